This is an optimization exercise on Yosys and OpenROAD, whose aim is small area, not a production implementation.
RTL that was checked went through simulation tests only; none was proved equivalent to the original.
The runs stand in the order in which they began. Some may have run side by side, so a run need not build on the results above it, and the first need not be the original design.
Not every run is shown, and edits may drop behaviour that the tests do not exercise.
For run 1, only the layout was checked, not whether the RTL still works.
Power and IR drop assume default switching activity.

<file path="flow/design.v">
module sine_lut (input wire [7:0] addr, output reg [11:0] data);
  always @(*) begin
    case (addr)
      8'd0  : data = 12'd2048;
      8'd1  : data = 12'd2098;
      8'd2  : data = 12'd2148;
      8'd3  : data = 12'd2199;
      8'd4  : data = 12'd2249;
      8'd5  : data = 12'd2299;
      8'd6  : data = 12'd2348;
      8'd7  : data = 12'd2398;
      8'd8  : data = 12'd2447;
      8'd9  : data = 12'd2497;
      8'd10 : data = 12'd2545;
      8'd11 : data = 12'd2594;
      8'd12 : data = 12'd2642;
      8'd13 : data = 12'd2690;
      8'd14 : data = 12'd2738;
      8'd15 : data = 12'd2785;
      8'd16 : data = 12'd2831;
      8'd17 : data = 12'd2878;
      8'd18 : data = 12'd2923;
      8'd19 : data = 12'd2968;
      8'd20 : data = 12'd3013;
      8'd21 : data = 12'd3057;
      8'd22 : data = 12'd3100;
      8'd23 : data = 12'd3143;
      8'd24 : data = 12'd3185;
      8'd25 : data = 12'd3227;
      8'd26 : data = 12'd3267;
      8'd27 : data = 12'd3307;
      8'd28 : data = 12'd3347;
      8'd29 : data = 12'd3385;
      8'd30 : data = 12'd3423;
      8'd31 : data = 12'd3459;
      8'd32 : data = 12'd3495;
      8'd33 : data = 12'd3531;
      8'd34 : data = 12'd3565;
      8'd35 : data = 12'd3598;
      8'd36 : data = 12'd3630;
      8'd37 : data = 12'd3662;
      8'd38 : data = 12'd3692;
      8'd39 : data = 12'd3722;
      8'd40 : data = 12'd3750;
      8'd41 : data = 12'd3777;
      8'd42 : data = 12'd3804;
      8'd43 : data = 12'd3829;
      8'd44 : data = 12'd3853;
      8'd45 : data = 12'd3876;
      8'd46 : data = 12'd3898;
      8'd47 : data = 12'd3919;
      8'd48 : data = 12'd3939;
      8'd49 : data = 12'd3958;
      8'd50 : data = 12'd3975;
      8'd51 : data = 12'd3992;
      8'd52 : data = 12'd4007;
      8'd53 : data = 12'd4021;
      8'd54 : data = 12'd4034;
      8'd55 : data = 12'd4045;
      8'd56 : data = 12'd4056;
      8'd57 : data = 12'd4065;
      8'd58 : data = 12'd4073;
      8'd59 : data = 12'd4080;
      8'd60 : data = 12'd4085;
      8'd61 : data = 12'd4089;
      8'd62 : data = 12'd4093;
      8'd63 : data = 12'd4094;
      8'd64 : data = 12'd4095;
      8'd65 : data = 12'd4094;
      8'd66 : data = 12'd4093;
      8'd67 : data = 12'd4089;
      8'd68 : data = 12'd4085;
      8'd69 : data = 12'd4080;
      8'd70 : data = 12'd4073;
      8'd71 : data = 12'd4065;
      8'd72 : data = 12'd4056;
      8'd73 : data = 12'd4045;
      8'd74 : data = 12'd4034;
      8'd75 : data = 12'd4021;
      8'd76 : data = 12'd4007;
      8'd77 : data = 12'd3992;
      8'd78 : data = 12'd3975;
      8'd79 : data = 12'd3958;
      8'd80 : data = 12'd3939;
      8'd81 : data = 12'd3919;
      8'd82 : data = 12'd3898;
      8'd83 : data = 12'd3876;
      8'd84 : data = 12'd3853;
      8'd85 : data = 12'd3829;
      8'd86 : data = 12'd3804;
      8'd87 : data = 12'd3777;
      8'd88 : data = 12'd3750;
      8'd89 : data = 12'd3722;
      8'd90 : data = 12'd3692;
      8'd91 : data = 12'd3662;
      8'd92 : data = 12'd3630;
      8'd93 : data = 12'd3598;
      8'd94 : data = 12'd3565;
      8'd95 : data = 12'd3531;
      8'd96 : data = 12'd3495;
      8'd97 : data = 12'd3459;
      8'd98 : data = 12'd3423;
      8'd99 : data = 12'd3385;
      8'd100: data = 12'd3347;
      8'd101: data = 12'd3307;
      8'd102: data = 12'd3267;
      8'd103: data = 12'd3227;
      8'd104: data = 12'd3185;
      8'd105: data = 12'd3143;
      8'd106: data = 12'd3100;
      8'd107: data = 12'd3057;
      8'd108: data = 12'd3013;
      8'd109: data = 12'd2968;
      8'd110: data = 12'd2923;
      8'd111: data = 12'd2878;
      8'd112: data = 12'd2831;
      8'd113: data = 12'd2785;
      8'd114: data = 12'd2738;
      8'd115: data = 12'd2690;
      8'd116: data = 12'd2642;
      8'd117: data = 12'd2594;
      8'd118: data = 12'd2545;
      8'd119: data = 12'd2497;
      8'd120: data = 12'd2447;
      8'd121: data = 12'd2398;
      8'd122: data = 12'd2348;
      8'd123: data = 12'd2299;
      8'd124: data = 12'd2249;
      8'd125: data = 12'd2199;
      8'd126: data = 12'd2148;
      8'd127: data = 12'd2098;
      8'd128: data = 12'd2048;
      8'd129: data = 12'd1998;
      8'd130: data = 12'd1948;
      8'd131: data = 12'd1897;
      8'd132: data = 12'd1847;
      8'd133: data = 12'd1797;
      8'd134: data = 12'd1748;
      8'd135: data = 12'd1698;
      8'd136: data = 12'd1649;
      8'd137: data = 12'd1599;
      8'd138: data = 12'd1551;
      8'd139: data = 12'd1502;
      8'd140: data = 12'd1454;
      8'd141: data = 12'd1406;
      8'd142: data = 12'd1358;
      8'd143: data = 12'd1311;
      8'd144: data = 12'd1265;
      8'd145: data = 12'd1218;
      8'd146: data = 12'd1173;
      8'd147: data = 12'd1128;
      8'd148: data = 12'd1083;
      8'd149: data = 12'd1039;
      8'd150: data = 12'd996;
      8'd151: data = 12'd953;
      8'd152: data = 12'd911;
      8'd153: data = 12'd869;
      8'd154: data = 12'd829;
      8'd155: data = 12'd789;
      8'd156: data = 12'd749;
      8'd157: data = 12'd711;
      8'd158: data = 12'd673;
      8'd159: data = 12'd637;
      8'd160: data = 12'd601;
      8'd161: data = 12'd565;
      8'd162: data = 12'd531;
      8'd163: data = 12'd498;
      8'd164: data = 12'd466;
      8'd165: data = 12'd434;
      8'd166: data = 12'd404;
      8'd167: data = 12'd374;
      8'd168: data = 12'd346;
      8'd169: data = 12'd319;
      8'd170: data = 12'd292;
      8'd171: data = 12'd267;
      8'd172: data = 12'd243;
      8'd173: data = 12'd220;
      8'd174: data = 12'd198;
      8'd175: data = 12'd177;
      8'd176: data = 12'd157;
      8'd177: data = 12'd138;
      8'd178: data = 12'd121;
      8'd179: data = 12'd104;
      8'd180: data = 12'd89;
      8'd181: data = 12'd75;
      8'd182: data = 12'd62;
      8'd183: data = 12'd51;
      8'd184: data = 12'd40;
      8'd185: data = 12'd31;
      8'd186: data = 12'd23;
      8'd187: data = 12'd16;
      8'd188: data = 12'd11;
      8'd189: data = 12'd7;
      8'd190: data = 12'd3;
      8'd191: data = 12'd2;
      8'd192: data = 12'd1;
      8'd193: data = 12'd2;
      8'd194: data = 12'd3;
      8'd195: data = 12'd7;
      8'd196: data = 12'd11;
      8'd197: data = 12'd16;
      8'd198: data = 12'd23;
      8'd199: data = 12'd31;
      8'd200: data = 12'd40;
      8'd201: data = 12'd51;
      8'd202: data = 12'd62;
      8'd203: data = 12'd75;
      8'd204: data = 12'd89;
      8'd205: data = 12'd104;
      8'd206: data = 12'd121;
      8'd207: data = 12'd138;
      8'd208: data = 12'd157;
      8'd209: data = 12'd177;
      8'd210: data = 12'd198;
      8'd211: data = 12'd220;
      8'd212: data = 12'd243;
      8'd213: data = 12'd267;
      8'd214: data = 12'd292;
      8'd215: data = 12'd319;
      8'd216: data = 12'd346;
      8'd217: data = 12'd374;
      8'd218: data = 12'd404;
      8'd219: data = 12'd434;
      8'd220: data = 12'd466;
      8'd221: data = 12'd498;
      8'd222: data = 12'd531;
      8'd223: data = 12'd565;
      8'd224: data = 12'd601;
      8'd225: data = 12'd637;
      8'd226: data = 12'd673;
      8'd227: data = 12'd711;
      8'd228: data = 12'd749;
      8'd229: data = 12'd789;
      8'd230: data = 12'd829;
      8'd231: data = 12'd869;
      8'd232: data = 12'd911;
      8'd233: data = 12'd953;
      8'd234: data = 12'd996;
      8'd235: data = 12'd1039;
      8'd236: data = 12'd1083;
      8'd237: data = 12'd1128;
      8'd238: data = 12'd1173;
      8'd239: data = 12'd1218;
      8'd240: data = 12'd1265;
      8'd241: data = 12'd1311;
      8'd242: data = 12'd1358;
      8'd243: data = 12'd1406;
      8'd244: data = 12'd1454;
      8'd245: data = 12'd1502;
      8'd246: data = 12'd1551;
      8'd247: data = 12'd1599;
      8'd248: data = 12'd1649;
      8'd249: data = 12'd1698;
      8'd250: data = 12'd1748;
      8'd251: data = 12'd1797;
      8'd252: data = 12'd1847;
      8'd253: data = 12'd1897;
      8'd254: data = 12'd1948;
      8'd255: data = 12'd1998;
      default: data = 12'd2048;
    endcase
  end
endmodule
module dds_synth #(
  parameter integer NVOICES  = 8,
  parameter integer PHASE_W  = 32,
  parameter integer SAMPLE_W = 16
) (
  input  wire                       clk,
  input  wire                       rst,         
  input  wire                       tick,        
  input  wire [NVOICES*PHASE_W-1:0] freq_flat,
  input  wire [NVOICES-1:0]         gate_flat,
  input  wire [NVOICES*3-1:0]       wave_flat,
  input  wire [NVOICES*8-1:0]       level_flat,
  output reg  signed [SAMPLE_W-1:0] sample_o,
  output reg                        sample_valid
);
  reg  [PHASE_W-1:0] phase [0:NVOICES-1];
  integer i;
  localparam ST_IDLE = 1'b0, ST_RUN = 1'b1;
  reg        state;
  reg  [3:0] vcnt;
  reg  signed [SAMPLE_W+4:0] mix;         
  wire [PHASE_W-1:0] cur_freq  = freq_flat [vcnt*PHASE_W +: PHASE_W];
  wire               cur_gate  = gate_flat [vcnt];
  wire [2:0]         cur_wave  = wave_flat [vcnt*3 +: 3];
  wire [7:0]         cur_level = level_flat[vcnt*8 +: 8];
  wire [PHASE_W-1:0] phase_next = phase[vcnt] + cur_freq;
  wire [7:0]         phase_top  = phase_next[PHASE_W-1 -: 8];
  wire [11:0] sine_u;
  sine_lut u_sine (.addr(phase_top), .data(sine_u));
  wire [15:0] saw_u    = phase_next[PHASE_W-1 -: 16];
  wire [15:0] tri_ramp = phase_next[PHASE_W-1] ? ~phase_next[PHASE_W-2 -: 16]
                                               :  phase_next[PHASE_W-2 -: 16];
  reg signed [SAMPLE_W-1:0] wave_s;
  always @(*) begin
    case (cur_wave[1:0])
      2'd0: wave_s = $signed({(sine_u ^ 12'h800), 4'b0});             
      2'd1: wave_s = $signed(saw_u ^ 16'h8000);                       
      2'd2: wave_s = phase_next[PHASE_W-1] ? 16'sh7FFF : -16'sh8000;  
      2'd3: wave_s = $signed(tri_ramp ^ 16'h8000);                    
      default: wave_s = {SAMPLE_W{1'b0}};
    endcase
  end
  wire signed [SAMPLE_W+8:0] prod   = wave_s * $signed({1'b0, cur_level});
  wire signed [SAMPLE_W-1:0] scaled = cur_gate ? prod[SAMPLE_W+7:8] : {SAMPLE_W{1'b0}};
  wire signed [SAMPLE_W+5:0] mix_sum = mix + scaled;
  wire signed [SAMPLE_W-1:0] mix_out = mix_sum[SAMPLE_W+2:3];
  always @(posedge clk or posedge rst) begin
    if (rst) begin
      state        <= ST_IDLE;
      vcnt         <= 4'd0;
      mix          <= 0;
      sample_o     <= 0;
      sample_valid <= 1'b0;
      for (i = 0; i < NVOICES; i = i + 1) phase[i] <= {PHASE_W{1'b0}};
    end
    else begin
      sample_valid <= 1'b0;
      case (state)
        ST_IDLE: begin
          if (tick) begin
            vcnt  <= 4'd0;
            mix   <= 0;
            state <= ST_RUN;
          end
        end
        ST_RUN: begin
          phase[vcnt] <= phase_next;                  
          if (vcnt == NVOICES-1) begin
            sample_o     <= mix_out;                   
            sample_valid <= 1'b1;
            state        <= ST_IDLE;
          end
          else begin
            mix  <= mix + scaled;
            vcnt <= vcnt + 4'd1;
          end
        end
      endcase
    end
  end
endmodule
module core
  (
    input   wire rst_n_i,
    input   wire clk_i,
    input   wire wb_cyc_i,
    input   wire wb_stb_i,
    input   wire [2:1] wb_adr_i,
    input   wire [1:0] wb_sel_i,
    input   wire wb_we_i,
    input   wire [15:0] wb_dat_i,
    output  wire wb_ack_o,
    output  wire wb_err_o,
    output  wire wb_rty_o,
    output  wire wb_stall_o,
    output  reg [15:0] wb_dat_o,
    input   wire [15:0] magic_i,
    input   wire [15:0] fpga_id_i,
    output  wire [15:0] scratch_o,
    input   wire [15:0] version_i
  );
  wire rd_req_int;
  wire wr_req_int;
  reg rd_ack_int;
  reg wr_ack_int;
  wire wb_en;
  wire ack_int;
  reg wb_rip;
  reg wb_wip;
  reg [15:0] scratch_reg;
  reg scratch_wreq;
  wire scratch_wack;
  reg rd_ack_d0;
  reg [15:0] rd_dat_d0;
  reg wr_req_d0;
  reg [2:1] wr_adr_d0;
  reg [15:0] wr_dat_d0;
  assign wb_en = wb_cyc_i & wb_stb_i;
  always @(posedge(clk_i))
  begin
    if (!rst_n_i)
      wb_rip <= 1'b0;
    else
      wb_rip <= (wb_rip | (wb_en & ~wb_we_i)) & ~rd_ack_int;
  end
  assign rd_req_int = (wb_en & ~wb_we_i) & ~wb_rip;
  always @(posedge(clk_i))
  begin
    if (!rst_n_i)
      wb_wip <= 1'b0;
    else
      wb_wip <= (wb_wip | (wb_en & wb_we_i)) & ~wr_ack_int;
  end
  assign wr_req_int = (wb_en & wb_we_i) & ~wb_wip;
  assign ack_int = rd_ack_int | wr_ack_int;
  assign wb_ack_o = ack_int;
  assign wb_stall_o = ~ack_int & wb_en;
  assign wb_rty_o = 1'b0;
  assign wb_err_o = 1'b0;
  always @(posedge(clk_i))
  begin
    if (!rst_n_i)
      begin
        rd_ack_int <= 1'b0;
        wb_dat_o <= 16'b0000000000000000;
        wr_req_d0 <= 1'b0;
        wr_adr_d0 <= 2'b00;
        wr_dat_d0 <= 16'b0000000000000000;
      end
    else
      begin
        rd_ack_int <= rd_ack_d0;
        wb_dat_o <= rd_dat_d0;
        wr_req_d0 <= wr_req_int;
        wr_adr_d0 <= wb_adr_i;
        wr_dat_d0 <= wb_dat_i;
      end
  end
  assign scratch_o = scratch_reg;
  assign scratch_wack = scratch_wreq;
  always @(posedge(clk_i))
  begin
    if (!rst_n_i)
      scratch_reg <= 16'b0000000000000000;
    else
      if (scratch_wreq == 1'b1)
        scratch_reg <= wr_dat_d0;
  end
  always @(*)
  begin
    scratch_wreq = 1'b0;
    case (wr_adr_d0[2:1])
    2'b00:
      wr_ack_int = wr_req_d0;
    2'b01:
      wr_ack_int = wr_req_d0;
    2'b10:
      begin
        scratch_wreq = wr_req_d0;
        wr_ack_int = scratch_wack;
      end
    2'b11:
      wr_ack_int = wr_req_d0;
    default:
      wr_ack_int = wr_req_d0;
    endcase
  end
  always @(*)
  begin
    rd_dat_d0 = 16'h0000;
    case (wb_adr_i[2:1])
    2'b00:
      begin
        rd_ack_d0 = rd_req_int;
        rd_dat_d0 = magic_i;
      end
    2'b01:
      begin
        rd_ack_d0 = rd_req_int;
        rd_dat_d0 = fpga_id_i;
      end
    2'b10:
      begin
        rd_ack_d0 = rd_req_int;
        rd_dat_d0 = scratch_reg;
      end
    2'b11:
      begin
        rd_ack_d0 = rd_req_int;
        rd_dat_d0 = version_i;
      end
    default:
      rd_ack_d0 = rd_req_int;
    endcase
  end
endmodule
module audio
  (
    input   wire rst_n_i,
    input   wire clk_i,
    input   wire wb_cyc_i,
    input   wire wb_stb_i,
    input   wire [6:1] wb_adr_i,
    input   wire [1:0] wb_sel_i,
    input   wire wb_we_i,
    input   wire [15:0] wb_dat_i,
    output  wire wb_ack_o,
    output  wire wb_err_o,
    output  wire wb_rty_o,
    output  wire wb_stall_o,
    output  reg [15:0] wb_dat_o,
    output  wire ctrl_enable_o,
    output  wire [1:0] ctrl_srate_o,
    input   wire [7:0] status_active_voices_i,
    input   wire [15:0] sample_i,
    input   wire [15:0] dac_i,
    output  wire [31:0] voice_0_freq_o,
    output  wire voice_0_ctrl_gate_o,
    output  wire [2:0] voice_0_ctrl_wave_o,
    output  wire [7:0] voice_0_ctrl_level_o,
    output  wire [31:0] voice_1_freq_o,
    output  wire voice_1_ctrl_gate_o,
    output  wire [2:0] voice_1_ctrl_wave_o,
    output  wire [7:0] voice_1_ctrl_level_o,
    output  wire [31:0] voice_2_freq_o,
    output  wire voice_2_ctrl_gate_o,
    output  wire [2:0] voice_2_ctrl_wave_o,
    output  wire [7:0] voice_2_ctrl_level_o,
    output  wire [31:0] voice_3_freq_o,
    output  wire voice_3_ctrl_gate_o,
    output  wire [2:0] voice_3_ctrl_wave_o,
    output  wire [7:0] voice_3_ctrl_level_o,
    output  wire [31:0] voice_4_freq_o,
    output  wire voice_4_ctrl_gate_o,
    output  wire [2:0] voice_4_ctrl_wave_o,
    output  wire [7:0] voice_4_ctrl_level_o,
    output  wire [31:0] voice_5_freq_o,
    output  wire voice_5_ctrl_gate_o,
    output  wire [2:0] voice_5_ctrl_wave_o,
    output  wire [7:0] voice_5_ctrl_level_o,
    output  wire [31:0] voice_6_freq_o,
    output  wire voice_6_ctrl_gate_o,
    output  wire [2:0] voice_6_ctrl_wave_o,
    output  wire [7:0] voice_6_ctrl_level_o,
    output  wire [31:0] voice_7_freq_o,
    output  wire voice_7_ctrl_gate_o,
    output  wire [2:0] voice_7_ctrl_wave_o,
    output  wire [7:0] voice_7_ctrl_level_o
  );
  wire rd_req_int;
  wire wr_req_int;
  reg rd_ack_int;
  reg wr_ack_int;
  wire wb_en;
  wire ack_int;
  reg wb_rip;
  reg wb_wip;
  reg ctrl_enable_reg;
  reg [1:0] ctrl_srate_reg;
  reg ctrl_wreq;
  wire ctrl_wack;
  reg [31:0] voice_0_freq_reg;
  reg [1:0] voice_0_freq_wreq;
  wire [1:0] voice_0_freq_wack;
  reg voice_0_ctrl_gate_reg;
  reg [2:0] voice_0_ctrl_wave_reg;
  reg [7:0] voice_0_ctrl_level_reg;
  reg voice_0_ctrl_wreq;
  wire voice_0_ctrl_wack;
  reg [31:0] voice_1_freq_reg;
  reg [1:0] voice_1_freq_wreq;
  wire [1:0] voice_1_freq_wack;
  reg voice_1_ctrl_gate_reg;
  reg [2:0] voice_1_ctrl_wave_reg;
  reg [7:0] voice_1_ctrl_level_reg;
  reg voice_1_ctrl_wreq;
  wire voice_1_ctrl_wack;
  reg [31:0] voice_2_freq_reg;
  reg [1:0] voice_2_freq_wreq;
  wire [1:0] voice_2_freq_wack;
  reg voice_2_ctrl_gate_reg;
  reg [2:0] voice_2_ctrl_wave_reg;
  reg [7:0] voice_2_ctrl_level_reg;
  reg voice_2_ctrl_wreq;
  wire voice_2_ctrl_wack;
  reg [31:0] voice_3_freq_reg;
  reg [1:0] voice_3_freq_wreq;
  wire [1:0] voice_3_freq_wack;
  reg voice_3_ctrl_gate_reg;
  reg [2:0] voice_3_ctrl_wave_reg;
  reg [7:0] voice_3_ctrl_level_reg;
  reg voice_3_ctrl_wreq;
  wire voice_3_ctrl_wack;
  reg [31:0] voice_4_freq_reg;
  reg [1:0] voice_4_freq_wreq;
  wire [1:0] voice_4_freq_wack;
  reg voice_4_ctrl_gate_reg;
  reg [2:0] voice_4_ctrl_wave_reg;
  reg [7:0] voice_4_ctrl_level_reg;
  reg voice_4_ctrl_wreq;
  wire voice_4_ctrl_wack;
  reg [31:0] voice_5_freq_reg;
  reg [1:0] voice_5_freq_wreq;
  wire [1:0] voice_5_freq_wack;
  reg voice_5_ctrl_gate_reg;
  reg [2:0] voice_5_ctrl_wave_reg;
  reg [7:0] voice_5_ctrl_level_reg;
  reg voice_5_ctrl_wreq;
  wire voice_5_ctrl_wack;
  reg [31:0] voice_6_freq_reg;
  reg [1:0] voice_6_freq_wreq;
  wire [1:0] voice_6_freq_wack;
  reg voice_6_ctrl_gate_reg;
  reg [2:0] voice_6_ctrl_wave_reg;
  reg [7:0] voice_6_ctrl_level_reg;
  reg voice_6_ctrl_wreq;
  wire voice_6_ctrl_wack;
  reg [31:0] voice_7_freq_reg;
  reg [1:0] voice_7_freq_wreq;
  wire [1:0] voice_7_freq_wack;
  reg voice_7_ctrl_gate_reg;
  reg [2:0] voice_7_ctrl_wave_reg;
  reg [7:0] voice_7_ctrl_level_reg;
  reg voice_7_ctrl_wreq;
  wire voice_7_ctrl_wack;
  reg rd_ack_d0;
  reg [15:0] rd_dat_d0;
  reg wr_req_d0;
  reg [6:1] wr_adr_d0;
  reg [15:0] wr_dat_d0;
  assign wb_en = wb_cyc_i & wb_stb_i;
  always @(posedge(clk_i))
  begin
    if (!rst_n_i)
      wb_rip <= 1'b0;
    else
      wb_rip <= (wb_rip | (wb_en & ~wb_we_i)) & ~rd_ack_int;
  end
  assign rd_req_int = (wb_en & ~wb_we_i) & ~wb_rip;
  always @(posedge(clk_i))
  begin
    if (!rst_n_i)
      wb_wip <= 1'b0;
    else
      wb_wip <= (wb_wip | (wb_en & wb_we_i)) & ~wr_ack_int;
  end
  assign wr_req_int = (wb_en & wb_we_i) & ~wb_wip;
  assign ack_int = rd_ack_int | wr_ack_int;
  assign wb_ack_o = ack_int;
  assign wb_stall_o = ~ack_int & wb_en;
  assign wb_rty_o = 1'b0;
  assign wb_err_o = 1'b0;
  always @(posedge(clk_i))
  begin
    if (!rst_n_i)
      begin
        rd_ack_int <= 1'b0;
        wb_dat_o <= 16'b0000000000000000;
        wr_req_d0 <= 1'b0;
        wr_adr_d0 <= 6'b000000;
        wr_dat_d0 <= 16'b0000000000000000;
      end
    else
      begin
        rd_ack_int <= rd_ack_d0;
        wb_dat_o <= rd_dat_d0;
        wr_req_d0 <= wr_req_int;
        wr_adr_d0 <= wb_adr_i;
        wr_dat_d0 <= wb_dat_i;
      end
  end
  assign ctrl_enable_o = ctrl_enable_reg;
  assign ctrl_srate_o = ctrl_srate_reg;
  assign ctrl_wack = ctrl_wreq;
  always @(posedge(clk_i))
  begin
    if (!rst_n_i)
      begin
        ctrl_enable_reg <= 1'b0;
        ctrl_srate_reg <= 2'b00;
      end
    else
      if (ctrl_wreq == 1'b1)
        begin
          ctrl_enable_reg <= wr_dat_d0[0];
          ctrl_srate_reg <= wr_dat_d0[2:1];
        end
  end
  assign voice_0_freq_o = voice_0_freq_reg;
  assign voice_0_freq_wack = voice_0_freq_wreq;
  always @(posedge(clk_i))
  begin
    if (!rst_n_i)
      voice_0_freq_reg <= 32'b00000000000000000000000000000000;
    else
      begin
        if (voice_0_freq_wreq[0] == 1'b1)
          voice_0_freq_reg[15:0] <= wr_dat_d0;
        if (voice_0_freq_wreq[1] == 1'b1)
          voice_0_freq_reg[31:16] <= wr_dat_d0;
      end
  end
  assign voice_0_ctrl_gate_o = voice_0_ctrl_gate_reg;
  assign voice_0_ctrl_wave_o = voice_0_ctrl_wave_reg;
  assign voice_0_ctrl_level_o = voice_0_ctrl_level_reg;
  assign voice_0_ctrl_wack = voice_0_ctrl_wreq;
  always @(posedge(clk_i))
  begin
    if (!rst_n_i)
      begin
        voice_0_ctrl_gate_reg <= 1'b0;
        voice_0_ctrl_wave_reg <= 3'b000;
        voice_0_ctrl_level_reg <= 8'b00000000;
      end
    else
      if (voice_0_ctrl_wreq == 1'b1)
        begin
          voice_0_ctrl_gate_reg <= wr_dat_d0[0];
          voice_0_ctrl_wave_reg <= wr_dat_d0[3:1];
          voice_0_ctrl_level_reg <= wr_dat_d0[15:8];
        end
  end
  assign voice_1_freq_o = voice_1_freq_reg;
  assign voice_1_freq_wack = voice_1_freq_wreq;
  always @(posedge(clk_i))
  begin
    if (!rst_n_i)
      voice_1_freq_reg <= 32'b00000000000000000000000000000000;
    else
      begin
        if (voice_1_freq_wreq[0] == 1'b1)
          voice_1_freq_reg[15:0] <= wr_dat_d0;
        if (voice_1_freq_wreq[1] == 1'b1)
          voice_1_freq_reg[31:16] <= wr_dat_d0;
      end
  end
  assign voice_1_ctrl_gate_o = voice_1_ctrl_gate_reg;
  assign voice_1_ctrl_wave_o = voice_1_ctrl_wave_reg;
  assign voice_1_ctrl_level_o = voice_1_ctrl_level_reg;
  assign voice_1_ctrl_wack = voice_1_ctrl_wreq;
  always @(posedge(clk_i))
  begin
    if (!rst_n_i)
      begin
        voice_1_ctrl_gate_reg <= 1'b0;
        voice_1_ctrl_wave_reg <= 3'b000;
        voice_1_ctrl_level_reg <= 8'b00000000;
      end
    else
      if (voice_1_ctrl_wreq == 1'b1)
        begin
          voice_1_ctrl_gate_reg <= wr_dat_d0[0];
          voice_1_ctrl_wave_reg <= wr_dat_d0[3:1];
          voice_1_ctrl_level_reg <= wr_dat_d0[15:8];
        end
  end
  assign voice_2_freq_o = voice_2_freq_reg;
  assign voice_2_freq_wack = voice_2_freq_wreq;
  always @(posedge(clk_i))
  begin
    if (!rst_n_i)
      voice_2_freq_reg <= 32'b00000000000000000000000000000000;
    else
      begin
        if (voice_2_freq_wreq[0] == 1'b1)
          voice_2_freq_reg[15:0] <= wr_dat_d0;
        if (voice_2_freq_wreq[1] == 1'b1)
          voice_2_freq_reg[31:16] <= wr_dat_d0;
      end
  end
  assign voice_2_ctrl_gate_o = voice_2_ctrl_gate_reg;
  assign voice_2_ctrl_wave_o = voice_2_ctrl_wave_reg;
  assign voice_2_ctrl_level_o = voice_2_ctrl_level_reg;
  assign voice_2_ctrl_wack = voice_2_ctrl_wreq;
  always @(posedge(clk_i))
  begin
    if (!rst_n_i)
      begin
        voice_2_ctrl_gate_reg <= 1'b0;
        voice_2_ctrl_wave_reg <= 3'b000;
        voice_2_ctrl_level_reg <= 8'b00000000;
      end
    else
      if (voice_2_ctrl_wreq == 1'b1)
        begin
          voice_2_ctrl_gate_reg <= wr_dat_d0[0];
          voice_2_ctrl_wave_reg <= wr_dat_d0[3:1];
          voice_2_ctrl_level_reg <= wr_dat_d0[15:8];
        end
  end
  assign voice_3_freq_o = voice_3_freq_reg;
  assign voice_3_freq_wack = voice_3_freq_wreq;
  always @(posedge(clk_i))
  begin
    if (!rst_n_i)
      voice_3_freq_reg <= 32'b00000000000000000000000000000000;
    else
      begin
        if (voice_3_freq_wreq[0] == 1'b1)
          voice_3_freq_reg[15:0] <= wr_dat_d0;
        if (voice_3_freq_wreq[1] == 1'b1)
          voice_3_freq_reg[31:16] <= wr_dat_d0;
      end
  end
  assign voice_3_ctrl_gate_o = voice_3_ctrl_gate_reg;
  assign voice_3_ctrl_wave_o = voice_3_ctrl_wave_reg;
  assign voice_3_ctrl_level_o = voice_3_ctrl_level_reg;
  assign voice_3_ctrl_wack = voice_3_ctrl_wreq;
  always @(posedge(clk_i))
  begin
    if (!rst_n_i)
      begin
        voice_3_ctrl_gate_reg <= 1'b0;
        voice_3_ctrl_wave_reg <= 3'b000;
        voice_3_ctrl_level_reg <= 8'b00000000;
      end
    else
      if (voice_3_ctrl_wreq == 1'b1)
        begin
          voice_3_ctrl_gate_reg <= wr_dat_d0[0];
          voice_3_ctrl_wave_reg <= wr_dat_d0[3:1];
          voice_3_ctrl_level_reg <= wr_dat_d0[15:8];
        end
  end
  assign voice_4_freq_o = voice_4_freq_reg;
  assign voice_4_freq_wack = voice_4_freq_wreq;
  always @(posedge(clk_i))
  begin
    if (!rst_n_i)
      voice_4_freq_reg <= 32'b00000000000000000000000000000000;
    else
      begin
        if (voice_4_freq_wreq[0] == 1'b1)
          voice_4_freq_reg[15:0] <= wr_dat_d0;
        if (voice_4_freq_wreq[1] == 1'b1)
          voice_4_freq_reg[31:16] <= wr_dat_d0;
      end
  end
  assign voice_4_ctrl_gate_o = voice_4_ctrl_gate_reg;
  assign voice_4_ctrl_wave_o = voice_4_ctrl_wave_reg;
  assign voice_4_ctrl_level_o = voice_4_ctrl_level_reg;
  assign voice_4_ctrl_wack = voice_4_ctrl_wreq;
  always @(posedge(clk_i))
  begin
    if (!rst_n_i)
      begin
        voice_4_ctrl_gate_reg <= 1'b0;
        voice_4_ctrl_wave_reg <= 3'b000;
        voice_4_ctrl_level_reg <= 8'b00000000;
      end
    else
      if (voice_4_ctrl_wreq == 1'b1)
        begin
          voice_4_ctrl_gate_reg <= wr_dat_d0[0];
          voice_4_ctrl_wave_reg <= wr_dat_d0[3:1];
          voice_4_ctrl_level_reg <= wr_dat_d0[15:8];
        end
  end
  assign voice_5_freq_o = voice_5_freq_reg;
  assign voice_5_freq_wack = voice_5_freq_wreq;
  always @(posedge(clk_i))
  begin
    if (!rst_n_i)
      voice_5_freq_reg <= 32'b00000000000000000000000000000000;
    else
      begin
        if (voice_5_freq_wreq[0] == 1'b1)
          voice_5_freq_reg[15:0] <= wr_dat_d0;
        if (voice_5_freq_wreq[1] == 1'b1)
          voice_5_freq_reg[31:16] <= wr_dat_d0;
      end
  end
  assign voice_5_ctrl_gate_o = voice_5_ctrl_gate_reg;
  assign voice_5_ctrl_wave_o = voice_5_ctrl_wave_reg;
  assign voice_5_ctrl_level_o = voice_5_ctrl_level_reg;
  assign voice_5_ctrl_wack = voice_5_ctrl_wreq;
  always @(posedge(clk_i))
  begin
    if (!rst_n_i)
      begin
        voice_5_ctrl_gate_reg <= 1'b0;
        voice_5_ctrl_wave_reg <= 3'b000;
        voice_5_ctrl_level_reg <= 8'b00000000;
      end
    else
      if (voice_5_ctrl_wreq == 1'b1)
        begin
          voice_5_ctrl_gate_reg <= wr_dat_d0[0];
          voice_5_ctrl_wave_reg <= wr_dat_d0[3:1];
          voice_5_ctrl_level_reg <= wr_dat_d0[15:8];
        end
  end
  assign voice_6_freq_o = voice_6_freq_reg;
  assign voice_6_freq_wack = voice_6_freq_wreq;
  always @(posedge(clk_i))
  begin
    if (!rst_n_i)
      voice_6_freq_reg <= 32'b00000000000000000000000000000000;
    else
      begin
        if (voice_6_freq_wreq[0] == 1'b1)
          voice_6_freq_reg[15:0] <= wr_dat_d0;
        if (voice_6_freq_wreq[1] == 1'b1)
          voice_6_freq_reg[31:16] <= wr_dat_d0;
      end
  end
  assign voice_6_ctrl_gate_o = voice_6_ctrl_gate_reg;
  assign voice_6_ctrl_wave_o = voice_6_ctrl_wave_reg;
  assign voice_6_ctrl_level_o = voice_6_ctrl_level_reg;
  assign voice_6_ctrl_wack = voice_6_ctrl_wreq;
  always @(posedge(clk_i))
  begin
    if (!rst_n_i)
      begin
        voice_6_ctrl_gate_reg <= 1'b0;
        voice_6_ctrl_wave_reg <= 3'b000;
        voice_6_ctrl_level_reg <= 8'b00000000;
      end
    else
      if (voice_6_ctrl_wreq == 1'b1)
        begin
          voice_6_ctrl_gate_reg <= wr_dat_d0[0];
          voice_6_ctrl_wave_reg <= wr_dat_d0[3:1];
          voice_6_ctrl_level_reg <= wr_dat_d0[15:8];
        end
  end
  assign voice_7_freq_o = voice_7_freq_reg;
  assign voice_7_freq_wack = voice_7_freq_wreq;
  always @(posedge(clk_i))
  begin
    if (!rst_n_i)
      voice_7_freq_reg <= 32'b00000000000000000000000000000000;
    else
      begin
        if (voice_7_freq_wreq[0] == 1'b1)
          voice_7_freq_reg[15:0] <= wr_dat_d0;
        if (voice_7_freq_wreq[1] == 1'b1)
          voice_7_freq_reg[31:16] <= wr_dat_d0;
      end
  end
  assign voice_7_ctrl_gate_o = voice_7_ctrl_gate_reg;
  assign voice_7_ctrl_wave_o = voice_7_ctrl_wave_reg;
  assign voice_7_ctrl_level_o = voice_7_ctrl_level_reg;
  assign voice_7_ctrl_wack = voice_7_ctrl_wreq;
  always @(posedge(clk_i))
  begin
    if (!rst_n_i)
      begin
        voice_7_ctrl_gate_reg <= 1'b0;
        voice_7_ctrl_wave_reg <= 3'b000;
        voice_7_ctrl_level_reg <= 8'b00000000;
      end
    else
      if (voice_7_ctrl_wreq == 1'b1)
        begin
          voice_7_ctrl_gate_reg <= wr_dat_d0[0];
          voice_7_ctrl_wave_reg <= wr_dat_d0[3:1];
          voice_7_ctrl_level_reg <= wr_dat_d0[15:8];
        end
  end
  always @(*)
  begin
    ctrl_wreq = 1'b0;
    voice_0_freq_wreq = 2'b0;
    voice_0_ctrl_wreq = 1'b0;
    voice_1_freq_wreq = 2'b0;
    voice_1_ctrl_wreq = 1'b0;
    voice_2_freq_wreq = 2'b0;
    voice_2_ctrl_wreq = 1'b0;
    voice_3_freq_wreq = 2'b0;
    voice_3_ctrl_wreq = 1'b0;
    voice_4_freq_wreq = 2'b0;
    voice_4_ctrl_wreq = 1'b0;
    voice_5_freq_wreq = 2'b0;
    voice_5_ctrl_wreq = 1'b0;
    voice_6_freq_wreq = 2'b0;
    voice_6_ctrl_wreq = 1'b0;
    voice_7_freq_wreq = 2'b0;
    voice_7_ctrl_wreq = 1'b0;
    case (wr_adr_d0[6:2])
    5'b00000:
      case (wr_adr_d0[1:1])
      1'b0:
        begin
          ctrl_wreq = wr_req_d0;
          wr_ack_int = ctrl_wack;
        end
      1'b1:
        wr_ack_int = wr_req_d0;
      default:
        wr_ack_int = wr_req_d0;
      endcase
    5'b00001:
      case (wr_adr_d0[1:1])
      1'b0:
        wr_ack_int = wr_req_d0;
      1'b1:
        wr_ack_int = wr_req_d0;
      default:
        wr_ack_int = wr_req_d0;
      endcase
    5'b10000:
      case (wr_adr_d0[1:1])
      1'b0:
        begin
          voice_0_freq_wreq[1] = wr_req_d0;
          wr_ack_int = voice_0_freq_wack[1];
        end
      1'b1:
        begin
          voice_0_freq_wreq[0] = wr_req_d0;
          wr_ack_int = voice_0_freq_wack[0];
        end
      default:
        wr_ack_int = wr_req_d0;
      endcase
    5'b10001:
      case (wr_adr_d0[1:1])
      1'b0:
        begin
          voice_0_ctrl_wreq = wr_req_d0;
          wr_ack_int = voice_0_ctrl_wack;
        end
      default:
        wr_ack_int = wr_req_d0;
      endcase
    5'b10010:
      case (wr_adr_d0[1:1])
      1'b0:
        begin
          voice_1_freq_wreq[1] = wr_req_d0;
          wr_ack_int = voice_1_freq_wack[1];
        end
      1'b1:
        begin
          voice_1_freq_wreq[0] = wr_req_d0;
          wr_ack_int = voice_1_freq_wack[0];
        end
      default:
        wr_ack_int = wr_req_d0;
      endcase
    5'b10011:
      case (wr_adr_d0[1:1])
      1'b0:
        begin
          voice_1_ctrl_wreq = wr_req_d0;
          wr_ack_int = voice_1_ctrl_wack;
        end
      default:
        wr_ack_int = wr_req_d0;
      endcase
    5'b10100:
      case (wr_adr_d0[1:1])
      1'b0:
        begin
          voice_2_freq_wreq[1] = wr_req_d0;
          wr_ack_int = voice_2_freq_wack[1];
        end
      1'b1:
        begin
          voice_2_freq_wreq[0] = wr_req_d0;
          wr_ack_int = voice_2_freq_wack[0];
        end
      default:
        wr_ack_int = wr_req_d0;
      endcase
    5'b10101:
      case (wr_adr_d0[1:1])
      1'b0:
        begin
          voice_2_ctrl_wreq = wr_req_d0;
          wr_ack_int = voice_2_ctrl_wack;
        end
      default:
        wr_ack_int = wr_req_d0;
      endcase
    5'b10110:
      case (wr_adr_d0[1:1])
      1'b0:
        begin
          voice_3_freq_wreq[1] = wr_req_d0;
          wr_ack_int = voice_3_freq_wack[1];
        end
      1'b1:
        begin
          voice_3_freq_wreq[0] = wr_req_d0;
          wr_ack_int = voice_3_freq_wack[0];
        end
      default:
        wr_ack_int = wr_req_d0;
      endcase
    5'b10111:
      case (wr_adr_d0[1:1])
      1'b0:
        begin
          voice_3_ctrl_wreq = wr_req_d0;
          wr_ack_int = voice_3_ctrl_wack;
        end
      default:
        wr_ack_int = wr_req_d0;
      endcase
    5'b11000:
      case (wr_adr_d0[1:1])
      1'b0:
        begin
          voice_4_freq_wreq[1] = wr_req_d0;
          wr_ack_int = voice_4_freq_wack[1];
        end
      1'b1:
        begin
          voice_4_freq_wreq[0] = wr_req_d0;
          wr_ack_int = voice_4_freq_wack[0];
        end
      default:
        wr_ack_int = wr_req_d0;
      endcase
    5'b11001:
      case (wr_adr_d0[1:1])
      1'b0:
        begin
          voice_4_ctrl_wreq = wr_req_d0;
          wr_ack_int = voice_4_ctrl_wack;
        end
      default:
        wr_ack_int = wr_req_d0;
      endcase
    5'b11010:
      case (wr_adr_d0[1:1])
      1'b0:
        begin
          voice_5_freq_wreq[1] = wr_req_d0;
          wr_ack_int = voice_5_freq_wack[1];
        end
      1'b1:
        begin
          voice_5_freq_wreq[0] = wr_req_d0;
          wr_ack_int = voice_5_freq_wack[0];
        end
      default:
        wr_ack_int = wr_req_d0;
      endcase
    5'b11011:
      case (wr_adr_d0[1:1])
      1'b0:
        begin
          voice_5_ctrl_wreq = wr_req_d0;
          wr_ack_int = voice_5_ctrl_wack;
        end
      default:
        wr_ack_int = wr_req_d0;
      endcase
    5'b11100:
      case (wr_adr_d0[1:1])
      1'b0:
        begin
          voice_6_freq_wreq[1] = wr_req_d0;
          wr_ack_int = voice_6_freq_wack[1];
        end
      1'b1:
        begin
          voice_6_freq_wreq[0] = wr_req_d0;
          wr_ack_int = voice_6_freq_wack[0];
        end
      default:
        wr_ack_int = wr_req_d0;
      endcase
    5'b11101:
      case (wr_adr_d0[1:1])
      1'b0:
        begin
          voice_6_ctrl_wreq = wr_req_d0;
          wr_ack_int = voice_6_ctrl_wack;
        end
      default:
        wr_ack_int = wr_req_d0;
      endcase
    5'b11110:
      case (wr_adr_d0[1:1])
      1'b0:
        begin
          voice_7_freq_wreq[1] = wr_req_d0;
          wr_ack_int = voice_7_freq_wack[1];
        end
      1'b1:
        begin
          voice_7_freq_wreq[0] = wr_req_d0;
          wr_ack_int = voice_7_freq_wack[0];
        end
      default:
        wr_ack_int = wr_req_d0;
      endcase
    5'b11111:
      case (wr_adr_d0[1:1])
      1'b0:
        begin
          voice_7_ctrl_wreq = wr_req_d0;
          wr_ack_int = voice_7_ctrl_wack;
        end
      default:
        wr_ack_int = wr_req_d0;
      endcase
    default:
      wr_ack_int = wr_req_d0;
    endcase
  end
  always @(*)
  begin
    rd_dat_d0 = 16'h0000;
    case (wb_adr_i[6:2])
    5'b00000:
      case (wb_adr_i[1:1])
      1'b0:
        begin
          rd_ack_d0 = rd_req_int;
          rd_dat_d0[0] = ctrl_enable_reg;
          rd_dat_d0[2:1] = ctrl_srate_reg;
          rd_dat_d0[15:3] = 13'b0;
        end
      1'b1:
        begin
          rd_ack_d0 = rd_req_int;
          rd_dat_d0[7:0] = status_active_voices_i;
          rd_dat_d0[15:8] = 8'b0;
        end
      default:
        rd_ack_d0 = rd_req_int;
      endcase
    5'b00001:
      case (wb_adr_i[1:1])
      1'b0:
        begin
          rd_ack_d0 = rd_req_int;
          rd_dat_d0 = sample_i;
        end
      1'b1:
        begin
          rd_ack_d0 = rd_req_int;
          rd_dat_d0 = dac_i;
        end
      default:
        rd_ack_d0 = rd_req_int;
      endcase
    5'b10000:
      case (wb_adr_i[1:1])
      1'b0:
        begin
          rd_ack_d0 = rd_req_int;
          rd_dat_d0 = voice_0_freq_reg[31:16];
        end
      1'b1:
        begin
          rd_ack_d0 = rd_req_int;
          rd_dat_d0 = voice_0_freq_reg[15:0];
        end
      default:
        rd_ack_d0 = rd_req_int;
      endcase
    5'b10001:
      case (wb_adr_i[1:1])
      1'b0:
        begin
          rd_ack_d0 = rd_req_int;
          rd_dat_d0[0] = voice_0_ctrl_gate_reg;
          rd_dat_d0[3:1] = voice_0_ctrl_wave_reg;
          rd_dat_d0[7:4] = 4'b0;
          rd_dat_d0[15:8] = voice_0_ctrl_level_reg;
        end
      default:
        rd_ack_d0 = rd_req_int;
      endcase
    5'b10010:
      case (wb_adr_i[1:1])
      1'b0:
        begin
          rd_ack_d0 = rd_req_int;
          rd_dat_d0 = voice_1_freq_reg[31:16];
        end
      1'b1:
        begin
          rd_ack_d0 = rd_req_int;
          rd_dat_d0 = voice_1_freq_reg[15:0];
        end
      default:
        rd_ack_d0 = rd_req_int;
      endcase
    5'b10011:
      case (wb_adr_i[1:1])
      1'b0:
        begin
          rd_ack_d0 = rd_req_int;
          rd_dat_d0[0] = voice_1_ctrl_gate_reg;
          rd_dat_d0[3:1] = voice_1_ctrl_wave_reg;
          rd_dat_d0[7:4] = 4'b0;
          rd_dat_d0[15:8] = voice_1_ctrl_level_reg;
        end
      default:
        rd_ack_d0 = rd_req_int;
      endcase
    5'b10100:
      case (wb_adr_i[1:1])
      1'b0:
        begin
          rd_ack_d0 = rd_req_int;
          rd_dat_d0 = voice_2_freq_reg[31:16];
        end
      1'b1:
        begin
          rd_ack_d0 = rd_req_int;
          rd_dat_d0 = voice_2_freq_reg[15:0];
        end
      default:
        rd_ack_d0 = rd_req_int;
      endcase
    5'b10101:
      case (wb_adr_i[1:1])
      1'b0:
        begin
          rd_ack_d0 = rd_req_int;
          rd_dat_d0[0] = voice_2_ctrl_gate_reg;
          rd_dat_d0[3:1] = voice_2_ctrl_wave_reg;
          rd_dat_d0[7:4] = 4'b0;
          rd_dat_d0[15:8] = voice_2_ctrl_level_reg;
        end
      default:
        rd_ack_d0 = rd_req_int;
      endcase
    5'b10110:
      case (wb_adr_i[1:1])
      1'b0:
        begin
          rd_ack_d0 = rd_req_int;
          rd_dat_d0 = voice_3_freq_reg[31:16];
        end
      1'b1:
        begin
          rd_ack_d0 = rd_req_int;
          rd_dat_d0 = voice_3_freq_reg[15:0];
        end
      default:
        rd_ack_d0 = rd_req_int;
      endcase
    5'b10111:
      case (wb_adr_i[1:1])
      1'b0:
        begin
          rd_ack_d0 = rd_req_int;
          rd_dat_d0[0] = voice_3_ctrl_gate_reg;
          rd_dat_d0[3:1] = voice_3_ctrl_wave_reg;
          rd_dat_d0[7:4] = 4'b0;
          rd_dat_d0[15:8] = voice_3_ctrl_level_reg;
        end
      default:
        rd_ack_d0 = rd_req_int;
      endcase
    5'b11000:
      case (wb_adr_i[1:1])
      1'b0:
        begin
          rd_ack_d0 = rd_req_int;
          rd_dat_d0 = voice_4_freq_reg[31:16];
        end
      1'b1:
        begin
          rd_ack_d0 = rd_req_int;
          rd_dat_d0 = voice_4_freq_reg[15:0];
        end
      default:
        rd_ack_d0 = rd_req_int;
      endcase
    5'b11001:
      case (wb_adr_i[1:1])
      1'b0:
        begin
          rd_ack_d0 = rd_req_int;
          rd_dat_d0[0] = voice_4_ctrl_gate_reg;
          rd_dat_d0[3:1] = voice_4_ctrl_wave_reg;
          rd_dat_d0[7:4] = 4'b0;
          rd_dat_d0[15:8] = voice_4_ctrl_level_reg;
        end
      default:
        rd_ack_d0 = rd_req_int;
      endcase
    5'b11010:
      case (wb_adr_i[1:1])
      1'b0:
        begin
          rd_ack_d0 = rd_req_int;
          rd_dat_d0 = voice_5_freq_reg[31:16];
        end
      1'b1:
        begin
          rd_ack_d0 = rd_req_int;
          rd_dat_d0 = voice_5_freq_reg[15:0];
        end
      default:
        rd_ack_d0 = rd_req_int;
      endcase
    5'b11011:
      case (wb_adr_i[1:1])
      1'b0:
        begin
          rd_ack_d0 = rd_req_int;
          rd_dat_d0[0] = voice_5_ctrl_gate_reg;
          rd_dat_d0[3:1] = voice_5_ctrl_wave_reg;
          rd_dat_d0[7:4] = 4'b0;
          rd_dat_d0[15:8] = voice_5_ctrl_level_reg;
        end
      default:
        rd_ack_d0 = rd_req_int;
      endcase
    5'b11100:
      case (wb_adr_i[1:1])
      1'b0:
        begin
          rd_ack_d0 = rd_req_int;
          rd_dat_d0 = voice_6_freq_reg[31:16];
        end
      1'b1:
        begin
          rd_ack_d0 = rd_req_int;
          rd_dat_d0 = voice_6_freq_reg[15:0];
        end
      default:
        rd_ack_d0 = rd_req_int;
      endcase
    5'b11101:
      case (wb_adr_i[1:1])
      1'b0:
        begin
          rd_ack_d0 = rd_req_int;
          rd_dat_d0[0] = voice_6_ctrl_gate_reg;
          rd_dat_d0[3:1] = voice_6_ctrl_wave_reg;
          rd_dat_d0[7:4] = 4'b0;
          rd_dat_d0[15:8] = voice_6_ctrl_level_reg;
        end
      default:
        rd_ack_d0 = rd_req_int;
      endcase
    5'b11110:
      case (wb_adr_i[1:1])
      1'b0:
        begin
          rd_ack_d0 = rd_req_int;
          rd_dat_d0 = voice_7_freq_reg[31:16];
        end
      1'b1:
        begin
          rd_ack_d0 = rd_req_int;
          rd_dat_d0 = voice_7_freq_reg[15:0];
        end
      default:
        rd_ack_d0 = rd_req_int;
      endcase
    5'b11111:
      case (wb_adr_i[1:1])
      1'b0:
        begin
          rd_ack_d0 = rd_req_int;
          rd_dat_d0[0] = voice_7_ctrl_gate_reg;
          rd_dat_d0[3:1] = voice_7_ctrl_wave_reg;
          rd_dat_d0[7:4] = 4'b0;
          rd_dat_d0[15:8] = voice_7_ctrl_level_reg;
        end
      default:
        rd_ack_d0 = rd_req_int;
      endcase
    default:
      rd_ack_d0 = rd_req_int;
    endcase
  end
endmodule
module fmc_wb_bridge (
  input  wire        clk,           
  input  wire        rst,           
  input  wire [15:0] AD_i,          
  output wire [15:0] AD_o,          
  output wire        AD_oe,         
  input  wire        NADV,          
  input  wire        NOE,           
  input  wire        NWE,           
  input  wire        NE1,           
  output wire        NWAIT,         
  output reg         wb_cyc_o,
  output reg         wb_stb_o,
  output reg  [7:0]  wb_adr_o,      
  output wire [1:0]  wb_sel_o,
  output reg         wb_we_o,
  output reg  [15:0] wb_dat_o,
  input  wire [15:0] wb_dat_i,
  input  wire        wb_ack_i
);
  reg [1:0] ne1_s, noe_s, nwe_s, nadv_s;
  always @(posedge clk) begin
    ne1_s  <= {ne1_s[0],  NE1};
    noe_s  <= {noe_s[0],  NOE};
    nwe_s  <= {nwe_s[0],  NWE};
    nadv_s <= {nadv_s[0], NADV};
  end
  wire ne1  = ne1_s[1];
  wire noe  = noe_s[1];
  wire nwe  = nwe_s[1];
  wire nadv = nadv_s[1];
  reg [15:0] ad_s0, ad_in;
  always @(posedge clk) begin
    ad_s0 <= AD_i;
    ad_in <= ad_s0;
  end
  reg [15:0] addr;
  always @(posedge clk or posedge rst) begin
    if (rst)        addr <= 16'd0;
    else if (!nadv) addr <= ad_in;
  end
  reg [15:0] wdata;
  always @(posedge clk) begin
    if (!ne1 && !nwe) wdata <= ad_in;
  end
  localparam ST_IDLE = 2'd0, ST_RD = 2'd1, ST_WR = 2'd2;
  reg [1:0]  state;
  reg        nwe_d;
  reg        rd_done;
  reg [15:0] rd_data;
  assign wb_sel_o = 2'b11;
  always @(posedge clk or posedge rst) begin
    if (rst) begin
      state    <= ST_IDLE;
      wb_cyc_o <= 1'b0;
      wb_stb_o <= 1'b0;
      wb_we_o  <= 1'b0;
      wb_adr_o <= 8'd0;
      wb_dat_o <= 16'd0;
      rd_done  <= 1'b0;
      rd_data  <= 16'd0;
      nwe_d    <= 1'b1;
    end
    else begin
      nwe_d <= nwe;
      case (state)
        ST_IDLE: begin
          wb_cyc_o <= 1'b0;
          wb_stb_o <= 1'b0;
          if (!ne1 && !noe && !rd_done) begin
            wb_cyc_o <= 1'b1;             
            wb_stb_o <= 1'b1;
            wb_we_o  <= 1'b0;
            wb_adr_o <= addr[7:0];
            state    <= ST_RD;
          end
          else if (!ne1 && nwe && !nwe_d) begin
            wb_cyc_o <= 1'b1;             
            wb_stb_o <= 1'b1;
            wb_we_o  <= 1'b1;
            wb_adr_o <= addr[7:0];
            wb_dat_o <= wdata;
            state    <= ST_WR;
          end
        end
        ST_RD: begin
          if (wb_ack_i) begin
            rd_data  <= wb_dat_i;
            rd_done  <= 1'b1;
            wb_cyc_o <= 1'b0;
            wb_stb_o <= 1'b0;
            state    <= ST_IDLE;
          end
        end
        ST_WR: begin
          if (wb_ack_i) begin
            wb_cyc_o <= 1'b0;
            wb_stb_o <= 1'b0;
            state    <= ST_IDLE;
          end
        end
        default: state <= ST_IDLE;
      endcase
      if (noe) rd_done <= 1'b0;
    end
  end
  wire drive_ad = (!ne1) && (!noe);
  assign AD_oe = drive_ad;
  assign AD_o  = drive_ad ? rd_data : 16'd0;
  assign NWAIT = 1'b1;
endmodule
module acm_top #(
  parameter integer TICK_DIV = 562           
) (
  input  wire        clk,
  input  wire        rst,                     
  input  wire [15:0] FMC_AD_i,                
  output wire [15:0] FMC_AD_o,                
  output wire        FMC_AD_oe,               
  input  wire        FMC_NADV,
  input  wire        FMC_NOE,
  input  wire        FMC_NWE,
  input  wire        FMC_NE1,
  output wire        FMC_NWAIT,
  input  wire [15:0] magic_i,
  input  wire [15:0] fpga_id_i,
  input  wire [15:0] version_i,
  output wire [15:0] scratch_o                
);
  wire        wb_cyc, wb_stb, wb_we, wb_ack;
  wire [7:0]  wb_adr;
  wire [1:0]  wb_sel;
  wire [15:0] wb_wdata, wb_rdata;
  fmc_wb_bridge bridge_inst (
    .clk(clk),
    .rst(rst),
    .AD_i(FMC_AD_i),
    .AD_o(FMC_AD_o),
    .AD_oe(FMC_AD_oe),
    .NADV(FMC_NADV),
    .NOE(FMC_NOE),
    .NWE(FMC_NWE),
    .NE1(FMC_NE1),
    .NWAIT(FMC_NWAIT),
    .wb_cyc_o(wb_cyc),
    .wb_stb_o(wb_stb),
    .wb_adr_o(wb_adr),
    .wb_sel_o(wb_sel),
    .wb_we_o(wb_we),
    .wb_dat_o(wb_wdata),
    .wb_dat_i(wb_rdata),
    .wb_ack_i(wb_ack)
  );
  wire sel_audio = wb_adr[6];
  wire        core_cyc  = wb_cyc & ~sel_audio;
  wire        audio_cyc = wb_cyc &  sel_audio;
  wire [15:0] core_rdata, audio_rdata;
  wire        core_ack,   audio_ack;
  assign wb_rdata = sel_audio ? audio_rdata : core_rdata;
  assign wb_ack   = sel_audio ? audio_ack   : core_ack;
  core core_inst (
    .rst_n_i(~rst), .clk_i(clk),
    .wb_cyc_i(core_cyc), .wb_stb_i(core_cyc & wb_stb), .wb_adr_i(wb_adr[1:0]),
    .wb_sel_i(wb_sel), .wb_we_i(wb_we), .wb_dat_i(wb_wdata),
    .wb_ack_o(core_ack), .wb_err_o(), .wb_rty_o(), .wb_stall_o(), .wb_dat_o(core_rdata),
    .magic_i(magic_i), .fpga_id_i(fpga_id_i), .scratch_o(scratch_o), .version_i(version_i)
  );
  wire [8*32-1:0] v_freq;
  wire [8-1:0]    v_gate;
  wire [8*3-1:0]  v_wave;
  wire [8*8-1:0]  v_level;
  wire signed [15:0] dds_sample;
  wire signed [16:0] dac_biased = ($signed(dds_sample) >>> 3) + 17'sd2048;
  wire [11:0] dac_code = dac_biased[16]       ? 12'd0    :    
                         (|dac_biased[15:12]) ? 12'd4095 :    
                         dac_biased[11:0];
  audio audio_inst (
    .rst_n_i(~rst), .clk_i(clk),
    .wb_cyc_i(audio_cyc), .wb_stb_i(audio_cyc & wb_stb), .wb_adr_i(wb_adr[5:0]),
    .wb_sel_i(wb_sel), .wb_we_i(wb_we), .wb_dat_i(wb_wdata),
    .wb_ack_o(audio_ack), .wb_err_o(), .wb_rty_o(), .wb_stall_o(), .wb_dat_o(audio_rdata),
    .ctrl_enable_o(), .ctrl_srate_o(),
    .status_active_voices_i(8'd0),
    .sample_i(dds_sample),
    .dac_i({4'b0, dac_code}),
    .voice_0_freq_o(v_freq[0*32 +: 32]), .voice_0_ctrl_gate_o(v_gate[0]),
    .voice_0_ctrl_wave_o(v_wave[0*3 +: 3]), .voice_0_ctrl_level_o(v_level[0*8 +: 8]),
    .voice_1_freq_o(v_freq[1*32 +: 32]), .voice_1_ctrl_gate_o(v_gate[1]),
    .voice_1_ctrl_wave_o(v_wave[1*3 +: 3]), .voice_1_ctrl_level_o(v_level[1*8 +: 8]),
    .voice_2_freq_o(v_freq[2*32 +: 32]), .voice_2_ctrl_gate_o(v_gate[2]),
    .voice_2_ctrl_wave_o(v_wave[2*3 +: 3]), .voice_2_ctrl_level_o(v_level[2*8 +: 8]),
    .voice_3_freq_o(v_freq[3*32 +: 32]), .voice_3_ctrl_gate_o(v_gate[3]),
    .voice_3_ctrl_wave_o(v_wave[3*3 +: 3]), .voice_3_ctrl_level_o(v_level[3*8 +: 8]),
    .voice_4_freq_o(v_freq[4*32 +: 32]), .voice_4_ctrl_gate_o(v_gate[4]),
    .voice_4_ctrl_wave_o(v_wave[4*3 +: 3]), .voice_4_ctrl_level_o(v_level[4*8 +: 8]),
    .voice_5_freq_o(v_freq[5*32 +: 32]), .voice_5_ctrl_gate_o(v_gate[5]),
    .voice_5_ctrl_wave_o(v_wave[5*3 +: 3]), .voice_5_ctrl_level_o(v_level[5*8 +: 8]),
    .voice_6_freq_o(v_freq[6*32 +: 32]), .voice_6_ctrl_gate_o(v_gate[6]),
    .voice_6_ctrl_wave_o(v_wave[6*3 +: 3]), .voice_6_ctrl_level_o(v_level[6*8 +: 8]),
    .voice_7_freq_o(v_freq[7*32 +: 32]), .voice_7_ctrl_gate_o(v_gate[7]),
    .voice_7_ctrl_wave_o(v_wave[7*3 +: 3]), .voice_7_ctrl_level_o(v_level[7*8 +: 8])
  );
  reg [15:0] tickcnt;
  reg        tick;
  always @(posedge clk or posedge rst) begin
    if (rst) begin
      tickcnt <= 16'd0;
      tick    <= 1'b0;
    end
    else if (tickcnt == TICK_DIV-1) begin
      tickcnt <= 16'd0;
      tick    <= 1'b1;
    end
    else begin
      tickcnt <= tickcnt + 16'd1;
      tick    <= 1'b0;
    end
  end
  dds_synth dds_inst (
    .clk(clk), .rst(rst), .tick(tick),
    .freq_flat(v_freq), .gate_flat(v_gate), .wave_flat(v_wave), .level_flat(v_level),
    .sample_o(dds_sample), .sample_valid()
  );
endmodule
</file>
<file path="flow/constraint.sdc">
create_clock -name core_clock -period 16.0 [get_ports {clk}]
set_input_delay 3.2000 -clock core_clock [delete_from_list [all_inputs] [get_ports {clk}]]
set_output_delay 3.2000 -clock core_clock [all_outputs]
set_load 0.01 [all_outputs]
</file>
<file path="flow/run.sh">
#!/bin/bash
# synth_recipe.tcl (not shown) runs the flow's synth.tcl, then flattens the netlist and writes it again
# the make line also repeats each setting of config.mk as NAME=value (left out here)
make -C /OpenROAD-flow-scripts/flow DESIGN_CONFIG=/design/flow/config.mk WORK_HOME=/design/flow/orfs CLKGATE_MAP_FILE= SYNTH_SCRIPT=/design/flow/synth_recipe.tcl finish
</file>
<file path="flow/config.mk">
export PLATFORM = sky130hd
export DESIGN_NAME = acm_top
export DESIGN_NICKNAME = acm_top
export VERILOG_FILES = /design/flow/design.v
export SDC_FILE = /design/flow/constraint.sdc
export NUM_CORES = 4
export LEC_CHECK = 0
export CAP_MARGIN = 20
export CORE_MARGIN = 2
export CORE_UTILIZATION = 40
export SLEW_MARGIN = 20
</file>
==> summary.txt, run 1 <==
- Core ar.: 118200 sq um
- CTS clk-pin slew, worst paths: 0.07 ns
- Slowest stage cell, crit path: or4_1
- Share of the synthesized area in the top cell type: between 10% and 20%
- Number of flops mapped to enable cells by yosys: 16
- Distinct cell type count after synthesis: 96
- Slew @ Worst Pin: 1.203 ns
- Min-delay worst type: reg2reg
- Endpoints failing setup: 0
- Pwr dens: roughly 97 nW/um^2
- Die extent in x: 349.7 um
- Worst r2r src: dds_inst.vcnt[1]$_DFFE_PP0P_
- Total design power: a little over 5 mW
- Design area: 53290 sq um
- Nets: 5611
- Clock power frac: 41.8%
- Clock Path Buffers: 3
- Status: finished clean
- Max-cap violations: 0
- Synth Cell Area: roughly 48000 sq um
- Largest net degree at the start of global routing: 220
- Synth area leaders: dfxtp_1 20%, dfrtp_1 19%, nand2_1 8.8%
- Slew HR: between 10% and 20%
- Syn Area/Cell: slightly below 9 sq um
- WP data required: 16.54 ns
- TritonRoute pass-1 iters: 8
- Clk latency of the worst-skew pair: 0.69 ns
- Most flop-heavy register: dds_inst.phase
- Setup Skew: 0.08406 ns
- Initial antenna violation count: 4
- Area Growth Syn to Fin: 11.46%
- Most common cell on crit path: ha_1
- CP arrival: around 16 ns
- Mapped Nets: around 5.7k
- Clock sinks: 854
- Crit start category: register
- Post-CTS Repair Setup Buffers: 0
- Crit path max fanout: 30
- Initial DRC Count: around 4.9k
- Register bit total from synthesis: 854
- DRC: 0
- DRT Wirelength: 167.2 mm
- Asr flop ratio synth: 42.74%
- H-tree depth: 3
- Layout Cells excl Fill: 6940
- ANT nets after route: 0
- GRT Overall Usage: 26.86%
- WS Path Type: reg2reg
- Cts bufs inserted: 91
- Top_reg_cell synth: dfxtp_1
- Ys Warns: 7
- CTS root buf: clkbuf_16
- Power Internal: 3.721 mW
- Final TNS setup: 0 ns
- Part of the cycle the worst path needs: 94.74%
- Critical path's largest stage delay: 0.73 ns
- First-pass GRT wire length: between 200 and 300 mm
- Vias: 41.45k
- Dpl cells: 6768
- Register area share after synthesis: 39.91%
- WL per Instance: 24.09 um
- Static leakage: 20.32 nW
- Peak VDD IR: between 0.1 and 0.15 mV
- Port Buffers: 102
- Total gr overflow: 0
- Max reg flops: 256
- Overall die height: 349.7 um
- Cell count after synthesis: around 5.4k
- Fill cells: around 12k
- Max Fclk: 65.97 MHz
- Fin. max-slew vios: 0
- Hold path start: bridge_inst.ad_s0[0]$_DFF_P_
- Critical Path End Type: register
- Period minus WS final: 15.16 ns
- Core Rows: 126
- Final core occ: between 40% and 50%
- Sw frac: about 28%
- Share of cells above drive strength 1: roughly a tenth
- Power share of the sequential group: 45.9%
- Hold_buf cts: 0
- Synth area leader: dfxtp_1
- Comb power frac: 12.3%
- Final hold vios: 0
- Dpl cell area: 50160 sq um
- TritonCTS clock tree: done
- Routability-driven placement congestion ratio: slightly below 1
- Vias per cell: 5.973
- Worst setup startpoint: dds_inst.vcnt[1]$_DFFE_PP0P_
- Switching pwr: 1.472 mW
- I/O pin count: 104
- RSZ-0062 raised after global routing: no
- Die footprint: approximately 120000 sq um
- Hpwl dp: 110.6 mm
- Post-CTS Resized: 0
- Vias in the first global route: 40.12k
- Starting Density: 40.44%
[Yosys cell counts (31+ instances only)]
cell type	instances
a31oi_1	36
mux4_2	102
mux2i_1	212
a21oi_1	445
and2_1	51
fa_1	101
inv_1	171
xnor2_1	59
nand3_1	91
mux2_2	109
a21o_1	44
nor3_1	70
nand2b_1	31
buf_2	38
ha_1	113
nor2b_1	36
nor2_1	332
dfxtp_1	473
a221oi_1	35
o22ai_1	71
nand2_1	1123
clkbuf_1	359
o21ai_0	407
a41oi_1	33
dfrtp_1	364
a22oi_1	44
a222oi_1	39
[critical path: cells and delay by family, from the launching register on]
| kind | cells | cell delay [ns] |
|---|---|---|
| buffers and inverters | 6 | 0.66 |
| AND/OR/NAND/NOR | 12 | 4.03 |
| AO/OA/AOI/OAI | 20 | 5.06 |
| flip-flops | 1 | 0.69 |
| XOR/XNOR | 2 | 0.39 |
| adder cells (fa/ha/maj) | 11 | 4.16 |
[final cells by class]
cell class                      count  area (sq um)  share of cell area [%]
Tap cell                         1536          1922                   3.606
Multi-Input combinational cell   3982         26510                   49.74
Sequential cell                   854         19100                   35.84
Timing Repair Buffer              226          2017                   3.784
Clock buffer                      135          2720                   5.104
Antenna cell                        1         2.502                0.004695
Clock inverter                     34         367.9                  0.6902
Inverter                          172         655.6                   1.230
[power groups by stage]
| stage | Clock (mW) | Combinational [mW] | Sequential [mW] |
|---|---|---|---|
| after floorplan | 0 | 0.484 | 2.31 |
| after global placement | 0 | 0.620 | 2.42 |
| after detailed placement | 0 | 0.626 | 2.42 |
| after CTS | 2.20 | 0.627 | 2.38 |
| after global routing | 2.29 | 0.669 | 2.39 |
| final | 2.17 | 0.639 | 2.38 |
[per-layer routing]
metal  GRT usage (%)  vias up  wire length [um]
met5               0        -                13
met4           12.07        2              8118
met3           4.518      432             15140
met2           41.86     2080             74490
met1           36.61    20106             69400
li1                -    18832                 -
[cells in the final DEF, fill, tap and decap left out, drive strengths merged, types with 31 or more instances in the layout]
master         instances
ha                   113
dfxtp                473
a222oi                39
clkbuf               135
buf                  125
xnor2                 59
or2                   33
a31oi                 37
a41oi                 33
nor3                  72
and2                  51
mux2                 109
inv                  177
nand2               1124
o22ai                 71
o211ai                31
o21ai                418
dfrtp                364
fa                   101
a21o                  44
nand2b                31
nand3                 91
nor2b                 36
nor2                 333
mux2i                212
a21oi                446
clkdlybuf4s50        101
a221oi                38
a22oi                 45
mux4                 102
[through the flow]
stage / hold slack (ns) / setup slack, ns
6_report: 0.3129 / 0.8419
5_1_grt: 0.3203 / 0.008047
4_1_cts: 0.3141 / 0.9001
3_5_place_dp: 0.3121 / 0.9428
3_3_place_gp: 0.3106 / 1.136
2_1_floorplan: 0.3045 / 0.7573
[final timing paths]
path | cells past startpoint | to | slack [ns]
max | 51 | dds_inst.sample_o[14]$_DFFE_PP0P_ | 0.84
min | 0 | bridge_inst.ad_in[0]$_DFF_P_ | 0.31
max reg2reg | 51 | dds_inst.sample_o[14]$_DFFE_PP0P_ | 0.84
min reg2reg | 0 | bridge_inst.ad_in[0]$_DFF_P_ | 0.31
max in group asynchronous | 5 | dds_inst.phase[5][18]$_DFFE_PP0P_ | 10.24
min in group asynchronous | 2 | bridge_inst.state[0]$_DFFE_PP0P_ | 2.83
[cell families after synthesis]
group,Yosys count,synth area share (%)
compound gates,1381,17.82
fa+ha+maj,215,7.207
mux,423,11.81
xor+xnor,90,1.677
flops,854,39.91
other cells,1,0.007843
buf+inv,611,4.990
simple gates,1872,16.58
==> run 2: changes to the inputs <==
==> flow/design.v (replaced) <==
module sine_q (input wire [6:0] idx, output wire [10:0] q);
  wire [6:0] k = idx[6] ? ({1'b0, ~idx[5:0]} + 7'd1) : {1'b0, idx[5:0]};
  localparam [63:0] T0 = 64'h76b59a07ffb58738;
  localparam [63:0] T1 = 64'h8057c1bbde8779aa;
  localparam [63:0] T2 = 64'hd0b6bd7d40d301cc;
  localparam [63:0] T3 = 64'he588d4fe6a4f01f0;
  localparam [63:0] T4 = 64'hf92a4c00736a54aa;
  localparam [63:0] T5 = 64'hfe3369552926cc66;
  localparam [63:0] T6 = 64'hffc38e664db496b4;
  localparam [63:0] T7 = 64'hfffc0f878e38e738;
  localparam [63:0] T8 = 64'hfffff007f03f07c0;
  localparam [63:0] T9 = 64'hfffffff8003ff800;
  localparam [63:0] T10 = 64'hffffffffffc00000;
  assign q[0] = T0[k[5:0]] | k[6];
  assign q[1] = T1[k[5:0]] | k[6];
  assign q[2] = T2[k[5:0]] | k[6];
  assign q[3] = T3[k[5:0]] | k[6];
  assign q[4] = T4[k[5:0]] | k[6];
  assign q[5] = T5[k[5:0]] | k[6];
  assign q[6] = T6[k[5:0]] | k[6];
  assign q[7] = T7[k[5:0]] | k[6];
  assign q[8] = T8[k[5:0]] | k[6];
  assign q[9] = T9[k[5:0]] | k[6];
  assign q[10] = T10[k[5:0]] | k[6];
endmodule
module acm_top #(
  parameter integer TICK_DIV = 562
) (
  input  wire        clk,
  input  wire        rst,
  input  wire [15:0] FMC_AD_i,
  output wire [15:0] FMC_AD_o,
  output wire        FMC_AD_oe,
  input  wire        FMC_NADV,
  input  wire        FMC_NOE,
  input  wire        FMC_NWE,
  input  wire        FMC_NE1,
  output wire        FMC_NWAIT,
  input  wire [15:0] magic_i,
  input  wire [15:0] fpga_id_i,
  input  wire [15:0] version_i,
  output wire [15:0] scratch_o
);
  reg [1:0] ne1_s, noe_s, nwe_s, nadv_s;
  reg [15:0] ad_s0, ad_in;
  always @(posedge clk) begin
    ne1_s  <= {ne1_s[0],  FMC_NE1};
    noe_s  <= {noe_s[0],  FMC_NOE};
    nwe_s  <= {nwe_s[0],  FMC_NWE};
    nadv_s <= {nadv_s[0], FMC_NADV};
    ad_s0  <= FMC_AD_i;
    ad_in  <= ad_s0;
  end
  wire ne1  = ne1_s[1];
  wire noe  = noe_s[1];
  wire nwe  = nwe_s[1];
  wire nadv = nadv_s[1];
  reg  [1:0]  st;         
  reg         wr;         
  reg         nwe_d;
  reg         rd_done;
  reg  [7:0]  addr;
  reg  [7:0]  adr;
  reg  [15:0] wdata;
  reg  [15:0] rd_data;
  wire idle  = (st == 2'd0);
  wire ph1   = st[0];
  wire ph2   = st[1];
  wire start_rd = idle & ~ne1 & ~noe & ~rd_done;
  wire start_wr = idle & ~ne1 & nwe & ~nwe_d & ~start_rd;
  wire start    = start_rd | start_wr;
  wire rd_ph1   = ph1 & ~wr;
  wire wr_ph1   = ph1 &  wr;
  wire rd_ph2   = ph2 & ~wr;
  wire wr_ph2   = ph2 &  wr;
  wire [15:0] wd = wdata & {16{~rst}};
  wire [15:0] rd_mux;
  always @(posedge clk or posedge rst) begin
    if (rst) begin
      st      <= 2'd0;
      wr      <= 1'b0;
      nwe_d   <= 1'b1;
      rd_done <= 1'b0;
    end else begin
      nwe_d <= nwe;
      st    <= {ph1, start};
      if (start) wr <= start_wr;
      if (noe)         rd_done <= 1'b0;
      else if (rd_ph2) rd_done <= 1'b1;
    end
  end
  always @(posedge clk) begin
    if (~nadv | rst) addr <= ad_in[7:0] & {8{~rst}};
    if (start) adr <= addr;
    if (rd_ph1)                  wdata <= rd_mux;
    else if (~ne1 & ~nwe & ~wr_ph1) wdata <= ad_in;
    if (rd_ph2 | rst) rd_data <= wd;
  end
  wire drive_ad = ~ne1 & ~noe;
  assign FMC_AD_oe = drive_ad;
  assign FMC_AD_o  = (drive_ad & ~rst) ? rd_data : 16'd0;
  assign FMC_NWAIT = 1'b1;
  wire sel_audio = adr[6];
  wire [5:0] a = adr[5:0];
  reg [15:0] scratch;
  reg [2:0]  ctrl;
  reg [31:0] freq  [0:7];
  reg        gate  [0:7];
  reg [2:0]  wave  [0:7];
  reg [7:0]  level [0:7];
  wire we_scratch = wr_ph2 & ~sel_audio & (adr[1:0] == 2'd2);
  wire we_ctrl    = wr_ph2 &  sel_audio & (a == 6'd0);
  always @(posedge clk) begin
    if (we_scratch | rst) scratch <= wd;
    if (we_ctrl | rst)    ctrl    <= wd[2:0];
  end
  assign scratch_o = scratch;
  genvar gv;
  generate
    for (gv = 0; gv < 8; gv = gv + 1) begin : g_voice
      wire hit   = wr_ph2 & sel_audio & a[5] & (a[4:2] == gv);
      wire we_hi = hit & (a[1:0] == 2'd0);
      wire we_lo = hit & (a[1:0] == 2'd1);
      wire we_ct = hit & (a[1:0] == 2'd2);
      always @(posedge clk) begin
        if (we_hi | rst) freq[gv][31:16] <= wd;
        if (we_lo | rst) freq[gv][15:0]  <= wd;
        if (we_ct | rst) begin
          gate[gv]  <= wd[0];
          wave[gv]  <= wd[3:1];
          level[gv] <= wd[15:8];
        end
      end
    end
  endgenerate
  reg  [9:0] cnt;
  reg        live;
  wire [9:0] cnt_inc;
  rca #(10) u_cnt (.a(cnt), .b(10'd0), .ci(1'b1), .s(cnt_inc), .co());
  wire wrap = (cnt == TICK_DIV - 1);
  always @(posedge clk or posedge rst) begin
    if (rst) begin
      cnt  <= 10'd10;
      live <= 1'b0;
    end else begin
      cnt  <= wrap ? 10'd0 : cnt_inc;
      if (wrap) live <= 1'b1;
    end
  end
  wire       run_a   = (cnt[9:3] == 7'd1);
  wire       run_b   = (cnt[9:4] == 6'd0) ? (cnt[3] & (cnt[2:0] != 3'd0)) : (cnt == 10'd16);
  wire [2:0] va      = cnt[2:0];
  wire [2:0] vb      = cnt[2:0] - 3'd1;
  wire       d_first = (cnt == 10'd11);
  wire       d_last  = (cnt == 10'd18);
  wire pend_ad = addr[6] & addr[5];
  wire pend_vb = wr & sel_audio & a[5];
  wire fw_lo = (start_wr & pend_ad & (addr[4:2] == va) & (addr[1:0] == 2'd1)) |
               (pend_vb & (ph1 | ph2) & (a[4:2] == va) & (a[1:0] == 2'd1));
  wire fw_hi = pend_vb & (ph1 | ph2) & (a[4:2] == vb) & (a[1:0] == 2'd0);
  wire fw_ct = pend_vb & (ph1 | ph2) & (a[4:2] == vb) & (a[1:0] == 2'd2);
  wire [7:0] oh_a = 8'd1 << va;
  wire [7:0] oh_b = 8'd1 << vb;
  integer v, i;
  reg  [15:0] ph_lo [0:7];
  reg  [15:0] ph_hi [0:7];
  reg  [15:0] a_freq;
  always @(*) begin
    a_freq = wdata & {16{fw_lo}};
    for (v = 0; v < 8; v = v + 1)
      a_freq = a_freq | (freq[v][15:0] & {16{oh_a[v] & ~fw_lo}});
  end
  wire [15:0] pn_lo;
  wire        cy_a;
  rca #(16) u_phl (.a(ph_lo[0]), .b(a_freq), .ci(1'b0), .s(pn_lo), .co(cy_a));
  reg         cy_b;
  always @(posedge clk) begin
    cy_b <= cy_a;
    if (run_a | ~live) begin
      for (i = 0; i < 7; i = i + 1) ph_lo[i] <= ph_lo[i + 1];
      ph_lo[7] <= pn_lo & {16{live}};
    end
  end
  reg  [15:0] b_freq;
  reg  [1:0]  b_wave;
  reg         b_gate;
  reg  [7:0]  b_level;
  always @(*) begin
    b_freq  = wdata & {16{fw_hi}};
    b_wave  = wdata[2:1] & {2{fw_ct}};
    b_gate  = wdata[0] & fw_ct;
    b_level = wdata[15:8] & {8{fw_ct}};
    for (v = 0; v < 8; v = v + 1) begin
      b_freq  = b_freq  | (freq[v][31:16] & {16{oh_b[v] & ~fw_hi}});
      b_wave  = b_wave  | (wave[v][1:0] & {2{oh_b[v] & ~fw_ct}});
      b_gate  = b_gate  | (gate[v] & oh_b[v] & ~fw_ct);
      b_level = b_level | (level[v] & {8{oh_b[v] & ~fw_ct}});
    end
  end
  wire [15:0] pn_hi;
  rca #(16) u_phh (.a(ph_hi[0]), .b(b_freq), .ci(cy_b), .s(pn_hi), .co());
  always @(posedge clk) begin
    if (run_b | ~live) begin
      for (i = 0; i < 7; i = i + 1) ph_hi[i] <= ph_hi[i + 1];
      ph_hi[7] <= pn_hi & {16{live}};
    end
  end
  wire [16:0] pb = {pn_hi, ph_lo[7][15]};    
  wire [10:0] sq;
  sine_q u_sine (.idx(pb[15:9]), .q(sq));
  reg  [15:0] w_b;
  always @(*) begin
    case (b_wave)
      2'd0: w_b = {1'b0, sq, 4'b0};
      2'd1: w_b = pb[16:1] ^ 16'h8000;
      2'd2: w_b = pb[16] ? 16'h7FFF : 16'h8000;
      default: w_b = (pb[15:0] ^ {16{pb[16]}}) ^ 16'h8000;
    endcase
  end
  reg [15:0] w_c;
  reg [7:0]  lv_c;
  reg        neg_c;
  always @(posedge clk) begin
    w_c   <= w_b;
    lv_c  <= b_level & {8{b_gate & live}};
    neg_c <= (b_wave == 2'd0) & pb[16] & live;
  end
  wire [23:0] prod;
  smul16x8 u_mul (.w(w_c), .l(lv_c), .p(prod));
  reg  [15:0] sc_d;
  reg         neg_d, z_d;
  always @(posedge clk) begin
    sc_d  <= prod[23:8];
    neg_d <= neg_c;
    z_d   <= (prod[7:4] == 4'd0);
  end
  reg  [18:0] mix;
  wire [15:0] sc = sc_d ^ {16{neg_d}};
  wire [18:0] mix_sum;
  rca #(19) u_mix (.a(d_first ? 19'd0 : mix), .b({{3{sc[15]}}, sc}), .ci(neg_d & z_d),
                   .s(mix_sum), .co());
  reg  [15:0] sample;
  always @(posedge clk) begin
    mix <= mix_sum;
    if (d_last | rst) sample <= mix_sum[18:3] & {16{~rst}};
  end
  wire [11:0] dac = (sample[15:14] == 2'b10) ? 12'd0 :
                    (sample[15:14] == 2'b01) ? 12'd4095 :
                    {~sample[14], sample[13:3]};
  wire a_core = ~sel_audio;
  wire a_low  = sel_audio & ~a[5] & (a[4:2] == 3'd0);
  wire a_vce  = sel_audio & a[5];
  wire [7:0] oh_r = 8'd1 << a[4:2];
  reg [15:0] rmux;
  integer r;
  always @(*) begin
    rmux = (magic_i   & {16{a_core & (adr[1:0] == 2'd0)}}) |
           (fpga_id_i & {16{a_core & (adr[1:0] == 2'd1)}}) |
           (scratch   & {16{a_core & (adr[1:0] == 2'd2)}}) |
           (version_i & {16{a_core & (adr[1:0] == 2'd3)}}) |
           ({13'd0, ctrl} & {16{a_low & (a[1:0] == 2'd0)}}) |
           (sample        & {16{a_low & (a[1:0] == 2'd2)}}) |
           ({4'd0, dac}   & {16{a_low & (a[1:0] == 2'd3)}});
    for (r = 0; r < 8; r = r + 1)
      rmux = rmux |
             (freq[r][31:16] & {16{a_vce & oh_r[r] & (a[1:0] == 2'd0)}}) |
             (freq[r][15:0]  & {16{a_vce & oh_r[r] & (a[1:0] == 2'd1)}}) |
             ({level[r], 4'b0, wave[r], gate[r]} & {16{a_vce & oh_r[r] & (a[1:0] == 2'd2)}});
  end
  assign rd_mux = rmux;
endmodule
module rca #(parameter integer W = 8) (
  input  wire [W-1:0] a,
  input  wire [W-1:0] b,
  input  wire         ci,
  output wire [W-1:0] s,
  output wire         co
);
  wire [W:0] c;
  assign c[0] = ci;
  genvar k;
  generate
    for (k = 0; k < W; k = k + 1) begin : g_bit
      assign s[k]   = a[k] ^ b[k] ^ c[k];
      assign c[k+1] = (a[k] & b[k]) | (c[k] & (a[k] ^ b[k]));
    end
  endgenerate
  assign co = c[W];
endmodule
module smul16x8 (
  input  wire [15:0] w,
  input  wire [7:0]  l,
  output wire [23:0] p
);
  wire [16:0] r [0:7];
  genvar j;
  generate
    for (j = 0; j < 8; j = j + 1) begin : g_row
      assign r[j] = {1'b0, ~(l[j] & w[15]), w[14:0] & {15{l[j]}}};
    end
  endgenerate
  wire [23:0] acc [0:7];
  assign acc[0] = {7'd0, r[0][15], ~r[0][15], r[0][14:0]};
  generate
    for (j = 1; j < 8; j = j + 1) begin : g_add
      wire [15:0] s;
      wire        co;
      rca #(16) u_row (.a(acc[j-1][j+15:j]), .b(r[j][15:0]), .ci(1'b0), .s(s), .co(co));
      if (j < 7) begin : g_mid
        assign acc[j] = {{(7-j){1'b0}}, co, s, acc[j-1][j-1:0]};
      end else begin : g_last
        assign acc[j] = {co, s, acc[j-1][j-1:0]};
      end
    end
  endgenerate
  assign p = acc[7] ^ 24'h800000;
endmodule
--- a/flow/config.mk
+++ b/flow/config.mk
@@ -8,4 +8,7 @@
 export CAP_MARGIN = 20
 export CORE_MARGIN = 2
-export CORE_UTILIZATION = 40
+export CORE_UTILIZATION = 60
+export CTS_BUF_LIST = sky130_fd_sc_hd__clkbuf_16
+export CTS_CLUSTER_DIAMETER = 80
+export CTS_CLUSTER_SIZE = 24
 export SLEW_MARGIN = 20
==> run 2 against run 1 <==
Count of clock-buffer cells in the layout down 94. Fmax up 11%. Routed wire length down 29%. Total power down 22%. Sequential cell count down 46. Largest cell class is now sequential cells.
==> summary.txt, run 2 <==
- Starting Density: between 60 and 70%
- Worst r2r src: lv_c[1]$_DFF_P_
- Min-delay worst type: reg2reg
- Period minus WS final: about 14 ns
- Initial DRC Count: 4237
- H-tree depth: 2
- Number of flops mapped to enable cells by yosys: slightly below 700
- RSZ-0062 raised after global routing: no
- Pwr dens: 101.1 nW/um^2
- Hpwl dp: 80.45 mm
- Setup crit end: sc_d[14]$_DFF_P_
- Vias: around 25k
- Status: finished clean
- I/O pin count: 104
- Met3 routed WL: around 19 mm
- Max Fclk: 73.50 MHz
- FF-to-FF End: sc_d[14]$_DFF_P_
- Distinct cell type count after synthesis: 83
- Peak VDD IR: 0.07592 mV
- Clock Path Buffers: 3
- Most flop-heavy register: freq
- Port Buffers: 102
- Most frequent cell after synthesis: edfxtp_1
- Part of the cycle the worst path needs: 85.04%
- Clock sinks: between 800 and 900
- Share of cells above drive strength 1: roughly 9.7%
- Final hold vios: 0
- Final TNS setup: 0 ns
- TritonRoute pass-1 iters: 9
- Fill cells: 4263
- Synth area leader: edfxtp_1
- WP data required: 16.50 ns
- Reg2reg path depth: 33
- Cell count after synthesis: approximately 2.6k
- Hold path start: ad_s0[7]$_DFF_P_
- DRC: 0
- Endpoints failing setup: 0
- WP depth: 33
- Static leakage: approximately 15 nW
- Slowest stage cell, crit path: dfxtp_1
- Hold_buf cts: 0
- Crit start category: register
- Core Rows: 90
- Critical path's largest stage delay: 0.69 ns
- Setup Skew: 0.04125 ns
- Syn Area/Cell: roughly 14 sq um
- Mapped Nets: 2807
- CTS clk-pin slew, worst paths: 0.10 ns
- Crit path max fanout: 16
- Ys Warns: 14
- Vias in the first global route: 24.31k
- Slew @ Worst Pin: between 1 and 1.5 ns
- Largest net degree at the start of global routing: 97
- CTS root buf: clkbuf_16
- Register area share after synthesis: 63.89%
- Core ar.: approximately 60000 sq um
- Asr flop ratio synth: 1.980%
- Final Hold Slack: 0.3302 ns
- Post-CTS Repair Setup Buffers: 0
- TritonCTS clock tree: done
- Top_reg_cell synth: edfxtp_1
- Commonest non-fill, non-tap cell in the layout: edfxtp_1
- Fin. max-slew vios: 0
- WS Path Type: reg2reg
- Routability-driven placement congestion ratio: about 1.0
- Max-cap violations: 0
- Post-CTS Resized: 0
- Synth Cell Area: 36250 sq um
- Metal1 wirelength: 40.92 mm
- Max reg flops: 256
- Buf/Inv on CP: 5
- Die footprint: 62390 sq um
- ANT nets after route: 0
- Die extent in x: 249.8 um
- Nets: 2908
- Total gr overflow: 0
- Highest metal used: met5
- Area Growth Syn to Fin: 10.36%
- CP arrival: 14.11 ns
- Initial antenna violation count: 5
- WL per Instance: 34.34 um
- Clk latency of the worst-skew pair: 0.63 ns
- Cts bufs inserted: 41
- Commonest cells post-synth: 689 x edfxtp_1, 215 x a22oi_1, 153 x fa_1, 143 x and2_1, 142 x nand2_1
- Most frequent cells in the layout: 689 x edfxtp_1, 215 x a22oi_1, 153 x fa_1
- Most common cell on crit path: fa_1
- Register-to-register path setup slack: 2.39 ns
- Top Registers: freq (256), ph_hi (128), ph_lo (128)
- GRT Overall Usage: a little under two fifths
- Overall die height: ~250 um
- DRT Wirelength: 119.4 mm
- Synth area leaders: edfxtp_1 57%, fa_1 8.5%, dfxtp_1 5.7%
- CP top delay family: adder cells
- Worst setup startpoint: lv_c[1]$_DFF_P_
- Met2 wire len: 50.49 mm
- First-pass GRT wire length: 170.0 mm
- Vias per cell: 7.199
- Slew HR: 12.44%
- Share of the synthesized area in the top cell type: 57.08%
- Critical Path End Type: register
- Register bit total from synthesis: approximately 810
-- run 2: final cells by class --
type	instances	area [sq um]	share of cell area, %
inverters	100	375.4	0.9384
clock buffers	41	1026	2.565
multi-input cells	1500	12480	31.19
clock inverters	34	173.9	0.4348
flip-flops and latches	808	23160	57.89
repair buffers	205	1800	4.501
well taps	782	978.4	2.446
diodes	6	15.01	0.03753
-- run 2: where the power goes --
group / switching [mW] / total (mW) / internal [mW] / leakage, nW
combinational: 0.272 / 0.393 / 0.121 / 5.91
sequential: 0.0962 / 2.51 / 2.41 / 8.59
clock: 0.666 / 1.15 / 0.480 / 0.673
total: 1.03 / 4.05 / 3.01 / 15.2
-- run 2: logic make-up (layout without fill, tap and decap cells) --
kind of cell | count (synthesis) | in the layout | share of synthesized area [%]
flops | 808 | 808 | 63.89
simple gates | 643 | 643 | 9.400
compound gates | 603 | 603 | 12.70
buf+inv | 247 | 380 | 2.648
fa+ha+maj | 192 | 192 | 9.728
xor+xnor | 38 | 38 | 0.9389
mux | 23 | 23 | 0.6869
other cells | 1 | 7 | 0.01035
-- run 2: metal layers --
metal	up-vias	track usage, %
met2	2222	55.26
met4	4	22.38
met1	12204	49.24
met5	-	1.236
li1	9985	-
met3	609	15.08
-- run 2: worst min path at each step --
| stage | cells past startpoint | slack [ns] | end |
|---|---|---|---|
| after detailed placement | 0 | 0.31 | noe_s[1]$_DFF_P_ |
| after floorplan | 0 | 0.31 | nwe_d$_DFF_PP1_ |
| after global routing | 0 | 0.34 | noe_s[1]$_DFF_P_ |
| after global placement | 0 | 0.31 | ad_in[3]$_DFF_P_ |
| final | 0 | 0.33 | ad_in[7]$_DFF_P_ |
| after CTS | 0 | 0.33 | ad_in[7]$_DFF_P_ |
-- run 2: through the flow --
stage	setup slack [ns]	utilization, %	std cells	power (mW)	instance area (sq um)
floorplan	2.841	-	2555	2.705	36250
global placement	2.537	64.43	3393	2.913	38670
detailed placement	2.359	64.46	3393	2.917	38690
CTS	2.328	66.46	3468	4.024	39890
global route	1.770	66.62	3470	4.137	39990
finish	2.394	66.65	3476	4.046	40000
==> run 3: changes to the inputs <==
--- a/flow/config.mk
+++ b/flow/config.mk
@@ -9,6 +9,6 @@
 export CORE_MARGIN = 2
 export CORE_UTILIZATION = 60
-export CTS_BUF_LIST = sky130_fd_sc_hd__clkbuf_16
-export CTS_CLUSTER_DIAMETER = 80
-export CTS_CLUSTER_SIZE = 24
+export CTS_BUF_LIST = sky130_fd_sc_hd__clkbuf_8
+export CTS_CLUSTER_DIAMETER = 70
+export CTS_CLUSTER_SIZE = 14
 export SLEW_MARGIN = 20
==> run 3 against run 2 <==
First-iteration DRC count is 7.4% higher. Cell area hardly changed. Area after synthesis stayed put. Still clean on timing, DRC and antenna.
==> summary.txt, run 3 <==
- Status: finished clean
- Final hold vios: 0
- WL per Instance: 34.18 um
- Period minus WS final: 13.58 ns
- Top_reg_cell synth: edfxtp_1
- Vias per cell: just over 7
- Hold_buf cts: 0
- Fin. max-slew vios: 0
- Share of the synthesized area in the top cell type: 57.08%
- Core ar.: 60020 sq um
- Pwr dens: approximately 100 nW/um^2
- Port Buffers: 102
- Total gr overflow: 0
- Critical path's largest stage delay: 0.67 ns
- Most frequent cell after synthesis: edfxtp_1
- Area Growth Syn to Fin: 10.43%
- RSZ-0062 raised after global routing: no
- Synth Cell Area: 36250 sq um
- Nets: slightly below 3k
- Commonest cells post-synth: 689 x edfxtp_1, 215 x a22oi_1, 153 x fa_1, 143 x and2_1, 142 x nand2_1
- Static leakage: 15.29 nW
- Syn Area/Cell: ~14 sq um
- H-tree depth: 3
- Crit path max fanout: 16
- CTS clk-pin slew, worst paths: 0.10 ns
- Register bit total from synthesis: 808
- Power Internal: 2.964 mW
- Part of the cycle the worst path needs: 84.87%
- Clock Path Buffers: 3
- Ys Warns: 14
- Cell count after synthesis: 2555
- CP top delay family: adder cells
- WS Path Type: reg2reg
- Comb power frac: around a tenth
- Max Fclk: 73.64 MHz
- Peak VDD IR: approximately 0.094 mV
- Most frequent cells in the layout: 689 x edfxtp_1, 215 x a22oi_1, 153 x fa_1
- Initial DRC Count: 4552
- CTS root buf: clkbuf_8
- Crit start category: register
- Core Rows: 90
- Top Registers: freq (256), ph_hi (128), ph_lo (128)
- Slew HR: 13.34%
- Max-cap violations: 0
- First-pass GRT wire length: 170.8 mm
- Commonest non-fill, non-tap cell in the layout: edfxtp_1
- Most common cell on crit path: fa_1
- DRC: 0
- Die extent in x: 249.8 um
- ANT nets after route: 0
- TritonRoute pass-1 iters: 12
- Largest net degree at the start of global routing: 97
- CP arrival: 14.16 ns
- DRT Wirelength: between 100 and 150 mm
- Sw frac: 26.40%
- Clock sinks: 808
- Synth area leaders: edfxtp_1 57%, fa_1 8.5%, dfxtp_1 5.7%
- Register area share after synthesis: 63.89%
- Critical Path End Type: register
- WP data required: 16.58 ns
- Final core occ: between 60% and 70%
- Most flop-heavy register: freq
- Final TNS setup: 0 ns
- Power share of the sequential group: between 60% and 70%
- Min-delay worst type: reg2reg
- Hpwl dp: ~80 mm
- Fill cells: 4257
- Clock power frac: around 28%
- Switching pwr: approximately 1.1 mW
- Mapped Nets: approximately 2.8k
- Max reg flops: 256
- I/O pin count: ~100
- Buf/Inv on CP: 5
- Endpoints failing setup: 0
- Routability-driven placement congestion ratio: 1.046
- Share of cells above drive strength 1: 10.42%
- Starting Density: about three fifths
- Setup Skew: approximately 0.072 ns
- GRT Overall Usage: 38.61%
- TritonCTS clock tree: done
- Clk latency of the worst-skew pair: 0.73 ns
- Initial antenna violation count: 7
- Cts bufs inserted: 68
- Asr flop ratio synth: 1.980%
- Setup WS post-layout: 2.421 ns
- Synth area leader: edfxtp_1
- Setup Slack @ Placement: 2.359 ns
- Number of flops mapped to enable cells by yosys: approximately 700
- Highest metal used: met5
- Overall die height: 249.8 um
- Slew @ Worst Pin: approximately 1.3 ns
- Met2 wire len: between 50 and 60 mm
- Met3 routed WL: 18.06 mm
- Post-CTS Resized: 0
- Post-CTS Repair Setup Buffers: 0
- Vias: 24.96k
- Slowest stage cell, crit path: dfxtp_1
- Die footprint: just over 60000 sq um
- Distinct cell type count after synthesis: 83
- Metal1 wirelength: 41.70 mm
- Vias in the first global route: 24.57k
## run 3: cell counts after synthesis
Identical to the previous run, type by type.
## run 3: final cells by class
class | count | area (sq um) | share of cell area [%]
Antenna cell | 4 | 10.01 | 0.02501
Sequential cell | 808 | 23160 | 57.86
Multi-Input combinational cell | 1500 | 12470 | 31.16
Inverter | 100 | 375.4 | 0.9378
Timing Repair Buffer | 204 | 1789 | 4.470
Tap cell | 782 | 978.4 | 2.445
Clock buffer | 70 | 963.4 | 2.407
Clock inverter | 54 | 279.0 | 0.6971
## run 3: final timing paths
check | from | end | slack [ns] | cells after the start
setup / recovery | lv_c[1]$_DFF_P_ | sc_d[14]$_DFF_P_ | 2.42 | 33
hold / removal | ad_s0[3]$_DFF_P_ | ad_in[3]$_DFF_P_ | 0.32 | 0
setup reg to reg | lv_c[1]$_DFF_P_ | sc_d[14]$_DFF_P_ | 2.42 | 33
hold reg to reg | ad_s0[3]$_DFF_P_ | ad_in[3]$_DFF_P_ | 0.32 | 0
max in group asynchronous | rst | nwe_d$_DFF_PP1_ | 12.53 | 4
min in group asynchronous | rst | cnt[0]$_DFF_PP0_ | 3.01 | 4
## run 3: cells by family after synthesis
kind of cell    share of synthesized area, %
flops                                  63.89
xor+xnor                              0.9389
compound gates                         12.70
simple gates                           9.400
other cells                          0.01035
mux                                   0.6869
fa+ha+maj                              9.728
buf+inv                                2.648
## run 3: routing by layer
layer  GRT usage (%)  vias to the layer above
li1                -                    10051
met1           49.65                    12132
met2           55.21                     2123
met3           15.06                      643
met4           23.73                        9
met5           2.625                        -
## run 3: power by group through the flow
stage / combinational [mW] / sequential (mW) / clock (mW)
2_1_floorplan: 0.201 / 2.50 / 0
3_3_place_gp: 0.367 / 2.55 / 0
3_5_place_dp: 0.370 / 2.55 / 0
4_1_cts: 0.372 / 2.50 / 1.14
5_1_grt: 0.402 / 2.51 / 1.21
6_report: 0.393 / 2.51 / 1.13
## run 3: per-stage QoR
step	cell area, sq um	power, mW	instances	hold WS [ns]
floorplan	36250	2.705	2555	0.3050
global placement	38670	2.913	3393	0.3126
detailed placement	38690	2.917	3393	0.3128
CTS	39930	4.008	3517	0.3291
global route	40020	4.127	3519	0.3331
finish	40030	4.027	3522	0.3221
==> run 4: changes to the inputs <==
==> flow/flow/run.sh (new file) <==
#!/bin/bash
set -euo pipefail
bash standard.sh "BUFFER_PORTS_ARGS=-buffer_cell sky130_fd_sc_hd__buf_1" finish > standard_flow.log 2>&1
==> flow/standard.sh (new file) <==
#!/bin/bash
# synth_recipe.tcl (not shown) runs the flow's synth.tcl, then flattens the netlist and writes it again
# the make line also repeats each setting of config.mk as NAME=value (left out here)
make -C /OpenROAD-flow-scripts/flow DESIGN_CONFIG=/design/flow/config.mk WORK_HOME=/design/flow/orfs CLKGATE_MAP_FILE= SYNTH_SCRIPT=/design/flow/synth_recipe.tcl "${@:-finish}"
--- a/flow/config.mk
+++ b/flow/config.mk
@@ -9,6 +9,6 @@
 export CORE_MARGIN = 2
 export CORE_UTILIZATION = 60
-export CTS_BUF_LIST = sky130_fd_sc_hd__clkbuf_8
-export CTS_CLUSTER_DIAMETER = 70
-export CTS_CLUSTER_SIZE = 14
+export CTS_BUF_LIST = sky130_fd_sc_hd__clkbuf_16
+export CTS_CLUSTER_DIAMETER = 80
+export CTS_CLUSTER_SIZE = 24
 export SLEW_MARGIN = 20
removed: flow/run.sh
==> run 4 against run 3 <==
Highest routed layer unchanged. Non-clock buffer count decreased by 3. Cell area decreased by 1.5%. Routed wire length decreased by 0.18%. Die area unchanged. Global-route usage decreased by 0.061 points. Final cell count decreased by 1.5%. Register-to-register slack improved by 0.05 ns.
==> summary.txt, run 4 <==
- Most common cell on crit path: fa_1
- Register area share after synthesis: about 64%
- DRC: 0
- Total gr overflow: 0
- DRT Wirelength: around 120 mm
- Most flop-heavy register: freq
- Top_reg_cell synth: edfxtp_1
- Clock sinks: a little over 800
- Crit start category: register
- Setup crit end: sc_d[14]$_DFF_P_
- Part of the cycle the worst path needs: 84.58%
- Die extent in x: 249.8 um
- Initial antenna violation count: 7
- Vias per cell: ~7.1
- Synth area leader: edfxtp_1
- Fill cells: 4335
- Power Internal: 3.015 mW
- Most frequent cell after synthesis: edfxtp_1
- Share of the synthesized area in the top cell type: roughly 57%
- Cell count after synthesis: 2555
- Port Buffers: 102
- WS Path Type: reg2reg
- TritonRoute pass-1 iters: 7
- Routability-driven placement congestion ratio: 1.042
- Most frequent cells in the layout: 689 x edfxtp_1, 215 x a22oi_1, 152 x fa_1
- Share of cells above drive strength 1: under 10%
- Max Fclk: 73.89 MHz
- RSZ-0062 raised after global routing: no
- Min-delay worst type: reg2reg
- Status: finished clean
- Top Registers: freq (256), ph_hi (128), ph_lo (128)
- Final hold vios: 0
- Comb power frac: 9.3%
- Synth area leaders: edfxtp_1 57%, fa_1 8.5%, dfxtp_1 5.7%
- First-pass GRT wire length: 169.9 mm
- Hold_buf cts: 0
- Commonest non-fill, non-tap cell in the layout: edfxtp_1
- Slew @ Worst Pin: 1.319 ns
- Post-CTS Repair Setup Buffers: 0
- WP data required: 16.50 ns
- Setup Skew: 0.05141 ns
- Core Rows: 90
- CP arrival: 14.03 ns
- Register-to-register path setup slack: 2.47 ns
- Critical path's largest stage delay: 0.65 ns
- Slew HR: about 11%
- Total design power: 4.055 mW
- Mapped Nets: 2807
- Endpoints failing setup: 0
- Fin. max-slew vios: 0
- ANT nets after route: 0
- Area Growth Syn to Fin: 8.720%
- Max reg flops: 256
- Core ar.: 60020 sq um
- Reg2reg path depth: 33
- Synth Cell Area: 36250 sq um
- Largest net degree at the start of global routing: 87
- Final TNS setup: 0 ns
- Starting Density: about three fifths
- Distinct cell type count after synthesis: 83
- WL per Instance: 34.64 um
- Syn Area/Cell: about 14 sq um
- Peak VDD IR: 0.1012 mV
- Clock Path Buffers: 3
- Cts bufs inserted: 41
- Sw frac: 25.65%
- Vias: 24.78k
- Number of flops mapped to enable cells by yosys: 689
- Pwr dens: about 100 nW/um^2
- Initial DRC Count: approximately 4.3k
- I/O pin count: 104
- Critical Path End Type: register
- Crit path max fanout: 15
- Final core occ: ~66%
- H-tree depth: 2
- TritonCTS clock tree: done
- CTS clk-pin slew, worst paths: 0.10 ns
- Slowest stage cell, crit path: dfxtp_1
- Post-CTS Resized: 0
- Clk latency of the worst-skew pair: 0.63 ns
- CTS root buf: clkbuf_16
- Power share of the sequential group: 61.8%
- Static leakage: 14.92 nW
- Die footprint: 62390 sq um
- Switching pwr: 1.040 mW
- Register bit total from synthesis: 808
- Clock power frac: 28.9%
- Hpwl dp: 80.49 mm
- Period minus WS final: 13.53 ns
- Overall die height: about 250 um
- Worst r2r src: lv_c[0]$_DFF_P_
- FF-to-FF End: sc_d[14]$_DFF_P_
- Asr flop ratio synth: just under 2%
- Ys Warns: 14
- Max-cap violations: 0
- Vias in the first global route: 24.12k
- Nets: roughly 2.9k
- Worst setup startpoint: lv_c[0]$_DFF_P_
- Commonest cells post-synth: 689 x edfxtp_1, 215 x a22oi_1, 153 x fa_1, 143 x and2_1, 142 x nand2_1
- GRT Overall Usage: 38.54%
[run 4: cell types whose count changed in the layout (fill, tap and decap cells not counted), moves of 22 or more]
cell,delta
clkbuf_8,-70
inv_1,-22
clkbuf_16,+43
clkdlybuf4s50_1,-101
buf_1,+101
[run 4: power by group through the flow]
stage / Clock [mW] / Sequential (mW) / Combinational (mW)
floorplan: 0 / 2.50 / 0.201
global placement: 0 / 2.55 / 0.349
global route: 1.24 / 2.52 / 0.387
detailed placement: 0 / 2.55 / 0.353
finish: 1.17 / 2.51 / 0.376
CTS: 1.18 / 2.50 / 0.354
[run 4: cell type report]
| cell class | instances | area (sq um) | area share, % |
|---|---|---|---|
| sequential | 808 | 23160 | 58.76 |
| timing repair buffer | 201 | 1131 | 2.870 |
| tap | 782 | 978.4 | 2.483 |
| multi-input combinational | 1500 | 12510 | 31.74 |
| clock buffer | 43 | 1076 | 2.731 |
| clock inverter | 32 | 172.7 | 0.4382 |
| inverter | 100 | 375.4 | 0.9525 |
| antenna | 3 | 7.507 | 0.01905 |
[run 4: per-stage QoR]
step | instances | instance area (sq um) | setup WS [ns] | hold slack, ns
floorplan | 2555 | 36250 | 2.841 | 0.3050
global placement | 3389 | 38010 | 2.539 | 0.3133
detailed placement | 3391 | 38070 | 2.384 | 0.3121
CTS | 3466 | 39320 | 2.367 | 0.3324
global route | 3466 | 39400 | 1.898 | 0.3384
finish | 3469 | 39410 | 2.467 | 0.3306
[run 4: per-layer routing]
| layer | part of all wire [%] | vias up | track usage [%] | wire length [um] |
|---|---|---|---|---|
| met3 | 15 | 548 | 14.26 | 17930 |
| met1 | 35 | 12229 | 50.11 | 41560 |
| met2 | 43 | 2032 | 55.70 | 51250 |
| met4 | 7.8 | 6 | 23.06 | 9376 |
| met5 | 0.030 | - | 0 | 36 |
| li1 | - | 9967 | - | - |
[run 4: logic make-up (layout without fill, tap and decap cells)]
group / after synthesis / count (layout) / synth area share (%)
AOI/OAI and AO/OA: 603 / 603 / 12.70
buffers and inverters: 247 / 376 / 2.648
DFF: 808 / 808 / 63.89
adders and majority gates: 192 / 192 / 9.728
and+or+nand+nor: 643 / 643 / 9.400
xor gates and xnor gates: 38 / 38 / 0.9389
other: 1 / 4 / 0.01035
muxes: 23 / 23 / 0.6869
[run 4: worst min-delay path by stage]
stage | start | to | cells past startpoint
6_report | ad_s0[5]$_DFF_P_ | ad_in[5]$_DFF_P_ | 0
4_1_cts | neg_c$_DFF_P_ | neg_d$_DFF_P_ | 0
2_1_floorplan | nwe_s[1]$_DFF_P_ | nwe_d$_DFF_PP1_ | 0
3_5_place_dp | nadv_s[0]$_DFF_P_ | nadv_s[1]$_DFF_P_ | 0
5_1_grt | ad_s0[5]$_DFF_P_ | ad_in[5]$_DFF_P_ | 0
3_3_place_gp | ad_s0[6]$_DFF_P_ | ad_in[6]$_DFF_P_ | 0
[run 4: worst max-delay path, delay by kind of cell (launching register included)]
family / cells / cell delay, ns
AND/OR/NAND/NOR: 1 / 0.22
buffers and inverters: 5 / 0.30
adder cells (fa/ha/maj): 27 / 12.26
flip-flops: 1 / 0.65
==> run 5: changes to the inputs <==
--- a/flow/design.v
+++ b/flow/design.v
@@ -163,22 +163,36 @@
   wire [7:0] oh_b = 8'd1 << vb;
   integer v, i;
+  reg  [1:0]  pq;
+  always @(posedge clk or posedge rst) begin
+    if (rst)       pq <= 2'd0;
+    else if (wrap) pq <= pq + 2'd1;
+  end
+  wire [3:0]  tsel = (4'd1 << pq) & {4{live}};
   reg  [15:0] ph_lo [0:7];
   reg  [15:0] ph_hi [0:7];
+  wire [15:0] lo_tap = (ph_lo[0] & {16{tsel[0]}}) | (ph_lo[6] & {16{tsel[1]}}) |
+                       (ph_lo[4] & {16{tsel[2]}}) | (ph_lo[2] & {16{tsel[3]}});
+  wire [15:0] hi_tap = (ph_hi[0] & {16{tsel[0]}}) | (ph_hi[6] & {16{tsel[1]}}) |
+                       (ph_hi[4] & {16{tsel[2]}}) | (ph_hi[2] & {16{tsel[3]}});
   reg  [15:0] a_freq;
   always @(*) begin
-    a_freq = wdata & {16{fw_lo}};
+    a_freq = wdata & {16{fw_lo & live}};
     for (v = 0; v < 8; v = v + 1)
-      a_freq = a_freq | (freq[v][15:0] & {16{oh_a[v] & ~fw_lo}});
+      a_freq = a_freq | (freq[v][15:0] & {16{oh_a[v] & ~fw_lo & live}});
   end
   wire [15:0] pn_lo;
   wire        cy_a;
-  rca #(16) u_phl (.a(ph_lo[0]), .b(a_freq), .ci(1'b0), .s(pn_lo), .co(cy_a));
-  reg         cy_b;
+  rca #(16) u_phl (.a(lo_tap), .b(a_freq), .ci(1'b0), .s(pn_lo), .co(cy_a));
+  reg         cy_b, p15_b;
+  wire [3:0]  wr_a = tsel & {4{run_a}} | {4{~live}};    
+  wire [3:0]  wr_b = tsel & {4{run_b}} | {4{~live}};
   always @(posedge clk) begin
-    cy_b <= cy_a;
-    if (run_a | ~live) begin
-      for (i = 0; i < 7; i = i + 1) ph_lo[i] <= ph_lo[i + 1];
-      ph_lo[7] <= pn_lo & {16{live}};
-    end
+    cy_b  <= cy_a;
+    p15_b <= pn_lo[15];
+    for (i = 0; i < 8; i = i + 1) ph_lo[i] <= ph_lo[(i + 1) % 8];
+    if (wr_a[0]) ph_lo[7] <= pn_lo;
+    if (wr_a[1]) ph_lo[5] <= pn_lo;
+    if (wr_a[2]) ph_lo[3] <= pn_lo;
+    if (wr_a[3]) ph_lo[1] <= pn_lo;
   end
   reg  [15:0] b_freq;
@@ -187,10 +201,10 @@
   reg  [7:0]  b_level;
   always @(*) begin
-    b_freq  = wdata & {16{fw_hi}};
+    b_freq  = wdata & {16{fw_hi & live}};
     b_wave  = wdata[2:1] & {2{fw_ct}};
     b_gate  = wdata[0] & fw_ct;
     b_level = wdata[15:8] & {8{fw_ct}};
     for (v = 0; v < 8; v = v + 1) begin
-      b_freq  = b_freq  | (freq[v][31:16] & {16{oh_b[v] & ~fw_hi}});
+      b_freq  = b_freq  | (freq[v][31:16] & {16{oh_b[v] & ~fw_hi & live}});
       b_wave  = b_wave  | (wave[v][1:0] & {2{oh_b[v] & ~fw_ct}});
       b_gate  = b_gate  | (gate[v] & oh_b[v] & ~fw_ct);
@@ -199,12 +213,13 @@
   end
   wire [15:0] pn_hi;
-  rca #(16) u_phh (.a(ph_hi[0]), .b(b_freq), .ci(cy_b), .s(pn_hi), .co());
+  rca #(16) u_phh (.a(hi_tap), .b(b_freq), .ci(cy_b), .s(pn_hi), .co());
   always @(posedge clk) begin
-    if (run_b | ~live) begin
-      for (i = 0; i < 7; i = i + 1) ph_hi[i] <= ph_hi[i + 1];
-      ph_hi[7] <= pn_hi & {16{live}};
-    end
+    for (i = 0; i < 8; i = i + 1) ph_hi[i] <= ph_hi[(i + 1) % 8];
+    if (wr_b[0]) ph_hi[7] <= pn_hi;
+    if (wr_b[1]) ph_hi[5] <= pn_hi;
+    if (wr_b[2]) ph_hi[3] <= pn_hi;
+    if (wr_b[3]) ph_hi[1] <= pn_hi;
   end
-  wire [16:0] pb = {pn_hi, ph_lo[7][15]};    
+  wire [16:0] pb = {pn_hi, p15_b};           
   wire [10:0] sq;
   sine_q u_sine (.idx(pb[15:9]), .q(sq));
==> run 5 against run 4 <==
Total power fell by 4.2%. Critical path depth decreased by 2. Largest cell class unchanged. Cell area down 2.3%. Sequential power fell by 4%. Die area down 2.1%. Still clean. Final cell count is 5.4% higher. Hold slack got worse by 0.0071 ns. Clock power grew 4%. First-iteration DRC count rose by 11%. Non-clock buffer count decreased by 9.
==> summary.txt, run 5 <==
- GRT Overall Usage: 41.19%
- Initial antenna violation count: 4
- Synth area leaders: edfxtp_1 37%, dfxtp_1 20%, fa_1 8.6%
- Switching pwr: roughly 0.96 mW
- Power Internal: 2.923 mW
- Register bit total from synthesis: 811
- Critical path's largest stage delay: 0.68 ns
- Routability-driven placement congestion ratio: 1.021
- First-pass GRT wire length: ~180 mm
- Cell count after synthesis: between 2k and 3k
- ANT nets after route: 0
- Part of the cycle the worst path needs: 86.11%
- Reg area: just over 20000 sq um
- Synth Cell Area: 35480 sq um
- Die footprint: 61100 sq um
- FF-to-FF End: sc_d[14]$_DFF_P_
- Core Rows: slightly below 90
- Fill cells: 4424
- Share of the synthesized area in the top cell type: around 37%
- Top Registers: freq (256), ph_hi (128), ph_lo (128)
- Core ar.: slightly below 60000 sq um
- Ys Warns: 8
- Vias per cell: roughly 7.2
- Commonest cells post-synth: 433 x edfxtp_1, 360 x dfxtp_1, 216 x a22oi_1, 173 x nand2_1, 153 x fa_1
- Port Buffers: 102
- Complex-gate fraction of the synthesized area: 15.78%
- Endpoints failing setup: 0
- Register-to-register path setup slack: 2.22 ns
- Crit start category: register
- Post-Synth Adder-Cell Area: 10.08%
- Mapped Nets: 3054
- Die extent in x: roughly 250 um
- Nets: around 3.1k
- Crit path max fanout: 16
- Post-CTS Repair Setup Buffers: 0
- Final TNS setup: 0 ns
- Critical Path End Type: register
- CP arrival: 14.28 ns
- WS Path Type: reg2reg
- WP data required: between 15 and 20 ns
- CTS root buf: clkbuf_16
- Design area: 38510 sq um
- Total gr overflow: 0
- Share of cells above drive strength 1: 10.60%
- Slew @ Worst Pin: 1.382 ns
- Largest family of logic cells by synthesized area: compound AO/OA/AOI/OAI gates
- Power share of the sequential group: 62.1%
- Clock power frac: 31.4%
- Most common cell on crit path: fa_1
- Area Growth Syn to Fin: 8.540%
- Max Fclk: 72.58 MHz
- Pwr dens: 100.9 nW/um^2
- Overall die height: 247.2 um
- DRT Wirelength: 125.1 mm
- Max reg flops: 256
- Top_reg_cell synth: edfxtp_1
- Slowest stage cell, crit path: dfxtp_1
- Fin. max-slew vios: 0
- Worst r2r src: lv_c[1]$_DFF_P_
- Asr flop ratio synth: approximately 2.2%
- Post-CTS Resized: 0
- Final hold vios: 0
- H-tree depth: 2
- CTS clk-pin slew, worst paths: roughly 0.09 ns
- Synth area leader: edfxtp_1
- Dpl cell area: between 30000 and 40000 sq um
- Hpwl dp: 81.78 mm
- Largest net degree at the start of global routing: 42
- Hold_buf cts: 0
- Setup crit end: sc_d[14]$_DFF_P_
- Vias: about 26k
- Worst setup startpoint: lv_c[1]$_DFF_P_
- Vias in the first global route: 25.35k
- Peak VDD IR: 0.1239 mV
- Sw frac: approximately 25%
- Slew HR: 7.779%
- Max-cap violations: 0
- WL per Instance: 34.22 um
- Synth Area in XOR/XNOR: 1.125%
- Initial DRC Count: around 4.8k
- Min-delay worst type: reg2reg
- I/O pin count: 104
- Setup Skew: 0.03938 ns
- Most frequent cell after synthesis: edfxtp_1
- TritonRoute pass-1 iters: 10
- Starting Density: 60.35%
- Clk latency of the worst-skew pair: between 0.6 and 0.7 ns
- Distinct cell type count after synthesis: between 80 and 90
- Number of flops mapped to enable cells by yosys: 433
- Most flop-heavy register: freq
- TritonCTS clock tree: done
- Static leakage: 14.51 nW
- Clock Path Buffers: 3
- Status: finished clean
- Syn Area/Cell: 12.68 sq um
- Most frequent cells in the layout: 433 x edfxtp_1, 360 x dfxtp_1, 216 x a22oi_1
- Commonest non-fill, non-tap cell in the layout: edfxtp_1
- Comb power frac: under 10%
- Period minus WS final: ~14 ns
- Clock sinks: 811
- Simple logic cell fraction of the synthesized area: a little under a tenth
- Multiplexer area fraction after synthesis: 2.532%
- Area of the multi-input gates: approximately 14000 sq um
- RSZ-0062 raised after global routing: no
- DRC: 0
- Register area share after synthesis: 58.23%
- Cts bufs inserted: 43
- Reg2reg path depth: 31
==> run 5: cell types whose count changed after synthesis, sizes merged, moves of 14 or more <==
cell,before,now
dfxtp,103,360
edfxtp,689,433
a21oi,44,122
mux2,15,68
nor2,111,152
a222oi,32,63
nand2,142,173
clkbuf,127,152
a221o,7,24
and3,20,6
==> run 5: cell families after synthesis <==
group,Yosys count
flops,811
compound gates,742
simple gates,649
buf+inv,275
fa+ha+maj,196
mux,80
xor+xnor,44
other cells,1
==> run 5: critical path, delay by kind of cell (launching register included) <==
family	cells	cell delay, ns
adders and majority gates	27	12.63
DFF	1	0.68
and+or+nand+nor	1	0.21
buffers and inverters	3	0.14
==> run 5: worst min-delay path by stage <==
stage	start	to	cells past startpoint
after floorplan	nwe_s[1]$_DFF_P_	nwe_d$_DFF_PP1_	0
after global placement	ph_hi[3][5]$_DFF_P_	ph_hi[2][5]$_DFF_P_	0
after detailed placement	ph_hi[3][5]$_DFF_P_	ph_hi[2][5]$_DFF_P_	0
after CTS	ph_hi[1][4]$_DFF_P_	ph_hi[0][4]$_DFF_P_	0
after global routing	ph_hi[1][4]$_DFF_P_	ph_hi[0][4]$_DFF_P_	0
final	ph_hi[3][9]$_DFF_P_	ph_hi[2][9]$_DFF_P_	0
==> run 5: cell type report <==
cell class                      count  area share (%)
Antenna cell                        5         0.03249
Timing Repair Buffer              192           2.791
Clock inverter                     27          0.5328
Sequential cell                   811           53.65
Inverter                           91          0.8869
Multi-Input combinational cell   1712           36.67
Clock buffer                       45           2.924
Tap cell                          773           2.511
==> run 5: power by group through the flow <==
| stage | combinational, mW | sequential (mW) | clock (mW) |
|---|---|---|---|
| final | 0.251 | 2.41 | 1.22 |
| after global routing | 0.252 | 2.42 | 1.30 |
| after CTS | 0.234 | 2.41 | 1.23 |
| after detailed placement | 0.234 | 2.45 | 0 |
| after global placement | 0.230 | 2.45 | 0 |
| after floorplan | 0.123 | 2.41 | 0 |
==> run 5: layer usage <==
metal / vias up / wire length (um) / track usage, % / part of all wire [%]
met5: - / 21 / 0 / 0.017
met4: 4 / 9301 / 23.79 / 7.4
met3: 593 / 19350 / 16.26 / 15
met2: 2285 / 51440 / 57.68 / 41
met1: 12871 / 44990 / 54.40 / 36
li1: 10632 / - / - / -
==> run 5: metrics by stage <==
stage	instances	total power [mW]	hold slack (ns)	util, %	setup WS (ns)
floorplan	2798	2.537	0.3050	-	2.671
global placement	3575	2.684	0.3095	63.03	2.356
detailed placement	3577	2.687	0.3121	63.11	2.142
CTS	3649	3.867	0.3256	65.37	2.103
global route	3651	3.968	0.3273	65.48	1.694
finish	3656	3.886	0.3235	65.50	2.223
==> run 6: changes to the inputs <==
--- a/flow/config.mk
+++ b/flow/config.mk
@@ -6,5 +6,5 @@
 export NUM_CORES = 4
 export LEC_CHECK = 0
-export CAP_MARGIN = 20
+export CAP_MARGIN = 10
 export CORE_MARGIN = 2
 export CORE_UTILIZATION = 60
@@ -12,3 +12,3 @@
 export CTS_CLUSTER_DIAMETER = 80
 export CTS_CLUSTER_SIZE = 24
-export SLEW_MARGIN = 20
+export SLEW_MARGIN = 10
==> run 6 against run 5 <==
Clock power about the same. Cell area down 0.21%. Via count down 0.70%. Largest cell class unchanged. Synthesized cell count unchanged. Die area unchanged. Sequential cell count unchanged. Fmax down 0.13%.
==> summary.txt, run 6 <==
- Status: finished clean
- Distinct cell type count after synthesis: 88
- Post-CTS Repair Setup Buffers: 0
- TritonCTS clock tree: done
- Hold-critical path depth: 0
- Final core occ: between 60% and 70%
- First-pass GRT wire length: 177.8 mm
- Peak VDD IR: 0.1081 mV
- Share of cells above drive strength 1: a little over 10%
- Setup WS post-layout: ~2.2 ns
- TritonRoute pass-1 iters: 10
- CTS root buf: clkbuf_16
- Area Growth Syn to Fin: 8.311%
- Vias in the first global route: 25.21k
- Cts bufs inserted: between 40 and 50
- Total gr overflow: 0
- Final TNS setup: 0 ns
- Slew @ Worst Pin: 1.398 ns
- Critical path's largest stage delay: around 0.68 ns
- Max Fclk: 72.49 MHz
- CTS clk-pin slew, worst paths: 0.08 ns
- Register bit total from synthesis: 811
- Max reg flops: 256
- Hold_buf cts: 0
- Clock Path Buffers: 3
- Number of flops mapped to enable cells by yosys: 433
- Mapped Nets: roughly 3.1k
- Register area share after synthesis: 58.23%
- WS Path Type: reg2reg
- Max-cap violations: 0
- Commonest cells post-synth: 433 x edfxtp_1, 360 x dfxtp_1, 216 x a22oi_1, 173 x nand2_1, 153 x fa_1
- ANT nets after route: 0
- I/O pin count: about 100
- Top_reg_cell synth: edfxtp_1
- Die extent in x: 247.2 um
- Vias per cell: 7.178
- RSZ-0062 raised after global routing: no
- Initial DRC Count: around 5k
- DRC: 0
- Top Registers: freq (256), ph_hi (128), ph_lo (128)
- Synth area leaders: edfxtp_1 37%, dfxtp_1 20%, fa_1 8.6%
- GRT Overall Usage: 41.06%
- Most flop-heavy register: freq
- Core ar.: 58800 sq um
- Final Hold Slack: 0.3301 ns
- WP data required: 16.50 ns
- Final hold vios: 0
- DRT Wirelength: 124.6 mm
- Dpl cell area: 37060 sq um
- Asr flop ratio synth: 2.219%
- Critical Path End Type: register
- Slowest stage cell, crit path: dfxtp_1
- Hpwl dp: 81.75 mm
- Min-delay worst type: reg2reg
- Fin. max-slew vios: 0
- Reg2reg path depth: 31
- Overall die height: between 200 and 250 um
- Fill cells: 4390
- Core Rows: 89
- Synth area leader: edfxtp_1
- Most common cell on crit path: fa_1
- Nets: 3103
- Die footprint: 61100 sq um
- Commonest non-fill, non-tap cell in the layout: edfxtp_1
- Static leakage: about 14 nW
- Endpoints failing setup: 0
- Part of the cycle the worst path needs: approximately 86%
- Design area: 38430 sq um
- Syn Area/Cell: 12.68 sq um
- Most frequent cell after synthesis: edfxtp_1
- Cell count after synthesis: 2798
- Vias: around 26k
- Clk latency of the worst-skew pair: 0.63 ns
- Setup Skew: 0.04375 ns
- Clock sinks: 811
- Crit start category: register
- Initial antenna violation count: 4
- Port Buffers: roughly 100
- Setup Slack @ Placement: 2.144 ns
- Synth Cell Area: 35480 sq um
- CP arrival: about 14 ns
- Starting Density: 60.35%
- Pwr dens: 101.2 nW/um^2
- Post-CTS Resized: 0
- Most frequent cells in the layout: 433 x edfxtp_1, 360 x dfxtp_1, 216 x a22oi_1
- Routability-driven placement congestion ratio: 1.021
- Slew HR: 6.725%
- Crit path max fanout: 16
- Largest net degree at the start of global routing: 42
- WL per Instance: between 30 and 40 um
- H-tree depth: 2
- Period minus WS final: approximately 14 ns
- Share of the synthesized area in the top cell type: 36.64%
- Ys Warns: 8
[run 6: cell counts after synthesis]
No cell type changed its count.
[run 6: path summary, 6_finish.rpt]
| check | endpoint | from | slack, ns |
|---|---|---|---|
| setup / recovery | sc_d[14]$_DFF_P_ | lv_c[1]$_DFF_P_ | 2.20 |
| max in group asynchronous | cnt[3]$_DFF_PP1_ | rst | 12.60 |
| setup reg to reg | sc_d[14]$_DFF_P_ | lv_c[1]$_DFF_P_ | 2.20 |
| min in group asynchronous | rd_done$_DFFE_PP0P_ | rst | 3.05 |
| hold reg to reg | ad_in[10]$_DFF_P_ | ad_s0[10]$_DFF_P_ | 0.33 |
| hold / removal | ad_in[10]$_DFF_P_ | ad_s0[10]$_DFF_P_ | 0.33 |
[run 6: area by class of cell]
cell class	instances	area (sq um)	area share (%)
antenna	1	2.502	0.006511
clock buffer	45	1126	2.930
clock inverter	28	202.7	0.5274
inverter	91	341.6	0.8888
multi-input combinational	1712	14070	36.61
sequential	811	20660	53.77
tap	773	967.2	2.517
timing repair buffer	189	1057	2.751
[run 6: where the power goes]
group / switching (mW) / internal, mW / total, mW
combinational: 0.185 / 0.0635 / 0.249
clock: 0.681 / 0.546 / 1.23
sequential: 0.0877 / 2.33 / 2.41
total: 0.954 / 2.94 / 3.89
[run 6: cell families (layout without fill, tap and decap cells)]
group / count (synthesis) / after routing / synth area share, %
other: 1 / 2 / 0.01057
AO/OA/AOI/OAI: 742 / 742 / 15.78
XOR/XNOR: 44 / 44 / 1.125
multiplexers: 80 / 80 / 2.532
AND/OR/NAND/NOR: 649 / 649 / 9.210
buffers and inverters: 275 / 353 / 3.032
adder cells (fa/ha/maj): 196 / 196 / 10.08
flip-flops: 811 / 811 / 58.23
[run 6: critical path, delay by kind of cell, from the launching register on]
kind                     cells  cell delay, ns
AND/OR/NAND/NOR              1            0.22
flip-flops                   1            0.68
adder cells (fa/ha/maj)     27           12.65
buffers and inverters        3            0.14
[run 6: metrics by stage]
step,power [mW],cells
2_1_floorplan,2.537,2798
3_3_place_gp,2.684,3575
3_5_place_dp,2.686,3575
4_1_cts,3.865,3648
5_1_grt,3.967,3649
6_report,3.889,3650
[run 6: layer usage]
layer / track usage (%) / up-vias / share of wire, %
li1: - / 10609 / -
met1: 54.86 / 12841 / 36
met2: 57.88 / 2186 / 41
met3: 15.50 / 557 / 15
met4: 22.54 / 6 / 7.0
met5: 0 / - / 0.036

port drivers added, routing unchanged:
How much do the figures lean on ideal ports? The routed layouts below were timed once more, with nothing changed but the port constraints.
Step 1, drivers: a clkbuf_16 drives clk and a buf_2 each remaining input, both assumed.
Step 2 times the ports against the registers' clock, not the clock port: input delays grow and output delays shrink by t, the midpoint of the rising clock arrivals with the driver on.
a / b / c = no drivers / after step 1 / after step 2; a / b = the first two.
| run | t (ns) | slack for setup (ns) | hold slack, ns | worst setup path after step 2 | slew at the worst register clock pin (ns) |
|---|---|---|---|---|---|
| run 1 | 0.714 | 0.842 / 0.842 / 0.842 | 0.313 / 0.313 / 0.313 | register to register | 0.07 / 0.07 |
| run 2 | 0.673 | 2.394 / 2.394 / 2.394 | 0.330 / 0.330 / 0.330 | register to register | 0.11 / 0.11 |
| run 3 | 0.752 | 2.421 / 2.421 / 2.421 | 0.322 / 0.322 / 0.322 | register to register | 0.11 / 0.11 |
| run 4 | 0.672 | 2.467 / 2.467 / 2.467 | 0.331 / 0.331 / 0.331 | register to register | 0.11 / 0.11 |
| run 5 | 0.673 | 2.223 / 2.223 / 2.223 | 0.324 / 0.324 / 0.324 | register to register | 0.10 / 0.10 |
| run 6 | 0.669 | 2.204 / 2.204 / 2.204 | 0.330 / 0.330 / 0.330 | register to register | 0.11 / 0.11 |
After both steps setup and hold are still met in every run listed.
